This is an optimization exercise on Yosys and OpenROAD, whose aim is a short achievable clock period and few clock cycles, not a production implementation.
RTL that was checked went through simulation tests only; none was proved equivalent to the original.
Runs are listed by start time; runs that overlapped did not see each other's results, and the first one shown may already differ from the original design.
Not every run is shown, and edits may drop behaviour that the tests do not exercise.
The RTL of runs 3, 4 and 6 was laid out without a check of its function.
Power figures rest on the tool's default switching activity, not on a simulated workload.

==> design/flow/design.v <==
module Mux2to1 #(
    parameter DATA_WIDTH = 32   
)(
    input [DATA_WIDTH-1:0] in0,   
    input [DATA_WIDTH-1:0] in1,   
    input sel,                    
    output reg [DATA_WIDTH-1:0] out  
);
    always @(*) begin
        out = (sel == 1'b0) ? in0 : in1;
    end
endmodule
module Adder (
    input  [31:0]  a,
    input  [31:0]  b, 
    output [31:0] out
);
	reg [31:0] result;
	always@(*) begin
		result = a + b;     
	end
	assign out = result;
endmodule
module pc_incrementer (
    input [31:0] pc_in,
    output [31:0] pc_out
);
    assign pc_out = pc_in + 32'd1;  
endmodule
module branch_mux (
    input branch_taken,           
    input [31:0] branch_address,  
    input [31:0] next_pc,         
    output reg [31:0] pc_out      
);
    always @(*) begin
        if (branch_taken) begin
            pc_out = branch_address;  
        end else begin
            pc_out = next_pc;         
        end
    end
endmodule
module program_counter (
    input clk,                 
    input reset,               
    input freeze,              
    input [31:0] next_address,  
    output reg [31:0] pc        
);
    always @(posedge clk or posedge reset) begin
        if (reset) begin
            pc <= 32'b0;  
        end else if (!freeze) begin
            pc <= next_address;  
        end
    end
endmodule
module IF_Stage (
    input clk,                      
    input rst,                      
    input freeze,                   
    input Branch_taken,             
    input [31:0] BranchAddr,        
    input [31:0] imem_data,         
    output [31:0] PC,               
    output [31:0] Instruction       
);
    wire [31:0] next_address;        
    wire [31:0] selected_address;    
    program_counter pc_module (
        .clk(clk),
        .reset(rst),
        .freeze(freeze & ~Branch_taken),  
        .next_address(selected_address),  
        .pc(PC)
    );
    pc_incrementer pc_inc (
        .pc_in(PC),
        .pc_out(next_address)
    );
    branch_mux branch_selector (
        .branch_taken(Branch_taken),
        .branch_address(BranchAddr),
        .next_pc(next_address),
        .pc_out(selected_address)
    );
    assign Instruction = imem_data;
endmodule
module IF_Stage_Reg (
    input clk,                      
    input rst,                      
    input freeze,                   
    input flush,                    
    input [31:0] PC_in,             
    input [31:0] Instruction_in,    
    output reg [31:0] PC,           
    output reg [31:0] Instruction   
);
    always @(posedge clk or posedge rst) begin
        if (rst) begin
            PC <= 32'b0;
            Instruction <= 32'b0;
        end else if (flush) begin
            PC <= 32'b0;
            Instruction <= 32'b0;
        end else if (!freeze) begin
            PC <= PC_in;
            Instruction <= Instruction_in;
        end
    end
endmodule
module ConditionCheck(
    input [3:0] condition,
    input [3:0] status,
    output reg result
);
    wire n, z, c, v;
    assign {z, c, n, v} = status;
always @(condition, n, z, c, v) begin
        result = 1'b0;
        case (condition)
            4'b0000: result = z;              
            4'b0001: result = ~z;             
            4'b0010: result = c;              
            4'b0011: result = ~c;             
            4'b0100: result = n;              
            4'b0101: result = ~n;             
            4'b0110: result = v;              
            4'b0111: result = ~v;             
            4'b1000: result = c & ~z;         
            4'b1001: result = ~c | z;         
            4'b1010: result = (n == v);       
            4'b1011: result = (n != v);       
            4'b1100: result = ~z & (n == v);  
            4'b1101: result = z & (n != v);   
            4'b1110: result = 1'b1;           
            default: result = 1'b0;
        endcase
    end
endmodule
module ControlUnit(
    input [1:0] mode,
    input [3:0] opcode,
    input sIn,
    output reg [3:0] aluCmd,
    output reg memRead, memWrite,
    output reg wbEn, branch, sOut
);
    always @(mode, opcode, sIn) begin
        aluCmd = 4'd0;
        {memRead, memWrite} = 2'd0;
        {wbEn, branch, sOut} = 3'd0;
        case (opcode)
            4'b1101: aluCmd = 4'b0001;  
            4'b1111: aluCmd = 4'b1001;  
            4'b0100: aluCmd = 4'b0010;  
            4'b0101: aluCmd = 4'b0011;  
            4'b0010: aluCmd = 4'b0100;  
            4'b0110: aluCmd = 4'b0101;  
            4'b0000: aluCmd = 4'b0110;  
            4'b1100: aluCmd = 4'b0111;  
            4'b0001: aluCmd = 4'b1000;  
            4'b1010: aluCmd = 4'b0100;  
            4'b1000: aluCmd = 4'b0110;  
            default: aluCmd = 4'b0001;
        endcase
        case (mode)
            2'b00: begin
                sOut = sIn;
                wbEn = (opcode == 4'b1010 || opcode == 4'b1000) ? 1'b0 : 1'b1;
            end
            2'b01: begin
                wbEn = sIn;
                memRead = sIn;
                memWrite = ~sIn;
            end
            2'b10: branch = 1'b1;
            default:;
        endcase
    end
endmodule
module RegisterFile (
    input clk, rst,
    input [3:0] src1, src2, Dest_wb,
    input [31:0] Result_WB,
    input writeBackEn,
    output [31:0] Val_Rn,Val_Rm 
);
    reg [31:0] register_array [15:0];
    assign Val_Rn = register_array[src1];
    assign Val_Rm = register_array[src2];
    integer i;
    always @(negedge clk) begin
        if (rst) begin
            for (i = 0; i < 16; i = i + 1) begin
                register_array[i] <= 32'b0;
            end
        end else if (writeBackEn) begin
            register_array[Dest_wb] <= Result_WB;
        end
    end
endmodule
module ID_Stage (
    input clk,                
    input rst,                
    input [31:0] Instruction,  
    input [31:0] Result_WB,    
    input writeBackEn,         
    input [3:0] Dest_wb,       
    input hazard,              
    input [3:0] SR,            
    output WB_EN,              
    output MEM_R_EN,           
    output MEM_W_EN,           
    output [3:0] EXE_CMD,      
    output [31:0] Val_Rn,      
    output [31:0] Val_Rm,      
    output imm,                
    output [11:0] Shift_operand,  
    output signed [23:0] Signed_imm_24,  
    output [3:0] Dest,         
    output [3:0] src1,         
    output [3:0] src2,         
    output B,
    output S,
    output Two_src             
);
    wire [3:0] cond_code;           
    wire [1:0] mode;                
    wire [3:0] opcode;              
    wire cond_result;               
    wire ctrl_wbEn, ctrl_memRead, ctrl_memWrite, ctrl_branch, ctrl_s;
    wire [3:0] reg_src2;            
    wire [3:0] ctrl_aluCmd;         
    wire cond_final;                
    assign cond_code = Instruction[31:28];
    assign mode = Instruction[27:26];
    assign opcode = Instruction[24:21];
    assign imm = Instruction[25];
    assign Shift_operand = Instruction[11:0];
    assign Signed_imm_24 = Instruction[23:0];
    assign Dest = Instruction[15:12];
    assign src1 = Instruction[19:16];
    assign Two_src = ~imm | ctrl_memWrite;
    ConditionCheck condition_check(
        .condition(cond_code),
        .status(SR),
        .result(cond_result)
    );
    ControlUnit control_unit(
        .mode(mode),
        .opcode(opcode),
        .sIn(Instruction[20]),
        .aluCmd(ctrl_aluCmd),
        .memRead(ctrl_memRead),
        .memWrite(ctrl_memWrite),
        .wbEn(ctrl_wbEn),
        .branch(ctrl_branch),
        .sOut(ctrl_s)
    );
    RegisterFile rf(
        .clk(clk),
        .rst(rst),
        .src1(Instruction[19:16]),
        .src2(reg_src2),
        .Dest_wb(Dest_wb),
        .Result_WB(Result_WB),
        .writeBackEn(writeBackEn),
        .Val_Rn(Val_Rn),
        .Val_Rm(Val_Rm)
    );
    Mux2to1 #(.DATA_WIDTH(4)) mux_regSrc2(
        .in0(Instruction[3:0]),
        .in1(Instruction[15:12]),
        .sel(ctrl_memWrite),
        .out(reg_src2)
    );
    assign cond_final = ~cond_result | hazard;
    assign src2 = reg_src2;
    Mux2to1 #(.DATA_WIDTH(9)) mux_ctrlSignals(
        .in0({ctrl_aluCmd, ctrl_memRead, ctrl_memWrite, ctrl_wbEn, ctrl_branch, ctrl_s}),
        .in1(9'd0),
        .sel(cond_final),
        .out({EXE_CMD, MEM_R_EN, MEM_W_EN, WB_EN, B, S})
    );
endmodule
module ID_Stage_Reg (
    input clk,                
    input rst,                
    input flush,              
    input WB_EN_IN,           
    input MEM_R_EN_IN,        
    input MEM_W_EN_IN,        
    input B_in,               
    input S_in,               
    input [3:0] EXE_CMD_IN,   
    input [31:0] PC_IN,       
    input [31:0] Val_Rn_IN,   
    input [31:0] Val_Rm_IN,   
    input imm_IN,             
    input signed [11:0] Shift_operand_IN,  
    input [23:0] Signed_imm_24_IN,         
    input [3:0] Dest_IN,      
    input [3:0] SR_in,
    output reg WB_EN,         
    output reg MEM_R_EN,      
    output reg MEM_W_EN,      
    output reg [3:0] EXE_CMD,  
    output reg [31:0] PC,     
    output reg [31:0] Val_Rn,  
    output reg [31:0] Val_Rm,  
    output reg imm,           
    output reg [11:0] Shift_operand,  
    output reg [23:0] Signed_imm_24,  
    output reg [3:0] Dest,     
    output reg B_out,
    output reg S_out,
    output reg [3:0] SR_out
);
    always @(posedge clk or posedge rst) begin
        if (rst) begin
            WB_EN <= 1'b0;
            MEM_R_EN <= 1'b0;
            MEM_W_EN <= 1'b0;
            B_out <= 1'b0;
            S_out <= 1'b0;
            EXE_CMD <= 4'b0;
            PC <= 32'b0;
            Val_Rn <= 32'b0;
            Val_Rm <= 32'b0;
            imm <= 1'b0;
            Shift_operand <= 12'b0;
            Signed_imm_24 <= 24'b0;
            Dest <= 4'b0;
            SR_out <= 4'b0;
        end else if (flush) begin
            WB_EN <= 1'b0;
            MEM_R_EN <= 1'b0;
            MEM_W_EN <= 1'b0;
            B_out <= 1'b0;
            S_out <= 1'b0;
            EXE_CMD <= 4'b0;
            PC <= 32'b0;
            Val_Rn <= 32'b0;
            Val_Rm <= 32'b0;
            imm <= 1'b0;
            Shift_operand <= 12'b0;
            Signed_imm_24 <= 24'b0;
            Dest <= 4'b0;
            SR_out <= 4'b0;
        end else begin
            WB_EN <= WB_EN_IN;
            MEM_R_EN <= MEM_R_EN_IN;
            MEM_W_EN <= MEM_W_EN_IN;
            B_out <= B_in;
            S_out <= S_in;
            EXE_CMD <= EXE_CMD_IN;
            PC <= PC_IN;
            Val_Rn <= Val_Rn_IN;
            Val_Rm <= Val_Rm_IN;
            imm <= imm_IN;
            Shift_operand <= Shift_operand_IN;
            Signed_imm_24 <= Signed_imm_24_IN;
            Dest <= Dest_IN;
            SR_out <= SR_in;
        end
    end
endmodule
module Val2_Generator
(
    input       [11:0]    shifter_operand,
    input                           imm, is_for_memory,
    input   [31:0]       val_Rm,
    output reg [31:0]   val2_out
);
    reg [31:0]  _32bit_immd_temp;
    always @(*) begin
        _32bit_immd_temp = {24'b0, shifter_operand[7:0]};
        if(is_for_memory == 1'b1)
            val2_out = {20'b0, shifter_operand};
        else if(imm == 1'b1) begin
            val2_out = (_32bit_immd_temp >> {shifter_operand[11:8], 1'b0}) |
                       (_32bit_immd_temp << (6'd32 - {shifter_operand[11:8], 1'b0}));
        end
        else begin
            case (shifter_operand[6:5])
                00: begin
                    val2_out = val_Rm << shifter_operand[11:7];
                end
                01: begin
                    val2_out = val_Rm >> shifter_operand[11:7];
                end
                10: begin
                    val2_out = val_Rm >>> shifter_operand[11:7];
                end
                11: begin
                    val2_out = (val_Rm >> shifter_operand[11:7]) |
                               (val_Rm << (6'd32 - shifter_operand[11:7]));
                end
                default:begin
                    val2_out = val_Rm << shifter_operand[11:7];
                end
            endcase
        end
    end
endmodule
module ALU
(
    input       [31:0]   val1, val2,
    input                           carry,
    input       [3:0]               EX_command,
    output  [31:0]   res,
    output  [3:0]               SR
);
    reg V1, C1;
    wire N1, Z1;
    reg [32:0] temp_res;
    assign res = temp_res[31:0];
    assign SR = {Z1, C1, N1, V1};
    assign N1 = res[31];
    assign Z1 = |res ? 0:1;
    always @(*) begin
        V1 = 1'b0;
        C1 = 1'b0;
        case (EX_command)
            4'b0001: begin
                temp_res = val2;
            end
            4'b1001: begin
                temp_res = ~val2;
            end
            4'b0010: begin
                temp_res = val1 + val2;
                C1 = temp_res[32];
                V1 = (val1[31] ~^ val2[31]) & (temp_res[31] ^ val1[31]);
            end
            4'b0011: begin
                temp_res = val1 + val2 + carry;
                C1 = temp_res[32];
                V1 = (val1[31] ~^ val2[31]) & (temp_res[31] ^ val1[31]);
            end
            4'b0100: begin
                temp_res = {val1[31], val1} - {val2[31], val2};
                C1 = temp_res[32];
                V1 = (val1[31] ^ val2[31]) & (temp_res[31] ^ val1[31]);
            end
            4'b0101: begin
                temp_res = val1 - val2 - {31'b0,~carry}; 
                C1 = temp_res[32];
                V1 = (val1[31] ^ val2[31]) & (temp_res[31] ^ val1[31]);
            end
            4'b0110: begin
                temp_res = val1 & val2;
            end
            4'b0111: begin
                temp_res = val1 | val2;
            end
            4'b1000: begin
                temp_res = val1 ^ val2;
            end
            4'b1100: begin
                temp_res = {val1[31], val1} - {val2[31], val2};
                C1 = temp_res[32];
                V1 = (val1[31] ^ val2[31]) & (temp_res[31] ^ val1[31]);
            end
            4'b1110: begin
                temp_res = val1 & val2;
            end
            4'b1010: begin
                temp_res = val1 + val2;
            end
            4'b1010: begin
                temp_res = val1 - val2;
            end
            default:
                temp_res = 32'b0;
        endcase
    end
endmodule
module EXE_Stage
(
  input                    clk,
  input                    rst,
  input  [31:0] pc_in,
  input  [23:0] signed_immediate,
  input  [3:0] EX_command,
  input  [3:0] SR_in,
  input  [11:0] shifter_operand,
  input  [3:0] dst_in,
  input  mem_read_in, mem_write_in, imm, WB_en_in, B_in,
  input  [31:0] val_Rn_in, val_Rm_in,
  output [3:0] dst_out,
  output [3:0] SR_out,
  output [31:0] ALU_res,
  output [31:0] val_Rm_out,
  output [31:0] branch_address,
  output mem_read_out, mem_write_out, WB_en_out, B_out,
  output [31:0] pc 
);
  wire [31:0] val2;
  wire is_for_memory;
  Adder Adder_Inst(
    .a(pc_in + 1'b1),
    .b({{(8){signed_immediate[23]}}, signed_immediate}),
    .out(branch_address)
  );
  wire [31:0] alu_src1;
  wire [31:0] alu_src2;
  Val2_Generator Val2_Generator_Inst(
    .val_Rm(val_Rm_in),
    .shifter_operand(shifter_operand),
    .imm(imm),
    .is_for_memory(is_for_memory),
    .val2_out(val2)
	);
  ALU ALU_Inst(
    .val1(val_Rn_in),
    .val2(val2),
    .EX_command(EX_command),
    .carry(SR_in[2]),
    .res(ALU_res),
    .SR(SR_out)
  );
  assign is_for_memory = mem_read_in | mem_write_in;
  assign pc = pc_in;
  assign dst_out = dst_in;
	assign mem_read_out = mem_read_in;
	assign mem_write_out = mem_write_in;
  assign WB_en_out = WB_en_in;
  assign B_out = B_in;
  assign val_Rm_out = val_Rm_in;
endmodule
module EXE_Stage_Reg
(
  input                    clk,
  input                    rst,
  input  [31:0] pc_in,
  input  [3:0] dst_in,
  input  mem_read_in, mem_write_in, WB_en_in,
  input  [31:0] val_Rm_in,
  input [31:0] ALU_res_in,
  output reg [3:0] dst_out,
  output reg [31:0] ALU_res_out,
  output reg [31:0] val_Rm_out,
  output reg mem_read_out, mem_write_out, WB_en_out,
  output reg [31:0] pc 
);
always @(posedge clk, posedge rst) begin
    if(rst) begin
      pc <= 0;
      dst_out <=  0;
      ALU_res_out <= 0;
      val_Rm_out <= 0;
      mem_read_out <= 0;
      mem_write_out <= 0;
      WB_en_out <= 0;
    end
    else begin
      pc <= pc_in;
      dst_out <= dst_in;
      ALU_res_out <= ALU_res_in;
      val_Rm_out <= val_Rm_in;
      mem_read_out <= mem_read_in;
      mem_write_out <= mem_write_in;
      WB_en_out <= WB_en_in;
    end
end
endmodule
module MEM_Reg
(
    input                       clk,
    input                       rst,
    input [3:0] dst,
    input [31:0] ALU_res,
    input [31:0] mem,
    input mem_read, WB_en,
    output reg [3:0] dst_out,
    output reg [31:0] ALU_res_out,
    output reg [31:0] mem_out,
    output reg mem_read_out, WB_en_out
);
always @(posedge clk, posedge rst) begin
    if(rst) begin
        dst_out <= 0;
        ALU_res_out <= 0;
        mem_out <= 0;
        mem_read_out <= 0;
        WB_en_out <= 0;
    end
    else begin
        dst_out <= dst;
        ALU_res_out <= ALU_res;
        mem_out <= mem;
        mem_read_out <= mem_read;
        WB_en_out <= WB_en;
    end
end
endmodule
module WB_Stage
(
    input                    clk,
    input                    rst,
    input [3:0] dst,
    input [31:0] ALU_res,
    input [31:0] mem,
    input mem_read, WB_en,
    output [3:0] WB_Dest,
    output WB_en_out,
    output [31:0] WB_Value
);
assign WB_Dest = dst;
assign WB_en_out = WB_en;
Mux2to1 #(.DATA_WIDTH(32)) MUX_2_to_1_Reg_File (
		.in0(ALU_res), .in1(mem),
		.sel(mem_read),
		.out(WB_Value)
	);
endmodule
module Status_Reg
(
    input            clk,
    input            rst,
    input            load,
    input      [3:0] status_in,
    output reg [3:0] status
);
    always @(negedge clk or posedge rst) begin
  if(rst) begin
    status <= 0;
  end  
  else if(load) begin
    status <= status_in;
  end
  else begin
    status <= status;
  end    
 end
endmodule
module HazardUnit(
    input [3:0] rn, rdm,
    input twoSrc,
    input [3:0] destEx, destMem,
    input wbEnEx, wbEnMem,  
    output reg hazard
);
   always @(*) begin
        hazard = 1'b0;
        if (wbEnEx) begin
            if ((rn == destEx) || (twoSrc && (rdm == destEx))) begin
                hazard = 1'b1;
            end
        end
        if (wbEnMem) begin
            if ((rn == destMem) || (twoSrc && (rdm == destMem))) begin
                hazard = 1'b1;
            end
        end
    end
endmodule
module arm_core (
    input         clk,
    input         rst,
    output [7:0]  imem_addr,
    input  [31:0] imem_data,
    output [5:0]  dmem_addr,
    output [31:0] dmem_wdata,
    output        dmem_we,
    input  [31:0] dmem_rdata,
    output        wb_en,
    output [3:0]  wb_dest,
    output [31:0] wb_value
);
  wire [31:0] IF_stage_pc_out;
  wire [31:0] IF_stage_instruction_out;
  wire [31:0] branch_address;
  wire EXE_stage_B_out;
  wire hazard_detected;
  IF_Stage IF_Stage_Inst (
    .clk(clk),
    .rst(rst),
    .freeze(hazard_detected),
    .Branch_taken(EXE_stage_B_out),
    .BranchAddr(branch_address),
    .imem_data(imem_data),
    .PC(IF_stage_pc_out),
    .Instruction(IF_stage_instruction_out)
  );
  assign imem_addr = IF_stage_pc_out[7:0];
  wire [31:0] IF_reg_pc_out;
  wire [31:0] IF_reg_instruction_out;
  IF_Stage_Reg IF_Reg_Inst (
    .clk(clk),
    .rst(rst),
    .freeze(hazard_detected),
    .flush(EXE_stage_B_out),
    .PC_in(IF_stage_pc_out),
    .Instruction_in(IF_stage_instruction_out),
    .PC(IF_reg_pc_out),
    .Instruction(IF_reg_instruction_out)
  );
  wire [3:0]  ID_stage_reg_file_dst;
  wire [3:0]  ID_stage_reg_file_src1, ID_stage_reg_file_src2;
  wire [31:0] ID_stage_val_Rn, ID_stage_val_Rm;
  wire [23:0] ID_stage_signed_immediate;
  wire [11:0] ID_stage_shifter_operand;
  wire [3:0]  ID_stage_EX_command_out;
  wire [3:0]  status;
  wire ID_stage_mem_read_out, ID_stage_mem_write_out, ID_stage_WB_en_out,
       ID_stage_Imm_out, ID_stage_B_out, ID_stage_SR_update_out;
  wire [3:0]  WB_Stage_dst_out;
  wire [31:0] WB_Value;
  wire WB_Stage_WB_en_out;
  wire has_src1;
  ID_Stage ID_Stage_Inst (
    .clk(clk),
    .rst(rst),
    .hazard(hazard_detected),
    .Instruction(IF_reg_instruction_out),
    .Dest_wb(WB_Stage_dst_out),
    .Result_WB(WB_Value),
    .writeBackEn(WB_Stage_WB_en_out),
    .SR(status),
    .Dest(ID_stage_reg_file_dst),
    .Val_Rn(ID_stage_val_Rn), .Val_Rm(ID_stage_val_Rm),
    .Signed_imm_24(ID_stage_signed_immediate),
    .Shift_operand(ID_stage_shifter_operand),
    .EXE_CMD(ID_stage_EX_command_out),
    .MEM_R_EN(ID_stage_mem_read_out), .MEM_W_EN(ID_stage_mem_write_out),
    .WB_EN(ID_stage_WB_en_out),
    .imm(ID_stage_Imm_out),
    .B(ID_stage_B_out),
    .S(ID_stage_SR_update_out),
    .Two_src(has_src1),
    .src1(ID_stage_reg_file_src1),
    .src2(ID_stage_reg_file_src2)
  );
  wire [31:0] ID_reg_pc_out;
  wire [3:0]  ID_reg_reg_file_dst_out;
  wire [31:0] ID_reg_val_Rn_out, ID_reg_val_Rm_out;
  wire [23:0] ID_reg_signed_immediate_out;
  wire [11:0] ID_reg_shifter_operand_out;
  wire [3:0]  ID_reg_SR_out, ID_reg_EX_command_out;
  wire ID_reg_mem_read_out, ID_reg_mem_write_out, ID_reg_WB_en_out,
       ID_reg_Imm_out, ID_reg_B_out, ID_reg_SR_update_out;
  ID_Stage_Reg ID_Reg_Inst (
    .clk(clk),
    .rst(rst),
    .flush(EXE_stage_B_out),
    .PC_IN(IF_reg_pc_out),
    .Dest_IN(ID_stage_reg_file_dst),
    .Val_Rn_IN(ID_stage_val_Rn), .Val_Rm_IN(ID_stage_val_Rm),
    .Signed_imm_24_IN(ID_stage_signed_immediate),
    .Shift_operand_IN(ID_stage_shifter_operand),
    .EXE_CMD_IN(ID_stage_EX_command_out),
    .MEM_R_EN_IN(ID_stage_mem_read_out), .MEM_W_EN_IN(ID_stage_mem_write_out),
    .WB_EN_IN(ID_stage_WB_en_out),
    .imm_IN(ID_stage_Imm_out),
    .B_in(ID_stage_B_out),
    .S_in(ID_stage_SR_update_out),
    .PC(ID_reg_pc_out),
    .Dest(ID_reg_reg_file_dst_out),
    .Val_Rn(ID_reg_val_Rn_out), .Val_Rm(ID_reg_val_Rm_out),
    .Signed_imm_24(ID_reg_signed_immediate_out),
    .Shift_operand(ID_reg_shifter_operand_out),
    .EXE_CMD(ID_reg_EX_command_out),
    .MEM_R_EN(ID_reg_mem_read_out), .MEM_W_EN(ID_reg_mem_write_out),
    .WB_EN(ID_reg_WB_en_out),
    .imm(ID_reg_Imm_out),
    .B_out(ID_reg_B_out),
    .S_out(ID_reg_SR_update_out),
    .SR_in(status),
    .SR_out(ID_reg_SR_out)
  );
  wire [31:0] EXE_stage_pc_out;
  wire [3:0]  EXE_stage_reg_file_dst_out;
  wire [31:0] EXE_stage_val_Rm_out;
  wire [3:0]  EXE_stage_SR_out;
  wire [31:0] ALU_res;
  wire EXE_stage_mem_read_out, EXE_stage_mem_write_out, EXE_stage_WB_en_out;
  EXE_Stage EXE_Stage_Inst (
    .clk(clk),
    .rst(rst),
    .pc_in(ID_reg_pc_out),
    .signed_immediate(ID_reg_signed_immediate_out),
    .EX_command(ID_reg_EX_command_out),
    .SR_in(ID_reg_SR_out),
    .shifter_operand(ID_reg_shifter_operand_out),
    .dst_in(ID_reg_reg_file_dst_out),
    .mem_read_in(ID_reg_mem_read_out), .mem_write_in(ID_reg_mem_write_out),
    .imm(ID_reg_Imm_out),
    .WB_en_in(ID_reg_WB_en_out),
    .B_in(ID_reg_B_out),
    .val_Rn_in(ID_reg_val_Rn_out), .val_Rm_in(ID_reg_val_Rm_out),
    .dst_out(EXE_stage_reg_file_dst_out),
    .SR_out(EXE_stage_SR_out),
    .ALU_res(ALU_res),
    .val_Rm_out(EXE_stage_val_Rm_out),
    .branch_address(branch_address),
    .mem_read_out(EXE_stage_mem_read_out), .mem_write_out(EXE_stage_mem_write_out),
    .WB_en_out(EXE_stage_WB_en_out),
    .B_out(EXE_stage_B_out),
    .pc(EXE_stage_pc_out)
  );
  wire [31:0] EXE_reg_pc_out;
  wire [3:0]  EXE_reg_dst_out;
  wire [31:0] EXE_reg_ALU_res_out;
  wire [31:0] EXE_reg_val_Rm_out;
  wire EXE_reg_mem_read_out, EXE_reg_mem_write_out, EXE_reg_WB_en_out;
  EXE_Stage_Reg EXE_Reg_Inst (
    .clk(clk),
    .rst(rst),
    .pc_in(EXE_stage_pc_out),
    .dst_in(EXE_stage_reg_file_dst_out),
    .mem_read_in(EXE_stage_mem_read_out), .mem_write_in(EXE_stage_mem_write_out),
    .WB_en_in(EXE_stage_WB_en_out),
    .val_Rm_in(EXE_stage_val_Rm_out),
    .ALU_res_in(ALU_res),
    .dst_out(EXE_reg_dst_out),
    .ALU_res_out(EXE_reg_ALU_res_out),
    .val_Rm_out(EXE_reg_val_Rm_out),
    .mem_read_out(EXE_reg_mem_read_out), .mem_write_out(EXE_reg_mem_write_out),
    .WB_en_out(EXE_reg_WB_en_out),
    .pc(EXE_reg_pc_out)
  );
  wire [31:0] Mem_Stage_mem_out;
  assign dmem_addr  = EXE_reg_ALU_res_out[7:2];
  assign dmem_wdata = EXE_reg_val_Rm_out;
  assign dmem_we    = EXE_reg_mem_write_out;
  assign Mem_Stage_mem_out = EXE_reg_mem_read_out ? dmem_rdata : 32'b0;
  wire [3:0]  Mem_Reg_dst_out;
  wire [31:0] Mem_Reg_ALU_res_out;
  wire [31:0] Mem_Reg_mem_out;
  wire Mem_Reg_read_out, Mem_Reg_WB_en_out;
  MEM_Reg Mem_Reg_Inst (
    .clk(clk),
    .rst(rst),
    .dst(EXE_reg_dst_out),
    .ALU_res(EXE_reg_ALU_res_out),
    .mem(Mem_Stage_mem_out),
    .mem_read(EXE_reg_mem_read_out),
    .WB_en(EXE_reg_WB_en_out),
    .dst_out(Mem_Reg_dst_out),
    .ALU_res_out(Mem_Reg_ALU_res_out),
    .mem_out(Mem_Reg_mem_out),
    .mem_read_out(Mem_Reg_read_out),
    .WB_en_out(Mem_Reg_WB_en_out)
  );
  WB_Stage WB_Stage_Inst (
    .clk(clk),
    .rst(rst),
    .dst(Mem_Reg_dst_out),
    .ALU_res(Mem_Reg_ALU_res_out),
    .mem(Mem_Reg_mem_out),
    .mem_read(Mem_Reg_read_out),
    .WB_en(Mem_Reg_WB_en_out),
    .WB_Dest(WB_Stage_dst_out),
    .WB_en_out(WB_Stage_WB_en_out),
    .WB_Value(WB_Value)
  );
  assign wb_en    = WB_Stage_WB_en_out;
  assign wb_dest  = WB_Stage_dst_out;
  assign wb_value = WB_Value;
  Status_Reg Status_Reg_Inst (
    .clk(clk),
    .rst(rst),
    .load(ID_reg_SR_update_out),
    .status_in(EXE_stage_SR_out),
    .status(status)
  );
  HazardUnit Hazard_Detection_Unit_Inst (
    .rn(ID_stage_reg_file_src1),
    .rdm(ID_stage_reg_file_src2),
    .destEx(ID_reg_reg_file_dst_out),
    .destMem(EXE_reg_dst_out),
    .wbEnEx(ID_reg_WB_en_out),
    .wbEnMem(EXE_reg_WB_en_out),
    .twoSrc(has_src1),
    .hazard(hazard_detected)
  );
endmodule
==> design/flow/run.sh <==
#!/bin/bash
# synth_recipe.tcl (not shown) runs the flow's synth.tcl, then flattens the netlist and writes it again
# the make line also repeats each setting of config.mk as NAME=value (left out here)
make -C /OpenROAD-flow-scripts/flow DESIGN_CONFIG=/design/flow/config.mk WORK_HOME=/design/flow/orfs CLKGATE_MAP_FILE= SYNTH_SCRIPT=/design/flow/synth_recipe.tcl finish
==> design/flow/config.mk <==
export PLATFORM = sky130hd
export DESIGN_NAME = arm_core
export DESIGN_NICKNAME = arm_core
export VERILOG_FILES = /design/flow/design.v
export SDC_FILE = /design/flow/constraint.sdc
export NUM_CORES = 4
export LEC_CHECK = 0
export CAP_MARGIN = 20
export CORE_MARGIN = 2
export CORE_UTILIZATION = 40
export PLACE_DENSITY = 0.6
export SLEW_MARGIN = 20
==> design/flow/constraint.sdc <==
create_clock -name core_clock -period 16.0 [get_ports {clk}]
set_input_delay 3.2000 -clock core_clock [delete_from_list [all_inputs] [get_ports {clk}]]
set_output_delay 3.2000 -clock core_clock [all_outputs]
set_load 0.01 [all_outputs]
==> results of run 1 <==
-- per-stage QoR --
step | worst slack (ps) | instances | util | hold WS, ps
5_1_grt | 78.4 | 7558 | 0.482 | 355
2_1_floorplan | 259 | 5166 | - | 331
6_report | 427 | 7563 | 0.482 | 344
3_3_place_gp | 663 | 6871 | 0.440 | 335
4_1_cts | 524 | 7558 | 0.482 | 344
3_5_place_dp | 639 | 6873 | 0.440 | 336
-- cell type report --
type,count,area share
repair buffers,461,0.0644
diodes,5,0.000203
clock buffers,111,0.0420
inverters,180,0.0111
clock inverters,575,0.0448
well taps,1662,0.0338
multi-input cells,3765,0.435
flip-flops and latches,804,0.369
-- placed cells by master (no fill, tap or decap), drive strengths merged, types with 63 or more instances in the layout --
cell type | Yosys | routed
xnor2 | 95 | 95
inv | 176 | 711
clkdlybuf4s50 | 0 | 149
buf | 91 | 312
a21oi | 236 | 236
clkbuf | 325 | 111
nand3 | 68 | 68
mux2i | 117 | 117
ha | 163 | 163
a31oi | 86 | 86
a311oi | 68 | 68
o21ai | 123 | 123
a211oi | 242 | 242
nand2 | 589 | 589
nor2b | 96 | 96
mux4 | 191 | 191
and2 | 192 | 192
nor2 | 737 | 737
nor3 | 63 | 63
dfrtp | 288 | 288
edfxtp | 512 | 512
-- cell usage after synthesis (62+ instances only) --
master,number,share of area
nand3_1,67,0.0065
clkbuf_1,325,0.024
a311oi_1,68,0.012
and2_1,190,0.023
a31oi_1,85,0.010
inv_1,171,0.012
nand2_1,589,0.043
edfxtp_1,512,0.30
dfrtp_1,288,0.14
mux4_2,191,0.084
xnor2_1,95,0.016
nor2_1,736,0.054
o21ai_0,118,0.011
a21oi_1,236,0.023
nor3_1,62,0.0060
ha_1,163,0.040
mux2i_1,117,0.023
nor2b_1,96,0.012
a211oi_1,240,0.035
-- worst max-delay path, cell delays in order, from the launching register on --
cell	delay [ps]
dfrtp_4	720
buf_12	320
mux4_2	340
mux2i_1	370
nor3_1	150
nor3_1	240
a31oi_1	230
fa_1	560
inv_1	70
ha_1	200
nor2_1	190
fa_1	270
nand2b_1	110
a2111o_1	500
a41oi_1	230
nand2_1	130
xnor2_1	160
o21ai_0	90
a211o_1	290
or3_1	400
or4b_1	550
nor4_1	280
buf_4	190
nand4b_1	120
or4_1	520
o41ai_2	220
-- final timing paths --
| check | start | end | slack, ps | depth (start not counted) |
|---|---|---|---|---|
| max | ID_Reg_Inst.Signed_imm_24[7] | Status_Reg_Inst.status[3] | 430 | 25 |
| max reg2reg | ID_Reg_Inst.Signed_imm_24[7] | Status_Reg_Inst.status[3] | 430 | 25 |
| min reg2reg | EXE_Reg_Inst.ALU_res_out[11] | Mem_Reg_Inst.ALU_res_out[11] | 340 | 0 |
| max in group asynchronous | rst | Status_Reg_Inst.status[2] | 4520 | 2 |
| min in group asynchronous | rst | Mem_Reg_Inst.ALU_res_out[6] | 3000 | 2 |
| min | EXE_Reg_Inst.ALU_res_out[11] | Mem_Reg_Inst.ALU_res_out[11] | 340 | 0 |
-- flip-flops by register name (all words and copies together) (netlist names), 13 cells and up --
name,count
ID_Stage_Inst.rf.register_array,512
EXE_Reg_Inst.ALU_res_out,32
Mem_Reg_Inst.mem_out,32
ID_Reg_Inst.Val_Rn,32
IF_Reg_Inst.Instruction,32
Mem_Reg_Inst.ALU_res_out,32
EXE_Reg_Inst.val_Rm_out,32
ID_Reg_Inst.Val_Rm,32
ID_Reg_Inst.Signed_imm_24,13
-- routing by layer --
layer,vias up,share of wire,GRT usage
met1,23156,0.39,0.424
met4,6,0.063,0.196
met3,715,0.094,0.0664
met5,-,0.00018,0
li1,20277,-,-
met2,2895,0.46,0.523
-- logic make-up after synthesis --
family,count (synthesis),share of synthesized area
AND/OR/NAND/NOR,1945,0.173
AO/OA/AOI/OAI,1167,0.159
flip-flops,804,0.441
buffers and inverters,597,0.0463
multiplexers,351,0.116
adder cells (fa/ha/maj),174,0.0428
XOR/XNOR,128,0.0218
==> flow_summary.ini, run 1 <==
[clocking]
h-tree-depth = 3
clk_pin_slew_ps = 70
root_buffer = clkbuf_16
cts_buffer_depth = 3
cts_buffers = 92
cts_sinks = 804
cts-resized-gates = 0
cts_setup_buffers = 0
cts_tree = done
clk_latency_ps = 730
ctsHoldBuffers = 0

[outcome]
outcome = finished clean

[floorplanning]
die_area_mm2 = 0.131
initial_core_util = 0.403
die_x_um = 363
coreArea_mm2 = 0.128
die_h_um = 363
row_count = 131
ios = 150

[finish]
design_area_mm2 = 0.0615
multi_input_area_mm2 = 0.0267
drive_gt1_frac = 0.139
n_fill_cell = 11851
syn2layout_area_growth_pct = 19.6
final_nets = 6050
seqCellArea_mm2 = 0.0227

[global_route]
grt_pass1_wl_um = 320000
antenna_found_initial = 18
grt_max_degree = 143
grt_pass1_vias = 46722
track_usage = 0.332
globalRouteOverflowTotal = 0

[logic_synthesis]
seq_area_frac_synth = 0.441
synth_seq_cells = 804
async_flop_share = 0.363
ys_warn_count = 17
synth_area_per_cell_um2 = 9.95
synth_edf_count = 512
synthCells = 5166
synthFlopType = edfxtp_1
synth_area_mm2 = 0.0514
ys_types = 112

[sta]
skew_ps = 81.4
slew_violations = 0
slew_headroom = 0.244
setup_viol = 0
hold_viol = 0
worst_pin_slew_ps = 1110
final.setup.tns_ps = 0
rsz0062_at_grt = no

[place]
io_buffers = 149
dpl-instance-area_mm2 = 0.0561
gp_congestion = 1.03
dp_hpwl_um = 149000

[critical_path]
path_max_fanout = 39
end_kind = flop
crit_type = flop to flop
start_kind = flop
cp.required_ps = 8650
worstPathArrival_ps = 8220

[routing]
wire_per_inst_um = 29.4
drcViolationCount = 0
final_antenna_net_count = 0
vias_per_cell = 6.22
wl_um = 222000
vias = 47049
drt-initial-drc-count = 6348
first_pass_iters = 7

[flow_run]
drv_cap = 0

[worst_hold_path]
hp-class = flop to flop
Testbench counts, summed over its fixed seeds: cycles 41,983.
Power of run 1 is not shown: the default activity estimate is doubtful for this run.
==> run 2: changes to the inputs <==
==> design/flow/design.v (replaced) <==
module arm_core (
    input         clk,
    input         rst,
    output [7:0]  imem_addr,
    input  [31:0] imem_data,
    output [5:0]  dmem_addr,
    output [31:0] dmem_wdata,
    output        dmem_we,
    input  [31:0] dmem_rdata,
    output        wb_en,
    output [3:0]  wb_dest,
    output [31:0] wb_value
);
  localparam OP_MOV = 4'd0, OP_MVN = 4'd1, OP_ADD = 4'd2, OP_ADC = 4'd3,
             OP_SUB = 4'd4, OP_SBC = 4'd5, OP_AND = 4'd6, OP_ORR = 4'd7,
             OP_EOR = 4'd8;
  function cond_pass;
    input [3:0] c;
    input n, z, cf, v;
    begin
      case (c)
        4'b0000: cond_pass = z;
        4'b0001: cond_pass = ~z;
        4'b0010: cond_pass = cf;
        4'b0011: cond_pass = ~cf;
        4'b0100: cond_pass = n;
        4'b0101: cond_pass = ~n;
        4'b0110: cond_pass = v;
        4'b0111: cond_pass = ~v;
        4'b1000: cond_pass = cf & ~z;
        4'b1001: cond_pass = ~cf | z;
        4'b1010: cond_pass = (n == v);
        4'b1011: cond_pass = (n != v);
        4'b1100: cond_pass = ~z & (n == v);
        4'b1101: cond_pass = z & (n != v);
        4'b1110: cond_pass = 1'b1;
        default: cond_pass = 1'b0;
      endcase
    end
  endfunction
  reg  [7:0]  pc;
  reg         ir_valid;
  reg  [31:0] ir;
  reg  [7:0]  ir_pc;
  reg         ir_pred;
  reg         de_valid;
  reg  [3:0]  de_cond;
  reg         de_S, de_wb, de_ld, de_st, de_br, de_pred;
  reg  [3:0]  de_op;
  reg  [3:0]  de_dest;
  reg  [31:0] de_a, de_b, de_sd;
  reg         de_fa_em, de_fa_mw, de_fb_em, de_fb_mw, de_fs_em, de_fs_mw;
  reg  [7:0]  de_target, de_fall;
  reg         em_wen, em_ld, em_st;
  reg  [3:0]  em_dest;
  reg  [31:0] em_val, em_sd;
  reg         mw_wen;
  reg  [3:0]  mw_dest;
  reg  [31:0] mw_val;
  reg         fN, fZ, fC, fV;
  reg  [31:0] rf [0:15];
  wire [31:0] opA = (de_fa_em & em_wen) ? em_val : de_fa_mw ? mw_val : de_a;
  wire [31:0] opB = (de_fb_em & em_wen) ? em_val : de_fb_mw ? mw_val : de_b;
  wire [31:0] opS = (de_fs_em & em_wen) ? em_val : de_fs_mw ? mw_val : de_sd;
  wire e_cond = cond_pass(de_cond, fN, fZ, fC, fV);
  wire e_act  = de_valid & e_cond;
  wire e_sub  = (de_op == OP_SUB) | (de_op == OP_SBC);
  wire e_cin  = (de_op == OP_SUB) ? 1'b1 :
                ((de_op == OP_ADC) | (de_op == OP_SBC)) ? fC : 1'b0;
  wire [31:0] bx  = e_sub ? ~opB : opB;
  wire [32:0] sum = {1'b0, opA} + {1'b0, bx} + {32'b0, e_cin};
  reg  [31:0] res;
  always @(*) begin
    case (de_op)
      OP_MOV:  res = opB;
      OP_MVN:  res = ~opB;
      OP_AND:  res = opA & opB;
      OP_ORR:  res = opA | opB;
      OP_EOR:  res = opA ^ opB;
      OP_ADD, OP_ADC, OP_SUB, OP_SBC: res = sum[31:0];
      default: res = 32'b0;
    endcase
  end
  wire arith = (de_op == OP_ADD) | (de_op == OP_ADC) | (de_op == OP_SUB) | (de_op == OP_SBC);
  wire nN = res[31];
  wire nZ = ~|res;
  wire nC = ~arith ? 1'b0 :
            (de_op == OP_SUB) ? (opA[31] ^ ~opB[31] ^ sum[32]) :
            (de_op == OP_SBC) ? ~sum[32] : sum[32];
  wire nV = arith & (opA[31] ~^ bx[31]) & (res[31] ^ opA[31]);
  wire e_taken    = e_act & de_br;
  wire e_redirect = de_valid & de_br & (e_taken != de_pred);
  wire [7:0] e_rpc = e_taken ? de_target : de_fall;
  wire [3:0] d_cond = ir[31:28];
  wire [1:0] d_mode = ir[27:26];
  wire       d_I    = ir[25];
  wire [3:0] d_opc  = ir[24:21];
  wire       d_Sb   = ir[20];
  wire [3:0] d_rn   = ir[19:16];
  wire [3:0] d_rd   = ir[15:12];
  wire [3:0] d_rm   = ir[3:0];
  wire [4:0] d_sha  = ir[11:7];
  reg  [3:0] d_op;
  reg        d_usea;
  always @(*) begin
    d_usea = 1'b1;
    case (d_opc)
      4'b1101: begin d_op = OP_MOV; d_usea = 1'b0; end
      4'b1111: begin d_op = OP_MVN; d_usea = 1'b0; end
      4'b0100: d_op = OP_ADD;
      4'b0101: d_op = OP_ADC;
      4'b0010: d_op = OP_SUB;
      4'b0110: d_op = OP_SBC;
      4'b0000: d_op = OP_AND;
      4'b1100: d_op = OP_ORR;
      4'b0001: d_op = OP_EOR;
      4'b1010: d_op = OP_SUB;
      4'b1000: d_op = OP_AND;
      default: begin d_op = OP_MOV; d_usea = 1'b0; end
    endcase
  end
  wire d_dp  = (d_mode == 2'b00);
  wire d_mem = (d_mode == 2'b01);
  wire d_ld  = d_mem & d_Sb;
  wire d_st  = d_mem & ~d_Sb;
  wire d_br  = (d_mode == 2'b10);
  wire d_wb  = (d_dp & ~(d_opc == 4'b1010 || d_opc == 4'b1000)) | d_ld;
  wire d_S   = d_dp & d_Sb;
  wire d_use_a  = (d_dp | d_mem) & d_usea;
  wire d_use_m  = d_dp & ~d_I;                
  wire d_shift  = d_use_m & (d_sha != 5'd0);  
  wire d_braw   = d_use_m & (d_sha == 5'd0);  
  wire d_use_s  = d_st;                       
  wire mw_hit_n = mw_wen & (mw_dest == d_rn);
  wire mw_hit_m = mw_wen & (mw_dest == d_rm);
  wire mw_hit_d = mw_wen & (mw_dest == d_rd);
  wire em_hit_m = em_wen & (em_dest == d_rm);
  wire [31:0] rd_n = mw_hit_n ? mw_val : rf[d_rn];
  wire [31:0] rd_d = mw_hit_d ? mw_val : rf[d_rd];
  wire [31:0] rd_m = em_hit_m ? em_val : mw_hit_m ? mw_val : rf[d_rm];
  wire [31:0] imm8 = {24'b0, ir[7:0]};
  wire [4:0]  rot  = {ir[11:8], 1'b0};
  wire [31:0] imm_rot = (imm8 >> rot) | (imm8 << (6'd32 - {1'b0, rot}));
  wire [31:0] shifted = (ir[6:5] == 2'b01) ? (rd_m >> d_sha) : (rd_m << d_sha);
  wire [31:0] d_b = d_mem ? {20'b0, ir[11:0]} : d_I ? imm_rot : shifted;
  wire de_wpot = de_valid & de_wb;
  wire hz_ld = de_wpot & de_ld &
               ((d_use_a & (de_dest == d_rn)) |
                (d_braw  & (de_dest == d_rm)) |
                (d_use_s & (de_dest == d_rd)));
  wire hz_sh = d_shift & ((de_wpot & (de_dest == d_rm)) |
                          (em_wen & em_ld & (em_dest == d_rm)));
  wire d_stall = ir_valid & (hz_ld | hz_sh);
  wire f_a_em = de_wpot & (de_dest == d_rn);
  wire f_a_mw = em_wen & (em_dest == d_rn);
  wire f_b_em = d_braw & de_wpot & (de_dest == d_rm);
  wire f_b_mw = d_braw & em_wen & (em_dest == d_rm);
  wire f_s_em = de_wpot & (de_dest == d_rd);
  wire f_s_mw = em_wen & (em_dest == d_rd);
  wire [3:0] f_cond = imem_data[31:28];
  wire       f_br   = (imem_data[27:25] == 3'b101);
  wire       ir_setter = ir_valid & (ir[27:26] == 2'b00) & ir[20];
  wire       f_flagsafe = ~ir_setter & ~(de_valid & de_S);
  wire       f_pred = f_br & ((f_cond == 4'b1110) |
                      ((f_cond != 4'b1111) &
                       (f_flagsafe ? cond_pass(f_cond, fN, fZ, fC, fV) : imem_data[23])));
  wire [7:0] pc1      = pc + 8'd1;
  wire [7:0] f_target = pc1 + imem_data[7:0];
  assign imem_addr = pc;
  always @(posedge clk or posedge rst) begin
    if (rst) begin
      pc <= 8'd0;
      ir_valid <= 1'b0; ir <= 32'b0; ir_pc <= 8'd0; ir_pred <= 1'b0;
    end else if (e_redirect) begin
      pc <= e_rpc;
      ir_valid <= 1'b0;
    end else if (!d_stall) begin
      pc <= f_pred ? f_target : pc1;
      ir_valid <= 1'b1; ir <= imem_data; ir_pc <= pc; ir_pred <= f_pred;
    end
  end
  always @(posedge clk or posedge rst) begin
    if (rst) begin
      de_valid <= 1'b0; de_cond <= 4'b0; de_S <= 1'b0; de_wb <= 1'b0;
      de_ld <= 1'b0; de_st <= 1'b0; de_br <= 1'b0; de_pred <= 1'b0;
      de_op <= 4'b0; de_dest <= 4'b0;
      de_a <= 32'b0; de_b <= 32'b0; de_sd <= 32'b0;
      de_fa_em <= 1'b0; de_fa_mw <= 1'b0; de_fb_em <= 1'b0; de_fb_mw <= 1'b0;
      de_fs_em <= 1'b0; de_fs_mw <= 1'b0;
      de_target <= 8'd0; de_fall <= 8'd0;
    end else begin
      de_valid <= ir_valid & ~d_stall & ~e_redirect & (d_dp | d_mem | d_br);
      de_cond <= d_cond; de_S <= d_S; de_wb <= d_wb;
      de_ld <= d_ld; de_st <= d_st; de_br <= d_br; de_pred <= ir_pred;
      de_op <= d_op; de_dest <= d_rd;
      de_a <= rd_n; de_b <= d_b; de_sd <= rd_d;
      de_fa_em <= f_a_em; de_fa_mw <= f_a_mw;
      de_fb_em <= f_b_em; de_fb_mw <= f_b_mw;
      de_fs_em <= f_s_em; de_fs_mw <= f_s_mw;
      de_target <= ir_pc + 8'd1 + ir[7:0];
      de_fall <= ir_pc + 8'd1;
    end
  end
  always @(posedge clk or posedge rst) begin
    if (rst) begin
      em_wen <= 1'b0; em_ld <= 1'b0; em_st <= 1'b0; em_dest <= 4'b0;
      em_val <= 32'b0; em_sd <= 32'b0;
      mw_wen <= 1'b0; mw_dest <= 4'b0; mw_val <= 32'b0;
      fN <= 1'b0; fZ <= 1'b0; fC <= 1'b0; fV <= 1'b0;
    end else begin
      em_wen <= e_act & de_wb;
      em_ld  <= e_act & de_ld;
      em_st  <= e_act & de_st;
      em_dest <= de_dest;
      em_val <= res;
      em_sd  <= opS;
      if (e_act & de_S) begin
        fN <= nN; fZ <= nZ; fC <= nC; fV <= nV;
      end
      mw_wen <= em_wen;
      mw_dest <= em_dest;
      mw_val <= em_ld ? dmem_rdata : em_val;
    end
  end
  integer i;
  always @(posedge clk or posedge rst) begin
    if (rst) begin
      for (i = 0; i < 16; i = i + 1) rf[i] <= 32'b0;
    end else if (mw_wen) begin
      rf[mw_dest] <= mw_val;
    end
  end
  assign dmem_addr  = em_val[7:2];
  assign dmem_wdata = em_sd;
  assign dmem_we    = em_st;
  assign wb_en    = mw_wen;
  assign wb_dest  = mw_dest;
  assign wb_value = mw_val;
endmodule
==> run 2 against run 1 <==
Effect of this change:
- die area is 2.3% higher
- routed wire length grew 21%
- critical endpoint is now fZ
- utilization down 2.9 points
- worst setup slack better by 9500 ps
- clock skew down 38 ps
- hold slack improved by 29 ps
- via count up 9.6%
- count of clock-buffer cells in the layout rose by 21
- first-iteration DRC count grew 50%
==> flow_summary.ini, run 2 <==
[global_route]
grt_max_degree = 165
grt_pass1_vias = 49107
antenna_found_initial = 25
grt_pass1_wl_um = 377000
track_usage = 0.388
globalRouteOverflowTotal = 0

[logic_synthesis]
synth_area_mm2 = 0.0526
synthCells = 5389
async_flop_share = 1.00
ys_warn_count = 2
yosys.area_share.simple = 0.105
synth_mux_area_frac = 0.188
synth_compound_area_frac = 0.220
synth_top_cell_by_area = dfrtp_1
synth_area_per_cell_um2 = 9.77
seq_area_frac_synth = 0.386
synth_edf_count = 0
synth.area.top_cells = dfrtp_1 39%, mux2_2 14%, a22oi_1 5.9%
yosysMostFrequentCell = dfrtp_1
synth_seq_cells = 811
synthTopCellsByCount = 811 x dfrtp_1, 641 x mux2_2, 417 x a22oi_1
ys_types = 101
synthFlopType = dfrtp_1
synth_xor_area_frac = 0.0233
synth_top_cell_area_share = 0.386
synth_fa_ha_area_frac = 0.0291
synth_top_family_by_area = compound AO/OA/AOI/OAI gates

[sta]
timing.fmax_mhz = 165
fin_ws_ps = 9950
hold_viol = 0
setup_viol = 0
slew_headroom = 0.103
skew_ps = 43.4
worst_pin_slew_ps = 1330
fin_crit_ps = 6050
final.setup.tns_ps = 0
period_share = 0.378
rsz0062_at_grt = no
slew_violations = 0

[floorplanning]
die_x_um = 367
coreArea_mm2 = 0.131
die_h_um = 367
ios = 150
initial_core_util = 0.402
die_area_mm2 = 0.134
row_count = 133

[routing]
wl_um = 270000
drt-initial-drc-count = 9503
wire_per_inst_um = 37.7
vias = 51586
first_pass_iters = 10
vias_per_cell = 7.21
final_antenna_net_count = 0
drcViolationCount = 0

[finish]
largest_register_ffs = 512
instances_no_fill = 7153
layout_commonest_cell = dfrtp_1
final_nets = 5494
top_register = rf
syn2layout_area_growth_pct = 12.9
drive_gt1_frac = 0.207
fin_util = 0.454
final_cell_mix = 799 x dfrtp_1, 641 x mux2_2, 417 x a22oi_1, 318 x nand2_1, 289 x nor2_1
n_fill_cell = 12402

[clocking]
clk_latency_ps = 770
h-tree-depth = 3
cts_setup_buffers = 0
cts_buffers = 95
cts_buffer_depth = 3
ctsHoldBuffers = 0
cts_tree = done
root_buffer = clkbuf_16
cts_sinks = 811
cts-resized-gates = 0
clk_pin_slew_ps = 60

[power]
power_per_cell_area_mw_per_mm2 = 192
p_leak_nw = 25.3
power_mw = 11.4
ir_drop_uv = 106

[place]
gp_congestion = 1.02
placed_cells = 6964
dp_slack_ps = 9570
dp_hpwl_um = 174000
io_buffers = 149

[flow_run]
drv_cap = 0

[worst_hold_path]
hp-class = flop to flop

[critical_path]
path_max_fanout = 60
end_kind = flop
start_kind = flop
worstPathArrival_ps = 6680
crit_type = flop to flop
cp.required_ps = 16630

[outcome]
outcome = finished clean
==> run 2: routing by layer <==
| layer | global-route usage | vias to the layer above | wire, µm |
|---|---|---|---|
| li1 | - | 20261 | - |
| met2 | 0.520 | 4479 | 106000 |
| met4 | 0.237 | 26 | 20400 |
| met1 | 0.510 | 25556 | 103000 |
| met5 | 0.00570 | - | 282 |
| met3 | 0.168 | 1264 | 40100 |
==> run 2: layout make-up <==
class	count	area, µm²	share of cell area
Multi-Input combinational cell	3959	30200	0.508
Sequential cell	811	20300	0.342
Timing Repair Buffer	327	2850	0.0480
Clock buffer	132	2720	0.0457
Tap cell	1755	2200	0.0370
Clock inverter	39	647	0.0109
Inverter	114	432	0.00727
Antenna cell	16	40.0	0.000674
==> run 2: kinds of logic after synthesis <==
logic type	count (synthesis)
AND/OR/NAND/NOR	1153
multiplexers	889
flip-flops	811
XOR/XNOR	139
AO/OA/AOI/OAI	1658
adder cells (fa/ha/maj)	120
buffers and inverters	619
==> run 2: power by group <==
group	switching, mW	total, mW	internal, mW
Sequential	1.27	4.12	2.85
Clock	0.981	2.38	1.40
Combinational	3.02	4.91	1.88
Total	5.27	11.4	6.13
==> run 2: metrics by stage <==
step / hold slack (ps) / cell area, µm²
floorplan: 349 / 52600
global placement: 361 / 56000
detailed placement: 364 / 56000
CTS: 377 / 59300
global route: 382 / 59400
finish: 373 / 59400
==> run 2: critical path, stage by stage, from the launching register on <==
cell and delay [ps]:
dfrtp_1 860, and2_2 270, buf_4 500, o21ai_1 290, xnor2_1 210, fa_1 490
fa_1 470, nor2b_1 170, o221a_2 260, o211ai_1 150, o21ai_1 150, buf_4 190
a21oi_1 80, a31oi_1 420, nor2_1 100, a211o_1 320, or3_1 380, or3_1 360
o41ai_1 240
==> run 2: worst paths after layout <==
kind                             start         end  slack, ps  cells past startpoint
worst max-delay path            em_wen          fZ       9950                     18
min in group asynchronous          rst   rf[5][25]       3090                      3
worst min-delay path            ir[31]  de_cond[3]        370                      0
max in group asynchronous          rst       ir[2]      10400                      5
worst max register to register  em_wen          fZ       9950                     18
worst min register to register  ir[31]  de_cond[3]        370                      0
Testbench counts for the RTL of run 2, summed over its fixed seeds: cycles 29,786.
==> run 3: changes to the inputs <==
==> design/flow/design.v (replaced) <==
module arm_core (
    input         clk,
    input         rst,
    output [7:0]  imem_addr,
    input  [31:0] imem_data,
    output [5:0]  dmem_addr,
    output [31:0] dmem_wdata,
    output        dmem_we,
    input  [31:0] dmem_rdata,
    output        wb_en,
    output [3:0]  wb_dest,
    output [31:0] wb_value
);
  localparam OP_MOV = 4'd0, OP_MVN = 4'd1, OP_ADD = 4'd2, OP_ADC = 4'd3,
             OP_SUB = 4'd4, OP_SBC = 4'd5, OP_AND = 4'd6, OP_ORR = 4'd7,
             OP_EOR = 4'd8;
  function cond_pass;
    input [3:0] c;
    input n, z, cf, v;
    begin
      case (c)
        4'b0000: cond_pass = z;
        4'b0001: cond_pass = ~z;
        4'b0010: cond_pass = cf;
        4'b0011: cond_pass = ~cf;
        4'b0100: cond_pass = n;
        4'b0101: cond_pass = ~n;
        4'b0110: cond_pass = v;
        4'b0111: cond_pass = ~v;
        4'b1000: cond_pass = cf & ~z;
        4'b1001: cond_pass = ~cf | z;
        4'b1010: cond_pass = (n == v);
        4'b1011: cond_pass = (n != v);
        4'b1100: cond_pass = ~z & (n == v);
        4'b1101: cond_pass = z & (n != v);
        4'b1110: cond_pass = 1'b1;
        default: cond_pass = 1'b0;
      endcase
    end
  endfunction
  reg  [7:0]  pc;
  reg         ir_valid;
  reg  [31:0] ir;
  reg  [7:0]  ir_pc;
  reg         ir_pred;
  reg         de_valid;
  reg  [3:0]  de_cond;
  reg         de_S, de_wb, de_ld, de_st, de_br, de_pred;
  reg         de_arith, de_sub, de_cin1, de_cinc, de_csub, de_csbc;
  reg         de_and, de_orr, de_eor, de_mov, de_mvn;
  reg  [3:0]  de_dest;
  reg  [31:0] de_a, de_b, de_sd;
  reg         de_sa_em, de_sa_mw, de_sa_de, de_sb_em, de_sb_mw, de_sb_de;
  reg         de_ss_em, de_ss_mw, de_ss_de;
  reg  [7:0]  de_target, de_fall;
  reg         em_wen, em_ld, em_st;
  reg  [3:0]  em_dest;
  reg  [31:0] em_val, em_sd;
  reg         mw_wen;
  reg  [3:0]  mw_dest;
  reg  [31:0] mw_val;
  reg         fN, fZ, fC, fV;
  reg  [31:0] rf [0:15];
  wire [31:0] opA = ({32{de_sa_em}} & em_val) | ({32{de_sa_mw}} & mw_val) | ({32{de_sa_de}} & de_a);
  wire [31:0] opB = ({32{de_sb_em}} & em_val) | ({32{de_sb_mw}} & mw_val) | ({32{de_sb_de}} & de_b);
  wire [31:0] opS = ({32{de_ss_em}} & em_val) | ({32{de_ss_mw}} & mw_val) | ({32{de_ss_de}} & de_sd);
  wire e_cond = cond_pass(de_cond, fN, fZ, fC, fV);
  wire e_act  = de_valid & e_cond;
  wire e_cin  = de_cin1 | (de_cinc & fC);
  wire [31:0] bx  = {32{de_sub}} ^ opB;
  wire [32:0] sum = {1'b0, opA} + {1'b0, bx} + {32'b0, e_cin};
  wire [31:0] lres = ({32{de_and}} & (opA & opB)) | ({32{de_orr}} & (opA | opB)) |
                     ({32{de_eor}} & (opA ^ opB)) | ({32{de_mov}} & opB) |
                     ({32{de_mvn}} & ~opB);
  wire [31:0] res  = de_arith ? sum[31:0] : lres;
  wire [31:0] zx = opA ^ bx;
  wire [31:0] zk = {opA[30:0] | bx[30:0], e_cin};
  wire zsum = &(zx ~^ zk);
  wire nN = res[31];
  wire nZ = de_arith ? zsum : ~|lres;
  wire nC = de_arith & (de_csub ? (opA[31] ^ ~opB[31] ^ sum[32]) :
                        de_csbc ? ~sum[32] : sum[32]);
  wire nV = de_arith & (opA[31] ~^ bx[31]) & (sum[31] ^ opA[31]);
  wire e_wen      = e_act & de_wb;
  wire e_taken    = e_act & de_br;
  wire e_redirect = de_valid & de_br & (e_taken != de_pred);
  wire [7:0] e_rpc = e_taken ? de_target : de_fall;
  wire [3:0] d_cond = ir[31:28];
  wire [1:0] d_mode = ir[27:26];
  wire       d_I    = ir[25];
  wire [3:0] d_opc  = ir[24:21];
  wire       d_Sb   = ir[20];
  wire [3:0] d_rn   = ir[19:16];
  wire [3:0] d_rd   = ir[15:12];
  wire [3:0] d_rm   = ir[3:0];
  wire [4:0] d_sha  = ir[11:7];
  reg  [3:0] d_op;
  reg        d_usea;
  always @(*) begin
    d_usea = 1'b1;
    case (d_opc)
      4'b1101: begin d_op = OP_MOV; d_usea = 1'b0; end
      4'b1111: begin d_op = OP_MVN; d_usea = 1'b0; end
      4'b0100: d_op = OP_ADD;
      4'b0101: d_op = OP_ADC;
      4'b0010: d_op = OP_SUB;
      4'b0110: d_op = OP_SBC;
      4'b0000: d_op = OP_AND;
      4'b1100: d_op = OP_ORR;
      4'b0001: d_op = OP_EOR;
      4'b1010: d_op = OP_SUB;
      4'b1000: d_op = OP_AND;
      default: begin d_op = OP_MOV; d_usea = 1'b0; end
    endcase
  end
  wire d_dp  = (d_mode == 2'b00);
  wire d_mem = (d_mode == 2'b01);
  wire d_ld  = d_mem & d_Sb;
  wire d_st  = d_mem & ~d_Sb;
  wire d_br  = (d_mode == 2'b10);
  wire d_wb  = (d_dp & ~(d_opc == 4'b1010 || d_opc == 4'b1000)) | d_ld;
  wire d_S   = d_dp & d_Sb;
  wire d_use_a  = (d_dp | d_mem) & d_usea;
  wire d_use_m  = d_dp & ~d_I;                
  wire d_shift  = d_use_m & (d_sha != 5'd0);  
  wire d_braw   = d_use_m & (d_sha == 5'd0);  
  wire d_use_s  = d_st;                       
  wire mw_hit_n = mw_wen & (mw_dest == d_rn);
  wire mw_hit_m = mw_wen & (mw_dest == d_rm);
  wire mw_hit_d = mw_wen & (mw_dest == d_rd);
  wire em_hit_m = em_wen & (em_dest == d_rm);
  wire [31:0] rd_n = mw_hit_n ? mw_val : (rf[d_rn] & {32{rf_v[d_rn]}});
  wire [31:0] rd_d = mw_hit_d ? mw_val : (rf[d_rd] & {32{rf_v[d_rd]}});
  wire [31:0] rd_m = em_hit_m ? em_val : mw_hit_m ? mw_val : (rf[d_rm] & {32{rf_v[d_rm]}});
  wire [31:0] imm8 = {24'b0, ir[7:0]};
  wire [4:0]  rot  = {ir[11:8], 1'b0};
  wire [31:0] imm_rot = (imm8 >> rot) | (imm8 << (6'd32 - {1'b0, rot}));
  wire [31:0] shifted = (ir[6:5] == 2'b01) ? (rd_m >> d_sha) : (rd_m << d_sha);
  wire [31:0] d_b = d_mem ? {20'b0, ir[11:0]} : d_I ? imm_rot : shifted;
  wire [7:0] d_pc1 = ir_pc + 8'd1;
  wire [7:0] d_tgt = d_pc1 + ir[7:0];
  wire d_tk = cond_pass(d_cond, fN, fZ, fC, fV);
  wire d_known = ir_valid & d_br & ~(de_valid & de_S);
  wire d_redirect = d_known & (d_tk != ir_pred);
  wire d_pred = d_known ? d_tk : ir_pred;
  wire d_redirect_kill = 1'b0;
  wire de_wpot = de_valid & de_wb;
  wire hz_ld = de_wpot & de_ld &
               ((d_use_a & (de_dest == d_rn)) |
                (d_braw  & (de_dest == d_rm)) |
                (d_use_s & (de_dest == d_rd)));
  wire hz_sh = d_shift & ((de_wpot & (de_dest == d_rm)) |
                          (em_wen & em_ld & (em_dest == d_rm)));
  wire d_stall = ir_valid & (hz_ld | hz_sh);
  wire f_a_em = e_wen & (de_dest == d_rn);
  wire f_a_mw = ~f_a_em & em_wen & (em_dest == d_rn);
  wire f_b_em = d_braw & e_wen & (de_dest == d_rm);
  wire f_b_mw = ~f_b_em & d_braw & em_wen & (em_dest == d_rm);
  wire f_s_em = e_wen & (de_dest == d_rd);
  wire f_s_mw = ~f_s_em & em_wen & (em_dest == d_rd);
  wire [3:0] f_cond = imem_data[31:28];
  wire       f_br   = (imem_data[27:25] == 3'b101);
  wire       ir_setter = ir_valid & (ir[27:26] == 2'b00) & ir[20];
  wire       f_flagsafe = ~ir_setter & ~(de_valid & de_S);
  reg  [15:0] pv_fwd, pv_bwd;
  integer k;
  always @(*) begin
    for (k = 0; k < 16; k = k + 1) begin
      pv_fwd[k] = (k == 14) | ((k != 15) & f_flagsafe & cond_pass(k[3:0], fN, fZ, fC, fV));
      pv_bwd[k] = (k == 14) | ((k != 15) & (~f_flagsafe | cond_pass(k[3:0], fN, fZ, fC, fV)));
    end
  end
  wire       f_pred = f_br & (imem_data[23] ? pv_bwd[f_cond] : pv_fwd[f_cond]);
  wire [7:0] pc1      = pc + 8'd1;
  wire [7:0] f_target = pc1 + imem_data[7:0];
  assign imem_addr = pc;
  always @(posedge clk or posedge rst) begin
    if (rst) begin
      pc <= 8'd0;
      ir_valid <= 1'b0;
    end else if (e_redirect) begin
      pc <= e_rpc;
      ir_valid <= 1'b0;
    end else if (d_redirect) begin
      pc <= d_tk ? d_tgt : d_pc1;
      ir_valid <= 1'b0;
    end else if (!d_stall) begin
      pc <= f_pred ? f_target : pc1;
      ir_valid <= 1'b1;
    end
  end
  always @(posedge clk) begin
    if (!d_stall) begin
      ir <= imem_data; ir_pc <= pc; ir_pred <= f_pred;
    end
  end
  always @(posedge clk or posedge rst) begin
    if (rst) de_valid <= 1'b0;
    else     de_valid <= ir_valid & ~d_stall & ~e_redirect & ~d_redirect_kill & (d_dp | d_mem | d_br);
  end
  always @(posedge clk) begin
      de_cond <= d_cond; de_S <= d_S; de_wb <= d_wb;
      de_ld <= d_ld; de_st <= d_st; de_br <= d_br; de_pred <= d_pred;
      de_arith <= (d_op == OP_ADD) | (d_op == OP_ADC) | (d_op == OP_SUB) | (d_op == OP_SBC);
      de_sub   <= (d_op == OP_SUB) | (d_op == OP_SBC);
      de_cin1  <= (d_op == OP_SUB);
      de_cinc  <= (d_op == OP_ADC) | (d_op == OP_SBC);
      de_csub  <= (d_op == OP_SUB);
      de_csbc  <= (d_op == OP_SBC);
      de_and <= (d_op == OP_AND); de_orr <= (d_op == OP_ORR); de_eor <= (d_op == OP_EOR);
      de_mov <= (d_op == OP_MOV); de_mvn <= (d_op == OP_MVN);
      de_dest <= d_rd;
      de_a <= rd_n; de_b <= d_b; de_sd <= rd_d;
      de_sa_em <= f_a_em; de_sa_mw <= f_a_mw; de_sa_de <= ~f_a_em & ~f_a_mw;
      de_sb_em <= f_b_em; de_sb_mw <= f_b_mw; de_sb_de <= ~f_b_em & ~f_b_mw;
      de_ss_em <= f_s_em; de_ss_mw <= f_s_mw; de_ss_de <= ~f_s_em & ~f_s_mw;
      de_target <= d_tgt;
      de_fall <= d_pc1;
  end
  always @(posedge clk or posedge rst) begin
    if (rst) begin
      em_wen <= 1'b0; em_ld <= 1'b0; em_st <= 1'b0;
      mw_wen <= 1'b0;
      fN <= 1'b0; fZ <= 1'b0; fC <= 1'b0; fV <= 1'b0;
    end else begin
      em_wen <= e_wen;
      em_ld  <= e_act & de_ld;
      em_st  <= e_act & de_st;
      if (e_act & de_S) begin
        fN <= nN; fZ <= nZ; fC <= nC; fV <= nV;
      end
      mw_wen <= em_wen;
    end
  end
  always @(posedge clk) begin
    em_dest <= de_dest;
    em_val  <= res;
    em_sd   <= opS;
    mw_dest <= em_dest;
    mw_val  <= em_ld ? dmem_rdata : em_val;
  end
  reg [15:0] rf_v;
  always @(posedge clk or posedge rst) begin
    if (rst) rf_v <= 16'b0;
    else if (mw_wen) rf_v[mw_dest] <= 1'b1;
  end
  always @(posedge clk) begin
    if (mw_wen) rf[mw_dest] <= mw_val;
  end
  assign dmem_addr  = em_val[7:2];
  assign dmem_wdata = em_sd;
  assign dmem_we    = em_st;
  assign wb_en    = mw_wen;
  assign wb_dest  = mw_dest;
  assign wb_value = mw_val;
endmodule
==> design/flow/flow/run.sh (new file) <==
#!/bin/bash
set -euo pipefail
cd "$(dirname "$0")/.."
bash standard.sh SETUP_SLACK_MARGIN=${MARGIN:-11.6} GPL_TIMING_DRIVEN=1 finish > standard.log 2>&1
==> design/flow/standard.sh (new file) <==
#!/bin/bash
# synth_recipe.tcl (not shown) runs the flow's synth.tcl, then flattens the netlist and writes it again
# the make line also repeats each setting of config.mk as NAME=value (left out here)
make -C /OpenROAD-flow-scripts/flow DESIGN_CONFIG=/design/flow/config.mk WORK_HOME=/design/flow/orfs CLKGATE_MAP_FILE= SYNTH_SCRIPT=/design/flow/synth_recipe.tcl "${@:-finish}"
removed: design/flow/run.sh
==> run 3 against run 2 <==
Effect of this change:
- still clean
- non-clock buffer count is 145 higher
- synthesized area is 1.8% lower
- sequential share of layout area is 3.5 points higher
- power is 32% lower
- maximum frequency is 31% higher
- global-route usage is 8.5 points lower
==> flow_summary.ini, run 3 <==
[clocking]
h-tree-depth = 3
cts_sinks = 853
cts_buffers = 96
root_buffer = clkbuf_16
clk_pin_slew_ps = 60
cts_tree = done
clk_latency_ps = 750
ctsHoldBuffers = 0
cts_buffer_depth = 3

[finish]
n_fill_cell = 11219
syn2layout_area_growth_pct = 18.1
layout_commonest_cell = edfxtp_1
largest_register_ffs = 512
top_register = rf
final_nets = 4436
drive_gt1_frac = 0.302
final_cell_mix = 553 x edfxtp_1, 485 x mux4_2, 262 x nand2_1, 255 x buf_4, 197 x dfxtp_1

[sta]
slew_headroom = 0.190
timing.fmax_mhz = 216
final.setup.tns_ps = 0
fin_ws_ps = 11380
worst_pin_slew_ps = 1200
skew_ps = 57.4
holdWs_ps = 411
setup_viol = 0
hold_viol = 0
slew_violations = 0
fin_crit_ps = 4620
rsz0062_at_grt = yes
period_share = 0.289

[floorplanning]
ios = 150
coreArea_mm2 = 0.128
die_x_um = 363
die_h_um = 363
initial_core_util = 0.404
die_area_mm2 = 0.132
row_count = 131

[logic_synthesis]
yosysMostFrequentCell = edfxtp_1
synth_seq_cells = 853
ys_types = 99
synthTopCellsByCount = 553 x edfxtp_1, 485 x mux4_2, 266 x dfxtp_1
seq_area_frac_synth = 0.441
synthCells = 3980
synth_area_mm2 = 0.0517
synth.area.top_cells = edfxtp_1 32%, mux4_2 21%, dfxtp_1 10%
synth_top_cell_by_area = edfxtp_1
synth_top_cell_area_share = 0.321
async_flop_share = 0.0399
synth_edf_count = 553
synthFlopType = edfxtp_1
synth_area_per_cell_um2 = 13.0
ys_warn_count = 1

[routing]
first_pass_iters = 11
wl_um = 204000
drt-initial-drc-count = 5533
drcViolationCount = 0
final_antenna_net_count = 0
vias = 39395
wire_per_inst_um = 34.2
vias_per_cell = 6.61

[global_route]
grt_max_degree = 65
grt_pass1_wl_um = 286000
grt_pass1_vias = 37947
globalRouteOverflowTotal = 0
antenna_found_initial = 15
track_usage = 0.304

[place]
gp_congestion = 1.04
dp_hpwl_um = 124000
io_buffers = 149
dp_slack_ps = 9570

[power]
p_leak_nw = 22.7
power_mw = 7.81
power_per_cell_area_mw_per_mm2 = 128
ir_drop_uv = 97.1

[critical_path]
end_kind = flop
start_kind = input pin
crit_type = input pin to flop
worstPathArrival_ps = 5170
cp.required_ps = 16550
path_max_fanout = 5

[outcome]
outcome = finished clean

[worst_hold_path]
hp-class = flop to flop

[flow_run]
drv_cap = 0
==> run 3: cell count changes after synthesis, moves of 266 or more <==
cell / before / now
edfxtp_1: 0 / 553
dfxtp_1: 0 / 266
mux2_2: 641 / 82
a22oi_1: 417 / 30
mux4_2: 16 / 485
dfrtp_1: 811 / 34
==> run 3: worst paths after layout <==
path | slack, ps | cells past startpoint | end | from
hold / removal | 410 | 0 | mw_dest[0] | em_dest[0]
setup reg to reg | 11620 | 11 | de_b[21] | flop
setup / recovery | 11380 | 13 | pc[2] | imem_data[29]
max in group asynchronous | 12690 | 3 | pc[4] | rst
min in group asynchronous | 2910 | 3 | rf_v[7] | rst
hold reg to reg | 410 | 0 | mw_dest[0] | em_dest[0]
==> run 3: logic make-up after synthesis <==
kind of cell / after synthesis / share of synthesized area
xor gates and xnor gates: 159 / 0.0272
AOI/OAI and AO/OA: 791 / 0.112
muxes: 743 / 0.264
and+or+nand+nor: 777 / 0.0761
DFF: 853 / 0.441
buffers and inverters: 501 / 0.0415
adders and majority gates: 156 / 0.0383
==> run 3: layout make-up <==
cell class,count,area [µm²],area share
inverters,166,623,0.0102
well taps,1662,2080,0.0341
flip-flops and latches,853,23000,0.377
clock buffers,132,2650,0.0434
diodes,3,7.51,0.000123
repair buffers,472,5030,0.0825
multi-input cells,2626,27000,0.443
clock inverters,47,594,0.00974
==> run 3: per-stage QoR <==
stage / instances / util / instance area, µm²
3_5_place_dp: 5574 / 0.429 / 54800
2_1_floorplan: 3980 / - / 51700
6_report: 5961 / 0.477 / 61000
4_1_cts: 5932 / 0.475 / 60700
5_1_grt: 5958 / 0.477 / 61000
3_3_place_gp: 5574 / 0.429 / 54800
==> run 3: what timing repair did <==
item                                    in CTS  in global routing
pin swaps                                   37                 30
endpoints found under the hold margin        0                  0
endpoints found under the setup margin     141                105
gates resized for setup                    643                 44
setup buffers                              151                 26
gates cloned                                28                  0
==> run 3: metal layers <==
metal | part of all wire | routed length (µm) | global-route usage
met4 | 0.043 | 8700 | 0.118
met1 | 0.38 | 77600 | 0.405
met2 | 0.44 | 89300 | 0.452
met5 | 0.00061 | 125 | 0
met3 | 0.14 | 28000 | 0.107
==> run 3: power breakdown <==
group / internal (mW) / leakage (nW) / switching, mW
Combinational: 1.17 / 13.4 / 1.47
Sequential: 2.66 / 7.74 / 0.244
Clock: 1.30 / 1.56 / 0.960
Total: 5.13 / 22.7 / 2.68
==> run 3: critical path: stages <==
cell and delay [ps]:
buf_8 80, mux4_2 500, xnor2_1 140, nand2_1 80, a21oi_2 220, a2111oi_4 50, buf_6 160, buf_8 130
or2_4 220, a21oi_2 110, a21oi_1 50, o21ai_1 150, mux2i_1 90
==> run 4: changes to the inputs <==
--- a/design/flow/design.v
+++ b/design/flow/design.v
@@ -139,11 +139,11 @@
   wire [31:0] d_b = d_mem ? {20'b0, ir[11:0]} : d_I ? imm_rot : shifted;
   wire [7:0] d_pc1 = ir_pc + 8'd1;
   wire [7:0] d_tgt = d_pc1 + ir[7:0];
-  wire d_tk = cond_pass(d_cond, fN, fZ, fC, fV);
-  wire d_known = ir_valid & d_br & ~(de_valid & de_S);
-  wire d_redirect = d_known & (d_tk != ir_pred);
+  wire z_after = (e_act & de_S) ? nZ : fZ;
+  wire d_tk = cond_pass(d_cond, fN, z_after, fC, fV);
+  wire d_known = ir_valid & d_br & (~(de_valid & de_S) | (d_cond[3:1] == 3'b000));
+  wire d_redirect = d_known & (d_tk != ir_pred) & ~e_redirect;
   wire d_pred = d_known ? d_tk : ir_pred;
-  wire d_redirect_kill = 1'b0;
   wire de_wpot = de_valid & de_wb;
   wire hz_ld = de_wpot & de_ld &
                ((d_use_a & (de_dest == d_rn)) |
@@ -170,23 +170,27 @@
       pv_bwd[k] = (k == 14) | ((k != 15) & (~f_flagsafe | cond_pass(k[3:0], fN, fZ, fC, fV)));
     end
   end
-  wire       f_pred = f_br & (imem_data[23] ? pv_bwd[f_cond] : pv_fwd[f_cond]);
-  wire [7:0] pc1      = pc + 8'd1;
-  wire [7:0] f_target = pc1 + imem_data[7:0];
+  wire       f_go = ~e_redirect & ~d_stall;
+  wire       f_pred, f_pred_go;
+  arm_fpred u_fpred (.d(imem_data), .pv_fwd(pv_fwd), .pv_bwd(pv_bwd), .go(f_go),
+                     .pred(f_pred), .pred_go(f_pred_go));
+  wire [7:0] pc1 = pc + 8'd1;
+  wire [7:0] f_target;
+  arm_add8 u_tadd (.a(pc1), .b(imem_data[7:0]), .y(f_target));
+  wire [7:0] pc_alt = e_redirect ? e_rpc : d_stall ? pc : pc1;
+  wire [7:0] pc_f, pc_next;
+  arm_mux8 u_pcsel (.sel(f_pred_go), .a(f_target), .b(pc_alt), .y(pc_f));
+  wire [7:0] d_rpc = ir_pred ? d_pc1 : d_tgt;   
+  arm_mux8 u_pcdsel (.sel(d_redirect), .a(d_rpc), .b(pc_f), .y(pc_next));
   assign imem_addr = pc;
   always @(posedge clk or posedge rst) begin
     if (rst) begin
       pc <= 8'd0;
       ir_valid <= 1'b0;
-    end else if (e_redirect) begin
-      pc <= e_rpc;
-      ir_valid <= 1'b0;
-    end else if (d_redirect) begin
-      pc <= d_tk ? d_tgt : d_pc1;
-      ir_valid <= 1'b0;
-    end else if (!d_stall) begin
-      pc <= f_pred ? f_target : pc1;
-      ir_valid <= 1'b1;
+    end else begin
+      pc <= pc_next;
+      if (e_redirect | d_redirect) ir_valid <= 1'b0;
+      else if (!d_stall) ir_valid <= 1'b1;
     end
   end
   always @(posedge clk) begin
@@ -196,7 +200,7 @@
   end
   always @(posedge clk or posedge rst) begin
     if (rst) de_valid <= 1'b0;
-    else     de_valid <= ir_valid & ~d_stall & ~e_redirect & ~d_redirect_kill & (d_dp | d_mem | d_br);
+    else     de_valid <= ir_valid & ~d_stall & ~e_redirect & (d_dp | d_mem | d_br);
   end
   always @(posedge clk) begin
       de_cond <= d_cond; de_S <= d_S; de_wb <= d_wb;
@@ -254,3 +258,30 @@
   assign wb_dest  = mw_dest;
   assign wb_value = mw_val;
 endmodule
+module arm_fpred (
+    input  [31:0] d,
+    input  [15:0] pv_fwd,
+    input  [15:0] pv_bwd,
+    input         go,
+    output        pred,
+    output        pred_go
+);
+  wire [15:0] v = d[23] ? pv_bwd : pv_fwd;
+  assign pred    = (d[27:25] == 3'b101) & v[d[31:28]];
+  assign pred_go = pred & go;
+endmodule
+module arm_add8 (
+    input  [7:0] a,
+    input  [7:0] b,
+    output [7:0] y
+);
+  assign y = a + b;
+endmodule
+module arm_mux8 (
+    input        sel,
+    input  [7:0] a,
+    input  [7:0] b,
+    output [7:0] y
+);
+  assign y = sel ? a : b;
+endmodule
--- a/design/flow/config.mk
+++ b/design/flow/config.mk
@@ -7,6 +7,8 @@
 export LEC_CHECK = 0
 export CAP_MARGIN = 20
 export CORE_MARGIN = 2
-export CORE_UTILIZATION = 40
-export PLACE_DENSITY = 0.6
+export CORE_UTILIZATION = 60
+export PLACE_DENSITY = 0.72
 export SLEW_MARGIN = 20
+export SYNTH_HIERARCHICAL = 1
+export SYNTH_MINIMUM_KEEP_SIZE = 0
==> run 4 against run 3 <==
Effect of this change:
- first-iteration DRC count increased by 28%
- maximum frequency decreased by 3.6%
- synthesized cell count increased by 1.4%
- die area decreased by 34%
- sequential power about the same
- design area decreased by 2.4%
- highest routed layer unchanged
- combinational power increased by 3%
- sequential share of layout area increased by 0.91 points
- still clean
==> flow_summary.ini, run 4 <==
[critical_path]
path_depth = 13
crit_type = flop to flop
slowest_stage = a222oi_1
cp.required_ps = 16530
ff2ff_path_depth = 13
path_max_fanout = 32
cpLargestDelayFamily = compound AO/OA/AOI/OAI gates
max_stage_delay_ps = 990
start_kind = flop
end_kind = flop
worstPathArrival_ps = 5320
path_cells = buf_4 -> a222oi_1 -> ha_1 -> xnor2_1 -> a2111oi_2 -> nand4_1 -> a31oi_4 -> nor3_1 -> a211o_1 -> xor2_1 -> and3b_2 -> buf_12 -> mux2_4
path_buf_inv = 2

[finish]
n_fill_cell = 5473
top_register = rf
drive_gt1_frac = 0.298
syn2layout_area_growth_pct = 17.7
final_cell_mix = 553 x edfxtp_1, 466 x mux4_2, 302 x nand2_1, 256 x buf_4, 213 x nor2_1
instances_no_fill = 5440
final_nets = 4405
layout_commonest_cell = edfxtp_1
seqCellArea_mm2 = 0.0230
largest_register_ffs = 512
multi_input_area_mm2 = 0.0264

[logic_synthesis]
synth_area_mm2 = 0.0506
synthFlopType = edfxtp_1
seq_area_frac_synth = 0.450
synth_top_cell_area_share = 0.328
synth_area_per_cell_um2 = 12.5
ys_types = 94
synthCells = 4034
yosysMostFrequentCell = edfxtp_1
synthTopCellsByCount = 553 x edfxtp_1, 466 x mux4_2, 302 x nand2_1
ys_warn_count = 7
async_flop_share = 0.0399
synth_edf_count = 553
synth.area.top_cells = edfxtp_1 33%, mux4_2 21%, dfxtp_1 11%
synth_seq_cells = 853
synth_top_cell_by_area = edfxtp_1

[clocking]
ctsHoldBuffers = 0
h-tree-depth = 3
clk_latency_ps = 700
root_buffer = clkbuf_16
cts_buffer_depth = 3
cts_sinks = 853
clk_pin_slew_ps = 70
cts_tree = done
cts_buffers = 89

[worst_hold_path]
hold_depth = 0
hp-class = flop to flop

[power]
ir_drop_uv = 162
p_leak_nw = 21.6
power_per_cell_area_mw_per_mm2 = 132

[place]
placed_cells = 5059
dp_hpwl_um = 120000
io_buffers = 149
gp_congestion = 1.09

[sta]
period_share = 0.300
setup_viol = 0
skew_ps = 73.2
rsz0062_at_grt = yes
hold_viol = 0
fin_crit_ps = 4800
final.setup.tns_ps = 0
timing.fmax_mhz = 208
slew_headroom = 0.0997
slew_violations = 0
worst_pin_slew_ps = 1350

[global_route]
antenna_found_initial = 4
grt_pass1_wl_um = 293000
track_usage = 0.477
grt_pass1_vias = 40114
globalRouteOverflowTotal = 0
grt_max_degree = 88

[routing]
drcViolationCount = 0
first_pass_iters = 9
vias_per_cell = 7.68
wire_per_inst_um = 38.2
wl_um = 208000
drt-initial-drc-count = 7096
final_antenna_net_count = 0
vias = 41794

[flow_run]
drv_cap = 0

[floorplanning]
die_x_um = 294
initial_core_util = 0.606
coreArea_mm2 = 0.0836
die_area_mm2 = 0.0867
die_h_um = 294
row_count = 106
ios = 150

[outcome]
outcome = finished clean
==> run 4: worst paths after layout <==
check / startpoint / to / slack (ps)
worst max-delay path: de_sa_em / pc[2] / 11200
worst min-delay path: em_dest[3] / mw_dest[3] / 410
worst max register to register: de_sa_em / pc[2] / 11200
worst min register to register: em_dest[3] / mw_dest[3] / 410
max in group asynchronous: rst / pc[5] / 12620
min in group asynchronous: rst / rf_v[5] / 2960
==> run 4: per-layer routing <==
metal	GRT usage	wire length, µm	up-vias
met5	0	21	-
met1	0.608	69800	20510
met3	0.142	29700	850
met4	0.354	19600	4
met2	0.692	88500	3903
li1	-	-	16527
==> run 4: area by class of cell <==
cell class / instances / share of cell area
clock buffers: 122 / 0.0417
repair buffers: 487 / 0.0874
inverters: 113 / 0.00723
well taps: 1080 / 0.0227
clock inverters: 45 / 0.0115
multi-input cells: 2734 / 0.443
diodes: 6 / 0.000252
flip-flops and latches: 853 / 0.386
==> run 4: timing repair <==
item	CTS	global route
setup endpoints to repair	148	106
gates cloned	29	3
pin swaps	24	30
setup buffers	135	40
resized for setup	607	63
==> run 4: cells by family after synthesis <==
logic type | count (synthesis) | synth area share
adder cells (fa/ha/maj) | 61 | 0.0155
multiplexers | 731 | 0.265
AO/OA/AOI/OAI | 841 | 0.117
buffers and inverters | 452 | 0.0363
other | 2 | 0.000148
XOR/XNOR | 162 | 0.0280
AND/OR/NAND/NOR | 932 | 0.0880
flip-flops | 853 | 0.450
==> run 4: through the flow <==
step	cell area, µm²	worst slack, ps	hold slack [ps]	power (mW)	utilization
finish	59500	11200	411	7.87	0.713
global route	59500	11200	415	8.04	0.713
CTS	59000	11210	409	7.67	0.706
detailed placement	53200	9580	416	4.97	0.637
global placement	53200	9670	415	4.94	0.637
floorplan	50600	10690	343	4.12	-
==> run 4: power breakdown <==
part	switching [mW]	leakage, nW	internal, mW
clock network	0.945	1.54	1.31
registers	0.230	7.76	2.66
logic	1.54	12.3	1.19
total	2.71	21.6	5.16
==> run 4: Yosys stat by module (local to each module, per instance) <==
module | times used | cells inside | flip-flops and latches
arm_core | 1 | 3941 | 853
arm_fpred | 1 | 33 | 0
arm_add8 | 1 | 42 | 0
arm_mux8 | 2 | 9 | 0
==> run 5: changes to the inputs <==
--- a/design/flow/design.v
+++ b/design/flow/design.v
@@ -43,6 +43,10 @@
   reg  [31:0] ir;
   reg  [7:0]  ir_pc;
   reg         ir_pred;
+  reg  [15:0] ir_n_oh, ir_m_oh, ir_d_oh;
+  reg  [3:0]  ir_sh_lo;
+  reg  [7:0]  ir_sh_hi;
+  reg         ir_lsr;
   reg         de_valid;
   reg  [3:0]  de_cond;
   reg         de_S, de_wb, de_ld, de_st, de_br, de_pred;
@@ -55,14 +59,18 @@
   reg  [7:0]  de_target, de_fall;
   reg         em_wen, em_ld, em_st;
   reg  [3:0]  em_dest;
-  reg  [31:0] em_val, em_sd;
+  reg  [31:0] em_val, em_valf, em_sd;
   reg         mw_wen;
   reg  [3:0]  mw_dest;
   reg  [31:0] mw_val;
   reg         fN, fZ, fC, fV;
+  reg  [7:0]  pc_o;
+  reg  [5:0]  em_addr;
+  reg  [31:0] wb_val_o;
   reg  [31:0] rf [0:15];
-  wire [31:0] opA = ({32{de_sa_em}} & em_val) | ({32{de_sa_mw}} & mw_val) | ({32{de_sa_de}} & de_a);
-  wire [31:0] opB = ({32{de_sb_em}} & em_val) | ({32{de_sb_mw}} & mw_val) | ({32{de_sb_de}} & de_b);
+  reg  [15:0] rf_v;
+  wire [31:0] opA = ({32{de_sa_em}} & em_valf) | ({32{de_sa_mw}} & mw_val) | ({32{de_sa_de}} & de_a);
+  wire [31:0] opB = ({32{de_sb_em}} & em_valf) | ({32{de_sb_mw}} & mw_val) | ({32{de_sb_de}} & de_b);
   wire [31:0] opS = ({32{de_ss_em}} & em_val) | ({32{de_ss_mw}} & mw_val) | ({32{de_ss_de}} & de_sd);
   wire e_cond = cond_pass(de_cond, fN, fZ, fC, fV);
   wire e_act  = de_valid & e_cond;
@@ -125,17 +133,25 @@
   wire d_shift  = d_use_m & (d_sha != 5'd0);  
   wire d_braw   = d_use_m & (d_sha == 5'd0);  
   wire d_use_s  = d_st;                       
-  wire mw_hit_n = mw_wen & (mw_dest == d_rn);
-  wire mw_hit_m = mw_wen & (mw_dest == d_rm);
-  wire mw_hit_d = mw_wen & (mw_dest == d_rd);
   wire em_hit_m = em_wen & (em_dest == d_rm);
-  wire [31:0] rd_n = mw_hit_n ? mw_val : (rf[d_rn] & {32{rf_v[d_rn]}});
-  wire [31:0] rd_d = mw_hit_d ? mw_val : (rf[d_rd] & {32{rf_v[d_rd]}});
-  wire [31:0] rd_m = em_hit_m ? em_val : mw_hit_m ? mw_val : (rf[d_rm] & {32{rf_v[d_rm]}});
+  wire [511:0] rf_flat;
+  genvar gr;
+  generate
+    for (gr = 0; gr < 16; gr = gr + 1) begin : g_rf
+      assign rf_flat[gr*32 +: 32] = rf[gr];
+    end
+  endgenerate
+  wire [31:0] rd_n, rd_d, rd_m0;
+  arm_rfread u_rd_n (.sel(ir_n_oh & rf_v), .regs(rf_flat), .y(rd_n));
+  arm_rfread u_rd_d (.sel(ir_d_oh & rf_v), .regs(rf_flat), .y(rd_d));
+  arm_rfread u_rd_m (.sel(ir_m_oh & rf_v), .regs(rf_flat), .y(rd_m0));
+  wire [31:0] rd_m = em_hit_m ? em_val : rd_m0;
   wire [31:0] imm8 = {24'b0, ir[7:0]};
   wire [4:0]  rot  = {ir[11:8], 1'b0};
   wire [31:0] imm_rot = (imm8 >> rot) | (imm8 << (6'd32 - {1'b0, rot}));
-  wire [31:0] shifted = (ir[6:5] == 2'b01) ? (rd_m >> d_sha) : (rd_m << d_sha);
+  wire [31:0] shifted;
+  arm_shift u_shift (.x(rd_m), .lo_l(ir_sh_lo & {4{~ir_lsr}}), .lo_r(ir_sh_lo & {4{ir_lsr}}),
+                     .hi_l(ir_sh_hi & {8{~ir_lsr}}), .hi_r(ir_sh_hi & {8{ir_lsr}}), .y(shifted));
   wire [31:0] d_b = d_mem ? {20'b0, ir[11:0]} : d_I ? imm_rot : shifted;
   wire [7:0] d_pc1 = ir_pc + 8'd1;
   wire [7:0] d_tgt = d_pc1 + ir[7:0];
@@ -160,29 +176,22 @@
   wire f_s_mw = ~f_s_em & em_wen & (em_dest == d_rd);
   wire [3:0] f_cond = imem_data[31:28];
   wire       f_br   = (imem_data[27:25] == 3'b101);
-  wire       ir_setter = ir_valid & (ir[27:26] == 2'b00) & ir[20];
-  wire       f_flagsafe = ~ir_setter & ~(de_valid & de_S);
-  reg  [15:0] pv_fwd, pv_bwd;
-  integer k;
-  always @(*) begin
-    for (k = 0; k < 16; k = k + 1) begin
-      pv_fwd[k] = (k == 14) | ((k != 15) & f_flagsafe & cond_pass(k[3:0], fN, fZ, fC, fV));
-      pv_bwd[k] = (k == 14) | ((k != 15) & (~f_flagsafe | cond_pass(k[3:0], fN, fZ, fC, fV)));
-    end
-  end
   wire       f_go = ~e_redirect & ~d_stall;
-  wire       f_pred, f_pred_go;
-  arm_fpred u_fpred (.d(imem_data), .pv_fwd(pv_fwd), .pv_bwd(pv_bwd), .go(f_go),
-                     .pred(f_pred), .pred_go(f_pred_go));
+  wire       f_pred = f_br & ((f_cond == 4'b1110) | ((f_cond != 4'b1111) & imem_data[23]));
+  wire       f_pred_go = f_pred & f_go;
   wire [7:0] pc1 = pc + 8'd1;
   wire [7:0] f_target;
   arm_add8 u_tadd (.a(pc1), .b(imem_data[7:0]), .y(f_target));
-  wire [7:0] pc_alt = e_redirect ? e_rpc : d_stall ? pc : pc1;
-  wire [7:0] pc_f, pc_next;
-  arm_mux8 u_pcsel (.sel(f_pred_go), .a(f_target), .b(pc_alt), .y(pc_f));
   wire [7:0] d_rpc = ir_pred ? d_pc1 : d_tgt;   
-  arm_mux8 u_pcdsel (.sel(d_redirect), .a(d_rpc), .b(pc_f), .y(pc_next));
-  assign imem_addr = pc;
+  wire [7:0] pc_alt = e_redirect ? e_rpc : d_redirect ? d_rpc : d_stall ? pc : pc1;
+  wire       sel_t = f_pred_go & ~d_redirect;
+  wire [7:0] pc_next;
+  arm_mux8 u_pcsel (.sel(sel_t), .a(f_target), .b(pc_alt), .y(pc_next));
+  wire       sel_to = sel_t & ~rst;
+  wire [7:0] pc_alt_o = pc_alt & {8{~rst}};
+  wire [7:0] pc_next_o;
+  arm_mux8 u_pcselo (.sel(sel_to), .a(f_target), .b(pc_alt_o), .y(pc_next_o));
+  assign imem_addr = pc_o;
   always @(posedge clk or posedge rst) begin
     if (rst) begin
       pc <= 8'd0;
@@ -196,6 +205,12 @@
   always @(posedge clk) begin
     if (!d_stall) begin
       ir <= imem_data; ir_pc <= pc; ir_pred <= f_pred;
+      ir_n_oh  <= 16'b1 << imem_data[19:16];
+      ir_m_oh  <= 16'b1 << imem_data[3:0];
+      ir_d_oh  <= 16'b1 << imem_data[15:12];
+      ir_sh_lo <= 4'b1 << imem_data[8:7];
+      ir_sh_hi <= 8'b1 << imem_data[11:9];
+      ir_lsr   <= (imem_data[6:5] == 2'b01);
     end
   end
   always @(posedge clk or posedge rst) begin
@@ -237,38 +252,32 @@
     end
   end
   always @(posedge clk) begin
+    pc_o <= pc_next_o;
+    if (e_act & (de_ld | de_st)) em_addr <= res[7:2];
+    if (em_wen) wb_val_o <= m_val;
+  end
+  always @(posedge clk) begin
     em_dest <= de_dest;
-    em_val  <= res;
+    em_valf <= res;
+    if (e_act) em_val <= res;
     em_sd   <= opS;
     mw_dest <= em_dest;
-    mw_val  <= em_ld ? dmem_rdata : em_val;
+    mw_val  <= m_val;
   end
-  reg [15:0] rf_v;
+  wire [31:0] m_val = em_ld ? dmem_rdata : em_val;
   always @(posedge clk or posedge rst) begin
     if (rst) rf_v <= 16'b0;
-    else if (mw_wen) rf_v[mw_dest] <= 1'b1;
+    else if (em_wen) rf_v[em_dest] <= 1'b1;
   end
   always @(posedge clk) begin
-    if (mw_wen) rf[mw_dest] <= mw_val;
+    if (em_wen) rf[em_dest] <= m_val;
   end
-  assign dmem_addr  = em_val[7:2];
+  assign dmem_addr  = em_addr;
   assign dmem_wdata = em_sd;
   assign dmem_we    = em_st;
   assign wb_en    = mw_wen;
   assign wb_dest  = mw_dest;
-  assign wb_value = mw_val;
-endmodule
-module arm_fpred (
-    input  [31:0] d,
-    input  [15:0] pv_fwd,
-    input  [15:0] pv_bwd,
-    input         go,
-    output        pred,
-    output        pred_go
-);
-  wire [15:0] v = d[23] ? pv_bwd : pv_fwd;
-  assign pred    = (d[27:25] == 3'b101) & v[d[31:28]];
-  assign pred_go = pred & go;
+  assign wb_value = wb_val_o;
 endmodule
 module arm_add8 (
     input  [7:0] a,
@@ -285,3 +294,37 @@
 );
   assign y = sel ? a : b;
 endmodule
+module arm_rfread (
+    input  [15:0]  sel,
+    input  [511:0] regs,
+    output [31:0]  y
+);
+  reg [31:0] acc;
+  integer k;
+  always @(*) begin
+    acc = 32'b0;
+    for (k = 0; k < 16; k = k + 1)
+      acc = acc | ({32{sel[k]}} & regs[k*32 +: 32]);
+  end
+  assign y = acc;
+endmodule
+module arm_shift (
+    input  [31:0] x,
+    input  [3:0]  lo_l,
+    input  [3:0]  lo_r,
+    input  [7:0]  hi_l,
+    input  [7:0]  hi_r,
+    output [31:0] y
+);
+  reg [31:0] s1, s2;
+  integer j;
+  always @(*) begin
+    s1 = 32'b0;
+    for (j = 0; j < 4; j = j + 1)
+      s1 = s1 | ({32{lo_l[j]}} & (x << j)) | ({32{lo_r[j]}} & (x >> j));
+    s2 = 32'b0;
+    for (j = 0; j < 8; j = j + 1)
+      s2 = s2 | ({32{hi_l[j]}} & (s1 << (4*j))) | ({32{hi_r[j]}} & (s1 >> (4*j)));
+  end
+  assign y = s2;
+endmodule
--- a/design/flow/config.mk
+++ b/design/flow/config.mk
@@ -7,8 +7,8 @@
 export LEC_CHECK = 0
 export CAP_MARGIN = 20
 export CORE_MARGIN = 2
-export CORE_UTILIZATION = 60
-export PLACE_DENSITY = 0.72
+export CORE_UTILIZATION = 45
+export PLACE_DENSITY = 0.62
 export SLEW_MARGIN = 20
 export SYNTH_HIERARCHICAL = 1
 export SYNTH_MINIMUM_KEEP_SIZE = 0
==> run 5 against run 4 <==
Effect of this change:
- still clean on timing, DRC and antenna
- global-route usage down 11 points
- worst setup slack better by 230 ps
- sequential power up 9.7%
- die area up 29%
- combinational power down 39%
- critical endpoint is now de_b[17]
==> flow_summary.ini, run 5 <==
[routing]
wl_um = 214000
wire_per_inst_um = 37.1
first_pass_iters = 15
drt-initial-drc-count = 8110
drcViolationCount = 0
final_antenna_net_count = 0
vias = 42802
vias_per_cell = 7.44

[floorplanning]
coreArea_mm2 = 0.109
initial_core_util = 0.452
ios = 150
row_count = 121
die_x_um = 334
die_h_um = 334
die_area_mm2 = 0.112

[power]
power_per_cell_area_mw_per_mm2 = 131
p_leak_nw = 20.3
power_mw = 7.46
ir_drop_uv = 103

[place]
placed_cells = 5391
io_buffers = 149
gp_congestion = 0.964
dp_hpwl_um = 126000

[critical_path]
ff2ff_path_depth = 13
rr_endpoint = de_b[17]
rr_startpoint = ir_m_oh[4]
end_kind = flop
worstPathArrival_ps = 5120
crit_type = flop to flop
path_max_fanout = 32
r2r_slack_ps = 11430
cp.required_ps = 16550
start_kind = flop
crit_start = ir_m_oh[4]
crit_end = de_b[17]

[clocking]
h-tree-depth = 3
clk_pin_slew_ps = 60
ctsHoldBuffers = 0
root_buffer = clkbuf_16
cts_tree = done
cts_sinks = 980
clk_latency_ps = 740
cts_buffers = 107
cts_buffer_depth = 3

[logic_synthesis]
synth_edf_count = 684
synth_area_mm2 = 0.0491
ys_types = 91
seq_area_frac_synth = 0.542
synthCells = 4030
synth_area_per_cell_um2 = 12.2
yosysMostFrequentCell = edfxtp_1
synth.area.top_cells = edfxtp_1 42%, dfxtp_1 11%, a22o_1 7.1%
synthTopCellsByCount = 684 x edfxtp_1, 397 x a22o_1, 387 x a221oi_1
synth_top_cell_by_area = edfxtp_1
synth_top_cell_area_share = 0.418
ys_warn_count = 9
synth_seq_cells = 980
async_flop_share = 0.0347
synthFlopType = edfxtp_1

[sta]
slew_headroom = 0.247
final.setup.tns_ps = 0
skew_ps = 67.2
timing.fmax_mhz = 219
hold_viol = 0
worst_pin_slew_ps = 1130
slew_violations = 0
fin_crit_ps = 4570
setup_viol = 0
period_share = 0.286
rsz0062_at_grt = yes
holdWs_ps = 417

[global_route]
track_usage = 0.366
globalRouteOverflowTotal = 0
grt_max_degree = 77
use_met2 = 0.515
grt_pass1_wl_um = 292000
grt_pass1_vias = 39663
use_met1 = 0.481
antenna_found_initial = 20
use_met3 = 0.136
busiest_layer = met2

[flow_run]
drv_cap = 0

[finish]
fin_util = 0.525
syn2layout_area_growth_pct = 16.1
final_nets = 4368
final_cell_mix = 684 x edfxtp_1, 397 x a22o_1, 383 x a221oi_1, 248 x dfxtp_1, 236 x buf_4
layout_commonest_cell = edfxtp_1
largest_register_ffs = 512
drive_gt1_frac = 0.196
instances_no_fill = 5755
top_register = rf

[outcome]
outcome = finished clean

[worst_hold_path]
hp-class = flop to flop
## run 5: cell count changes in the layout (fill, tap and decap cells not counted), moves of 177 or more
cell / delta
a22oi_1: +183
a221oi_1: +362
a22o_1: +392
nand2_1: -177
mux4_2: -466
## run 5: how the worst min path moves through the flow
stage	from	endpoint	slack [ps]	cells after the start
2_1_floorplan	ir[31]	de_cond[3]	350	0
3_3_place_gp	ir[15]	de_dest[3]	410	0
3_5_place_dp	ir[12]	de_dest[0]	410	0
4_1_cts	ir[12]	de_dest[0]	420	0
5_1_grt	ir[15]	de_dest[3]	440	0
6_report	ir[12]	de_dest[0]	420	0
## run 5: worst max-delay path, cell delays in order, from the launching register on
cell and delay (ps):
edfxtp_1 410, and2_1 190, buf_6 270, a22o_1 270
a221oi_1 330, nand4_1 480, mux2_4 450, buf_4 160
a222oi_1 340, nand3_2 290, a22oi_1 230, nand3_1 180
a222oi_1 610, nor2_2 180
## run 5: timing repair
action,4_1_cts,5_1_grt
buffers inserted,105,44
resized for setup,413,116
cloned,2,4
pin swaps,75,74
endpoints found under the setup margin,137,97
## run 5: through the flow
step / setup WS [ps] / area, µm²
CTS: 11390 / 56100
detailed placement: 9890 / 51700
floorplan: 11200 / 49200
global placement: 9980 / 51700
finish: 11430 / 57000
global route: 11310 / 57000
## run 5: Yosys stat by module, one instance, submodules excluded
module | flops+latches | times used
arm_rfread | 0 | 3
arm_mux8 | 0 | 2
arm_shift | 0 | 1
arm_add8 | 0 | 1
arm_core | 980 | 1
## run 5: area by class of cell
| type | count | area [µm²] |
|---|---|---|
| repair inverters | 2 | 12.5 |
| inverters | 96 | 364 |
| repair buffers | 407 | 3240 |
| flip-flops and latches | 980 | 26700 |
| fillers | 9366 | 51500 |
| well taps | 1414 | 1770 |
| multi-input cells | 2647 | 21200 |
| clock inverters | 60 | 709 |
| diodes | 5 | 12.5 |
| clock buffers | 144 | 3030 |
## run 5: power by group
group,switching [mW],internal (mW)
Clock,1.09,1.53
Combinational,1.03,0.624
Sequential,0.200,2.97
## run 5: logic make-up (layout without fill, tap and decap cells)
logic type / after synthesis / count (layout) / synth area share
AO/OA/AOI/OAI: 1475 / 1476 / 0.251
flip-flops: 980 / 980 / 0.542
AND/OR/NAND/NOR: 810 / 810 / 0.0861
buffers and inverters: 404 / 709 / 0.0426
multiplexers: 155 / 155 / 0.0359
XOR/XNOR: 145 / 145 / 0.0259
adder cells (fa/ha/maj): 61 / 61 / 0.0160
other: 0 / 5 / 0
## run 5: layer usage
metal,vias to the layer above,part of all wire
met3,846,0.15
met2,3681,0.41
met5,-,0.0012
met4,22,0.068
li1,17227,-
met1,21026,0.37
Testbench counts for the RTL of run 5, summed over its fixed seeds: cycles 29,140.
==> run 6: changes to the inputs <==
--- a/design/flow/design.v
+++ b/design/flow/design.v
@@ -69,20 +69,28 @@
   reg  [31:0] wb_val_o;
   reg  [31:0] rf [0:15];
   reg  [15:0] rf_v;
-  wire [31:0] opA = ({32{de_sa_em}} & em_valf) | ({32{de_sa_mw}} & mw_val) | ({32{de_sa_de}} & de_a);
-  wire [31:0] opB = ({32{de_sb_em}} & em_valf) | ({32{de_sb_mw}} & mw_val) | ({32{de_sb_de}} & de_b);
+  wire [31:0] opA, opB, opAl, opBl;
+  arm_fwd u_fa  (.s_em(de_sa_em), .s_mw(de_sa_mw), .s_de(de_sa_de),
+                 .em(em_valf), .mw(mw_val), .de(de_a), .y(opA));
+  arm_fwd u_fb  (.s_em(de_sb_em), .s_mw(de_sb_mw), .s_de(de_sb_de),
+                 .em(em_valf), .mw(mw_val), .de(de_b), .y(opB));
+  arm_fwd u_fal (.s_em(de_sa_em), .s_mw(de_sa_mw), .s_de(de_sa_de),
+                 .em(em_valf), .mw(mw_val), .de(de_a), .y(opAl));
+  arm_fwd u_fbl (.s_em(de_sb_em), .s_mw(de_sb_mw), .s_de(de_sb_de),
+                 .em(em_valf), .mw(mw_val), .de(de_b), .y(opBl));
   wire [31:0] opS = ({32{de_ss_em}} & em_val) | ({32{de_ss_mw}} & mw_val) | ({32{de_ss_de}} & de_sd);
   wire e_cond = cond_pass(de_cond, fN, fZ, fC, fV);
   wire e_act  = de_valid & e_cond;
   wire e_cin  = de_cin1 | (de_cinc & fC);
   wire [31:0] bx  = {32{de_sub}} ^ opB;
   wire [32:0] sum = {1'b0, opA} + {1'b0, bx} + {32'b0, e_cin};
-  wire [31:0] lres = ({32{de_and}} & (opA & opB)) | ({32{de_orr}} & (opA | opB)) |
-                     ({32{de_eor}} & (opA ^ opB)) | ({32{de_mov}} & opB) |
-                     ({32{de_mvn}} & ~opB);
+  wire [31:0] lres = ({32{de_and}} & (opAl & opBl)) | ({32{de_orr}} & (opAl | opBl)) |
+                     ({32{de_eor}} & (opAl ^ opBl)) | ({32{de_mov}} & opBl) |
+                     ({32{de_mvn}} & ~opBl);
   wire [31:0] res  = de_arith ? sum[31:0] : lres;
-  wire [31:0] zx = opA ^ bx;
-  wire [31:0] zk = {opA[30:0] | bx[30:0], e_cin};
+  wire [31:0] bxl = {32{de_sub}} ^ opBl;
+  wire [31:0] zx = opAl ^ bxl;
+  wire [31:0] zk = {opAl[30:0] | bxl[30:0], e_cin};
   wire zsum = &(zx ~^ zk);
   wire nN = res[31];
   wire nZ = de_arith ? zsum : ~|lres;
@@ -158,7 +166,13 @@
   wire z_after = (e_act & de_S) ? nZ : fZ;
   wire d_tk = cond_pass(d_cond, fN, z_after, fC, fV);
   wire d_known = ir_valid & d_br & (~(de_valid & de_S) | (d_cond[3:1] == 3'b000));
-  wire d_redirect = d_known & (d_tk != ir_pred) & ~e_redirect;
+  wire d_tk1 = cond_pass(d_cond, fN, 1'b1, fC, fV);
+  wire d_tk0 = cond_pass(d_cond, fN, 1'b0, fC, fV);
+  wire d_rbase = d_known & ~e_redirect;
+  wire d_redirect;
+  arm_zsel u_zsel (.z(nZ), .es(e_act & de_S), .zq(fZ),
+                   .r1(d_rbase & (d_tk1 != ir_pred)), .r0(d_rbase & (d_tk0 != ir_pred)),
+                   .y(d_redirect));
   wire d_pred = d_known ? d_tk : ir_pred;
   wire de_wpot = de_valid & de_wb;
   wire hz_ld = de_wpot & de_ld &
@@ -183,12 +197,15 @@
   wire [7:0] f_target;
   arm_add8 u_tadd (.a(pc1), .b(imem_data[7:0]), .y(f_target));
   wire [7:0] d_rpc = ir_pred ? d_pc1 : d_tgt;   
-  wire [7:0] pc_alt = e_redirect ? e_rpc : d_redirect ? d_rpc : d_stall ? pc : pc1;
+  wire [7:0] pc_alt0 = e_redirect ? e_rpc : d_stall ? pc : pc1;
+  wire [7:0] pc_alt;
+  arm_mux8 u_dsel (.sel(d_redirect), .a(d_rpc), .b(pc_alt0), .y(pc_alt));
   wire       sel_t = f_pred_go & ~d_redirect;
   wire [7:0] pc_next;
   arm_mux8 u_pcsel (.sel(sel_t), .a(f_target), .b(pc_alt), .y(pc_next));
   wire       sel_to = sel_t & ~rst;
-  wire [7:0] pc_alt_o = pc_alt & {8{~rst}};
+  wire [7:0] pc_alt_o;
+  arm_mux8 u_dselo (.sel(d_redirect), .a(d_rpc & {8{~rst}}), .b(pc_alt0 & {8{~rst}}), .y(pc_alt_o));
   wire [7:0] pc_next_o;
   arm_mux8 u_pcselo (.sel(sel_to), .a(f_target), .b(pc_alt_o), .y(pc_next_o));
   assign imem_addr = pc_o;
@@ -253,8 +270,15 @@
   end
   always @(posedge clk) begin
     pc_o <= pc_next_o;
-    if (e_act & (de_ld | de_st)) em_addr <= res[7:2];
-    if (em_wen) wb_val_o <= m_val;
+  end
+  always @(posedge clk or posedge rst) begin
+    if (rst) begin
+      em_addr <= 6'd0;
+      wb_val_o <= 32'd0;
+    end else begin
+      em_addr <= res[7:2];
+      wb_val_o <= m_val;
+    end
   end
   always @(posedge clk) begin
     em_dest <= de_dest;
@@ -262,7 +286,7 @@
     if (e_act) em_val <= res;
     em_sd   <= opS;
     mw_dest <= em_dest;
-    mw_val  <= m_val;
+    if (em_wen) mw_val <= m_val;
   end
   wire [31:0] m_val = em_ld ? dmem_rdata : em_val;
   always @(posedge clk or posedge rst) begin
@@ -328,3 +352,27 @@
   end
   assign y = s2;
 endmodule
+module arm_fwd (
+    input         s_em,
+    input         s_mw,
+    input         s_de,
+    input  [31:0] em,
+    input  [31:0] mw,
+    input  [31:0] de,
+    output [31:0] y
+);
+  assign y = ({32{s_em}} & em) | ({32{s_mw}} & mw) | ({32{s_de}} & de);
+endmodule
+module arm_zsel (
+    input  z,
+    input  es,
+    input  zq,
+    input  r1,
+    input  r0,
+    output y
+);
+  wire rq = zq ? r1 : r0;
+  wire a1 = es ? r1 : rq;
+  wire a0 = es ? r0 : rq;
+  assign y = z ? a1 : a0;
+endmodule
==> run 6 against run 5 <==
Effect of this change:
- sequential power about the same
- hold slack improved by 20 ps
- utilization decreased by 1.2 points
- first-iteration DRC count decreased by 6.1%
- critical path depth increased by 5
- count of clock-buffer cells in the layout decreased by 2
- synthesized area increased by 5.7%
- die area increased by 5.6%
==> flow_summary.ini, run 6 <==
[critical_path]
ff2ff_path_depth = 18
rr_endpoint = pc_o[0]
crit_end = pc_o[0]
cp.required_ps = 16570
path_max_fanout = 8
worstPathArrival_ps = 5150
r2r_slack_ps = 11420
start_kind = flop
rr_startpoint = de_sb_em
crit_type = flop to flop
end_kind = flop
crit_start = de_sb_em

[sta]
period_share = 0.286
final.setup.tns_ps = 0
fin_crit_ps = 4580
slew_headroom = 0.173
setup_viol = 0
worst_pin_slew_ps = 1240
slew_violations = 0
timing.fmax_mhz = 218
skew_ps = 38.5
holdWs_ps = 437
fin_ws_ps = 11420
hold_viol = 0
rsz0062_at_grt = yes

[place]
gp_congestion = 0.967
dpl-instance-area_mm2 = 0.0542
dp_hpwl_um = 128000
dp_slack_ps = 10120
placed_cells = 5771
io_buffers = 149

[logic_synthesis]
yosysMostFrequentCell = edfxtp_1
synthFlopType = edfxtp_1
synth_area_mm2 = 0.0519
synth_seq_cells = 980
seq_area_frac_synth = 0.516
ys_warn_count = 9
synth_edf_count = 678
synthTopCellsByCount = 678 x edfxtp_1, 397 x a22o_1, 382 x a221oi_1
synth.area.top_cells = edfxtp_1 39%, dfxtp_1 8.9%, a22o_1 6.7%
async_flop_share = 0.0735
synth_top_cell_by_area = edfxtp_1
synth_top_cell_area_share = 0.392
synthCells = 4337
ys_types = 86
synth_area_per_cell_um2 = 12.0

[power]
p_switching_mw = 2.20
power_frac_seq = 0.433
power_mw = 7.25
intPower_mw = 5.04
p_leak_nw = 22.4
power_per_cell_area_mw_per_mm2 = 124
combPwrFrac = 0.219
clkPwrFrac = 0.348
switching_share = 0.304
ir_drop_uv = 101

[clocking]
clk_latency_ps = 720
cts_tree = done
ctsHoldBuffers = 0
h-tree-depth = 3
root_buffer = clkbuf_16
clk_pin_slew_ps = 60
cts_buffers = 102
cts_sinks = 980
cts_buffer_depth = 3

[finish]
design_area_mm2 = 0.0587
layout_commonest_cell = edfxtp_1
largest_register_ffs = 512
top_register = rf
n_fill_cell = 9961
instances_no_fill = 6045
fin_util = 0.513
seqCellArea_mm2 = 0.0268
syn2layout_area_growth_pct = 13.0
final_cell_mix = 678 x edfxtp_1, 397 x a22o_1, 381 x a221oi_1, 273 x inv_1, 212 x a222oi_1
multi_input_area_mm2 = 0.0225
final_nets = 4663
drive_gt1_frac = 0.156

[routing]
wire_per_inst_um = 34.5
drt-initial-drc-count = 7615
wl_um = 209000
drcViolationCount = 0
final_antenna_net_count = 0
vias_per_cell = 7.22
vias = 43654
first_pass_iters = 15

[floorplanning]
die_h_um = 344
row_count = 124
die_x_um = 344
coreArea_mm2 = 0.114
initial_core_util = 0.454
ios = 150
die_area_mm2 = 0.118

[flow_run]
drv_cap = 0

[worst_hold_path]
hp-class = flop to flop

[global_route]
track_usage = 0.340
grt_max_degree = 73
grt_pass1_wl_um = 290000
grt_pass1_vias = 40978
antenna_found_initial = 14
globalRouteOverflowTotal = 0

[outcome]
outcome = finished clean
## run 6: cell count changes in the layout (fill, tap and decap cells not counted), moves of 37 or more
| cell | before | now |
|---|---|---|
| buf_4 | 236 | 155 |
| xor2_1 | 38 | 79 |
| nor2_1 | 176 | 126 |
| dfrtp_1 | 32 | 70 |
| dfxtp_1 | 248 | 211 |
| inv_1 | 91 | 273 |
| ha_1 | 48 | 150 |
| a222oi_1 | 123 | 212 |
## run 6: modules after synthesis, one instance, submodules excluded
module,cells inside,copies in the design
arm_zsel,2,1
arm_add8,42,1
arm_mux8,9,4
arm_fwd,73,4
arm_rfread,336,3
arm_core,2618,1
arm_shift,339,1
## run 6: worst max-delay path: stages (launching register included)
cell and delay [ps]:
dfxtp_4 390, buf_12 160, a222oi_1 310, inv_1 170, inv_2 90, ha_1 140, inv_1 40, a222oi_1 460
nand4_1 290, nor4_2 330, nand3_1 150, o21ai_4 310, mux2i_1 150, mux2_4 330, buf_12 130, nor4b_4 250
buf_4 170, and2_4 240, mux2_4 320
## run 6: final cells by class
type	count	area share
Multi-Input combinational cell	2748	0.384
Inverter	285	0.0184
Clock buffer	142	0.0505
Timing Repair Buffer	325	0.0479
Antenna cell	3	0.000128
Tap cell	1512	0.0323
Clock inverter	50	0.00962
Sequential cell	980	0.457
## run 6: kinds of logic after synthesis
kind of cell | share of synthesized area
DFF | 0.516
buffers and inverters | 0.0573
muxes | 0.0374
xor gates and xnor gates | 0.0319
and+or+nand+nor | 0.0769
adders and majority gates | 0.0380
AOI/OAI and AO/OA | 0.243
## run 6: metal layers
metal / GRT usage / share of wire
met1: 0.435 / 0.37
met2: 0.509 / 0.43
met3: 0.0961 / 0.13
met4: 0.210 / 0.071
met5: 0 / 0.000072
## run 6: worst min path at each step
stage	from	endpoint	slack, ps	cells after the start
detailed placement	ir[15]	de_dest[3]	430	0
global route	de_dest[0]	em_dest[0]	450	0
global placement	ir[15]	de_dest[3]	420	0
finish	ir[15]	de_dest[3]	440	0
CTS	ir[15]	de_dest[3]	440	0
floorplan	em_dest[3]	mw_dest[3]	330	0
## run 6: power groups by stage
stage          clock [mW]  combinational, mW  sequential (mW)
3_5_place_dp            0               1.52             3.18
2_1_floorplan           0              0.995             3.11
5_1_grt              2.63               1.68             3.15
6_report             2.52               1.59             3.14
4_1_cts              2.54               1.52             3.13
3_3_place_gp            0               1.50             3.18
## run 6: timing repair
action / in CTS / in global routing
endpoints found under the setup margin: 229 / 88
cloned: 3 / 4
hold endpoints to repair: 0 / 0
buffers inserted: 32 / 40
resized for setup: 429 / 41
pin swaps: 35 / 43
==> run 7: changes to the inputs <==
--- a/design/flow/design.v
+++ b/design/flow/design.v
@@ -92,6 +92,7 @@
   wire [31:0] zx = opAl ^ bxl;
   wire [31:0] zk = {opAl[30:0] | bxl[30:0], e_cin};
   wire zsum = &(zx ~^ zk);
+  wire z_d = de_arith ? &(opAl ~^ opBl) : ~|lres;
   wire nN = res[31];
   wire nZ = de_arith ? zsum : ~|lres;
   wire nC = de_arith & (de_csub ? (opA[31] ^ ~opB[31] ^ sum[32]) :
@@ -149,28 +150,32 @@
       assign rf_flat[gr*32 +: 32] = rf[gr];
     end
   endgenerate
-  wire [31:0] rd_n, rd_d, rd_m0;
+  wire [31:0] rd_n, rd_d;
   arm_rfread u_rd_n (.sel(ir_n_oh & rf_v), .regs(rf_flat), .y(rd_n));
   arm_rfread u_rd_d (.sel(ir_d_oh & rf_v), .regs(rf_flat), .y(rd_d));
-  arm_rfread u_rd_m (.sel(ir_m_oh & rf_v), .regs(rf_flat), .y(rd_m0));
-  wire [31:0] rd_m = em_hit_m ? em_val : rd_m0;
+  wire [31:0] rd_m;
+  arm_rfread_x u_rd_m (.sel(ir_m_oh & rf_v & {16{~em_hit_m}}), .regs(rf_flat),
+                       .sx(em_hit_m), .x(em_val), .y(rd_m));
   wire [31:0] imm8 = {24'b0, ir[7:0]};
   wire [4:0]  rot  = {ir[11:8], 1'b0};
   wire [31:0] imm_rot = (imm8 >> rot) | (imm8 << (6'd32 - {1'b0, rot}));
   wire [31:0] shifted;
+  wire d_regop = d_dp & ~d_I;
   arm_shift u_shift (.x(rd_m), .lo_l(ir_sh_lo & {4{~ir_lsr}}), .lo_r(ir_sh_lo & {4{ir_lsr}}),
-                     .hi_l(ir_sh_hi & {8{~ir_lsr}}), .hi_r(ir_sh_hi & {8{ir_lsr}}), .y(shifted));
-  wire [31:0] d_b = d_mem ? {20'b0, ir[11:0]} : d_I ? imm_rot : shifted;
+                     .hi_l(ir_sh_hi & {8{~ir_lsr & d_regop}}), .hi_r(ir_sh_hi & {8{ir_lsr & d_regop}}), .y(shifted));
+  wire [31:0] d_imm = d_mem ? {20'b0, ir[11:0]} : (d_dp & d_I) ? imm_rot : 32'b0;
+  wire [31:0] d_b = shifted | d_imm;
   wire [7:0] d_pc1 = ir_pc + 8'd1;
   wire [7:0] d_tgt = d_pc1 + ir[7:0];
   wire z_after = (e_act & de_S) ? nZ : fZ;
   wire d_tk = cond_pass(d_cond, fN, z_after, fC, fV);
-  wire d_known = ir_valid & d_br & (~(de_valid & de_S) | (d_cond[3:1] == 3'b000));
+  wire d_known = ir_valid & d_br & (~(de_valid & de_S) |
+                 ((d_cond[3:1] == 3'b000) & (~de_arith | de_csub)));
   wire d_tk1 = cond_pass(d_cond, fN, 1'b1, fC, fV);
   wire d_tk0 = cond_pass(d_cond, fN, 1'b0, fC, fV);
   wire d_rbase = d_known & ~e_redirect;
   wire d_redirect;
-  arm_zsel u_zsel (.z(nZ), .es(e_act & de_S), .zq(fZ),
+  arm_zsel u_zsel (.z(z_d), .es(e_act & de_S), .zq(fZ),
                    .r1(d_rbase & (d_tk1 != ir_pred)), .r0(d_rbase & (d_tk0 != ir_pred)),
                    .y(d_redirect));
   wire d_pred = d_known ? d_tk : ir_pred;
@@ -198,16 +203,11 @@
   arm_add8 u_tadd (.a(pc1), .b(imem_data[7:0]), .y(f_target));
   wire [7:0] d_rpc = ir_pred ? d_pc1 : d_tgt;   
   wire [7:0] pc_alt0 = e_redirect ? e_rpc : d_stall ? pc : pc1;
-  wire [7:0] pc_alt;
-  arm_mux8 u_dsel (.sel(d_redirect), .a(d_rpc), .b(pc_alt0), .y(pc_alt));
-  wire       sel_t = f_pred_go & ~d_redirect;
-  wire [7:0] pc_next;
-  arm_mux8 u_pcsel (.sel(sel_t), .a(f_target), .b(pc_alt), .y(pc_next));
-  wire       sel_to = sel_t & ~rst;
-  wire [7:0] pc_alt_o;
-  arm_mux8 u_dselo (.sel(d_redirect), .a(d_rpc & {8{~rst}}), .b(pc_alt0 & {8{~rst}}), .y(pc_alt_o));
-  wire [7:0] pc_next_o;
-  arm_mux8 u_pcselo (.sel(sel_to), .a(f_target), .b(pc_alt_o), .y(pc_next_o));
+  wire [7:0] pc_f, pc_next, pc_f_o, pc_next_o;
+  arm_mux8 u_pcsel  (.sel(f_pred_go), .a(f_target), .b(pc_alt0), .y(pc_f));
+  arm_mux8 u_dsel   (.sel(d_redirect), .a(d_rpc), .b(pc_f), .y(pc_next));
+  arm_mux8 u_pcselo (.sel(f_pred_go & ~rst), .a(f_target), .b(pc_alt0 & {8{~rst}}), .y(pc_f_o));
+  arm_mux8 u_dselo  (.sel(d_redirect), .a(d_rpc & {8{~rst}}), .b(pc_f_o), .y(pc_next_o));
   assign imem_addr = pc_o;
   always @(posedge clk or posedge rst) begin
     if (rst) begin
@@ -255,32 +255,26 @@
   end
   always @(posedge clk or posedge rst) begin
     if (rst) begin
-      em_wen <= 1'b0; em_ld <= 1'b0; em_st <= 1'b0;
-      mw_wen <= 1'b0;
+      em_wen <= 1'b0; em_ld <= 1'b0;
       fN <= 1'b0; fZ <= 1'b0; fC <= 1'b0; fV <= 1'b0;
     end else begin
       em_wen <= e_wen;
       em_ld  <= e_act & de_ld;
-      em_st  <= e_act & de_st;
       if (e_act & de_S) begin
         fN <= nN; fZ <= nZ; fC <= nC; fV <= nV;
       end
-      mw_wen <= em_wen;
     end
   end
   always @(posedge clk) begin
     pc_o <= pc_next_o;
   end
-  always @(posedge clk or posedge rst) begin
-    if (rst) begin
-      em_addr <= 6'd0;
-      wb_val_o <= 32'd0;
-    end else begin
-      em_addr <= res[7:2];
-      wb_val_o <= m_val;
-    end
+  always @(posedge clk) begin
+    em_addr  <= {6{de_ld | de_st}} & res[7:2];
+    wb_val_o <= m_val;
   end
   always @(posedge clk) begin
+    em_st   <= e_act & de_st;
+    mw_wen  <= em_wen;
     em_dest <= de_dest;
     em_valf <= res;
     if (e_act) em_val <= res;
@@ -376,3 +370,19 @@
   wire a0 = es ? r0 : rq;
   assign y = z ? a1 : a0;
 endmodule
+module arm_rfread_x (
+    input  [15:0]  sel,
+    input  [511:0] regs,
+    input          sx,
+    input  [31:0]  x,
+    output [31:0]  y
+);
+  reg [31:0] acc;
+  integer k;
+  always @(*) begin
+    acc = {32{sx}} & x;
+    for (k = 0; k < 16; k = k + 1)
+      acc = acc | ({32{sel[k]}} & regs[k*32 +: 32]);
+  end
+  assign y = acc;
+endmodule
==> design/flow/flow/run.sh (replaced) <==
#!/bin/bash
set -euo pipefail
cd "$(dirname "$0")/.."
bash standard.sh SETUP_SLACK_MARGIN=${MARGIN:-11.6} GPL_TIMING_DRIVEN=1 \
  "BUFFER_PORTS_ARGS=-buffer_cell sky130_fd_sc_hd__buf_4" \
  "CTS_ARGS=-sink_clustering_enable -repair_clock_nets -sink_clustering_size 30 -sink_clustering_max_diameter 100 -distance_between_buffers 1000 -branching_point_buffers_distance 1000" \
  finish > standard.log 2>&1
==> run 7 against run 6 <==
Effect of this change:
- sequential share of layout area increased by 1.3 points
- critical path depth down 8
- first-iteration DRC count rose by 20%
- power down 13%
- synthesized cell count decreased by 0.46%
- critical endpoint is now pc_o[7]
==> flow_summary.ini, run 7 <==
[outcome]
outcome = finished clean

[flow_run]
drv_cap = 0

[critical_path]
path_max_fanout = 8
crit_type = input pin to flop
rr_endpoint = de_b[19]
start_kind = input pin
ff2ff_path_depth = 15
r2r_slack_ps = 11600
end_kind = flop
worstPathArrival_ps = 5010
rr_startpoint = ir[3]
cp.required_ps = 16570

[logic_synthesis]
yosysMostFrequentCell = edfxtp_1
synth_area_mm2 = 0.0512
seq_area_frac_synth = 0.519
synth.area.top_cells = edfxtp_1 40%, dfxtp_1 11%, a221oi_1 5.4%
ys_warn_count = 10
synthTopCellsByCount = 678 x edfxtp_1, 319 x a22oi_1, 317 x a221oi_1
synth_top_cell_area_share = 0.398
synth_seq_cells = 980
synth_edf_count = 678
synthFlopType = edfxtp_1
ys_types = 98
synth_top_cell_by_area = edfxtp_1
async_flop_share = 0.0327
synthCells = 4317
synth_area_per_cell_um2 = 11.9

[global_route]
antenna_found_initial = 8
grt_pass1_vias = 40413
globalRouteOverflowTotal = 0
track_usage = 0.348
grt_pass1_wl_um = 293000
grt_max_degree = 74

[floorplanning]
die_area_mm2 = 0.117
initial_core_util = 0.455
die_h_um = 341
row_count = 123
coreArea_mm2 = 0.113
die_x_um = 341
ios = 150

[clocking]
root_buffer = clkbuf_16
h-tree-depth = 2
cts_buffers = 43
cts_tree = done
cts_sinks = 980
clk_pin_slew_ps = 110
clk_latency_ps = 710
cts_buffer_depth = 3
ctsHoldBuffers = 0

[routing]
wire_per_inst_um = 36.1
drcViolationCount = 0
vias_per_cell = 7.43
vias = 44040
final_antenna_net_count = 0
drt-initial-drc-count = 9101
wl_um = 214000
first_pass_iters = 14

[finish]
drive_gt1_frac = 0.167
final_nets = 4613
syn2layout_area_growth_pct = 10.6
top_register = rf
final_cell_mix = 678 x edfxtp_1, 314 x a22oi_1, 296 x a22o_1, 294 x a221oi_1, 287 x buf_4
seqCellArea_mm2 = 0.0266
largest_register_ffs = 512
n_fill_cell = 9912
layout_commonest_cell = edfxtp_1
multi_input_area_mm2 = 0.0226

[sta]
slew_headroom = 0.187
slew_violations = 0
rsz0062_at_grt = yes
fin_crit_ps = 4440
worst_pin_slew_ps = 1220
skew_ps = 59.0
final.setup.tns_ps = 0
setup_viol = 0
period_share = 0.277
timing.fmax_mhz = 225
hold_viol = 0
fin_ws_ps = 11560

[place]
io_buffers = 149
dp_slack_ps = 10280
gp_congestion = 0.962
dp_hpwl_um = 126000

[worst_hold_path]
hold_depth = 0
min-delay-start = de_dest[3]
hp-class = flop to flop
holdPathEnd = em_dest[3]

[power]
power_per_cell_area_mw_per_mm2 = 112
ir_drop_uv = 81.7
p_leak_nw = 21.4
-- run 7: cell types whose count changed in the layout (fill, tap and decap cells not counted), moves of 34 or more --
cell / previous run / this run
buf_4: 155 / 287
dfrtp_1: 70 / 30
clkbuf_16: 109 / 50
clkdlybuf4s50_1: 58 / 0
buf_2: 66 / 0
a22oi_1: 195 / 314
a22o_1: 397 / 296
and3_1: 11 / 53
nand4_1: 149 / 115
a221oi_1: 381 / 294
-- run 7: metal layers --
metal,global-route usage,routed length (µm),share of wire,up-vias
met4,0.201,15300,0.072,10
met2,0.499,87900,0.41,4103
met1,0.450,76700,0.36,21242
met3,0.127,33900,0.16,943
li1,-,-,-,17742
met5,0.00817,152,0.00071,-
-- run 7: worst max-delay path by stage --
| stage | startpoint | endpoint | slack [ps] |
|---|---|---|---|
| CTS | ir[0] | de_b[2] | 11490 |
| detailed placement | imem_data[30] | pc_o[4] | 10280 |
| floorplan | imem_data[0] | pc[6] | 11220 |
| finish | imem_data[30] | pc_o[7] | 11560 |
| global route | imem_data[30] | pc_o[4] | 11500 |
| global placement | imem_data[30] | pc_o[4] | 10210 |
-- run 7: per-module statistics from Yosys (local to each module, per instance) --
module        cells  times used
arm_fwd          73           4
arm_core       2531           1
arm_add8         42           1
arm_mux8          9           4
arm_rfread_x    403           1
arm_zsel          2           1
arm_shift       339           1
arm_rfread      336           2
-- run 7: cell families after synthesis --
logic type	after synthesis	synth area share
buffers and inverters	592	0.0557
DFF	980	0.519
xor gates and xnor gates	190	0.0328
AOI/OAI and AO/OA	1510	0.244
muxes	113	0.0272
adders and majority gates	155	0.0385
and+or+nand+nor	777	0.0828
-- run 7: metrics by stage --
stage | power, mW | hold WS (ps) | cell area, µm² | cells | utilization
after floorplan | 4.17 | 326 | 51300 | 4317 | -
after global placement | 4.75 | 422 | 53200 | 5740 | 0.472
after detailed placement | 4.77 | 421 | 53200 | 5740 | 0.472
after CTS | 6.21 | 428 | 55200 | 5844 | 0.490
after global routing | 6.54 | 440 | 56600 | 5927 | 0.503
final | 6.33 | 426 | 56600 | 5930 | 0.503
-- run 7: worst max-delay path, cell delays in order --
cell and delay (ps):
buf_8 80, nand3_4 100, nor2_4 120, a21oi_4 50
nor3_4 240, nor3b_4 240, buf_6 150, and2_4 250
mux2_4 310, mux2_4 260
-- run 7: report_power, final --
group | leakage (nW) | internal, mW | switching, mW
logic | 11.7 | 0.667 | 1.03
clock network | 0.681 | 0.572 | 0.872
registers | 9.03 | 2.99 | 0.207
-- run 7: final cells by class --
| cell class | instances | share of cell area |
|---|---|---|
| Sequential cell | 980 | 0.470 |
| Multi-Input combinational cell | 2749 | 0.400 |
| Timing Repair Buffer | 341 | 0.0529 |
| Tap cell | 1500 | 0.0331 |
| Clock buffer | 66 | 0.0213 |
| Inverter | 277 | 0.0185 |
| Clock inverter | 14 | 0.00413 |
| Antenna cell | 3 | 0.000133 |
-- run 7: repair_timing --
action	4_1_cts	5_1_grt
resized for setup	105	144
cloned	0	9
setup endpoints to repair	78	121
pin swaps	23	99
setup buffers	24	74
Testbench counts for the RTL of run 7, summed over its fixed seeds: cycles 29,142.
==> run 8: changes to the inputs <==
==> design/flow/flow/run.sh (replaced) <==
#!/bin/bash
set -euo pipefail
cd "$(dirname "$0")/.."
bash standard.sh SETUP_SLACK_MARGIN=${MARGIN:-11.6} GPL_TIMING_DRIVEN=1 \
  "BUFFER_PORTS_ARGS=-buffer_cell sky130_fd_sc_hd__buf_4" finish > standard.log 2>&1
==> run 8 against run 7 <==
Effect of this change:
- still clean
- sequential cell count is the same
- design area grew 3.2%
- first-iteration DRC count grew 5.6%
- sequential share of layout area shrank 1.5 points
- clock skew shrank 17 ps
- clock power grew 69%
- hold slack lost 2.7 ps
- register-to-register slack gained 30 ps
- sequential power is essentially flat
- count of clock-buffer cells in the layout grew 75
- critical path depth is the same
- critical path type unchanged
- critical endpoint is now pc_o[0]
==> flow_summary.ini, run 8 <==
[logic_synthesis]
synth_area_per_cell_um2 = 11.9
synthCells = 4317
synth_seq_cells = 980
synthTopCellsByCount = 678 x edfxtp_1, 319 x a22oi_1, 317 x a221oi_1
synth.area.top_cells = edfxtp_1 40%, dfxtp_1 11%, a221oi_1 5.4%
synth_top_cell_area_share = 0.398
yosysMostFrequentCell = edfxtp_1
ys_warn_count = 10
async_flop_share = 0.0327
synth_edf_count = 678
synth_top_cell_by_area = edfxtp_1
synthFlopType = edfxtp_1
seq_area_frac_synth = 0.519
ys_types = 98
synth_area_mm2 = 0.0512

[sta]
timing.fmax_mhz = 226
setup_viol = 0
fin_crit_ps = 4430
skew_ps = 42.2
slew_headroom = 0.167
rsz0062_at_grt = yes
fin_ws_ps = 11570
period_share = 0.277
hold_viol = 0
slew_violations = 0
worst_pin_slew_ps = 1250
final.setup.tns_ps = 0

[finish]
final_nets = 4670
final_cell_mix = 678 x edfxtp_1, 314 x a22oi_1, 302 x a221oi_1, 296 x a22o_1, 296 x buf_4
syn2layout_area_growth_pct = 14.1
fin_util = 0.519
largest_register_ffs = 512
drive_gt1_frac = 0.183
layout_commonest_cell = edfxtp_1
top_register = rf

[power]
power_per_cell_area_mw_per_mm2 = 125
clkPwrFrac = 0.333
p_switching_mw = 2.29
combPwrFrac = 0.230
p_leak_nw = 22.4
switching_share = 0.313
ir_drop_uv = 93.4
intPower_mw = 5.03
power_frac_seq = 0.437

[floorplanning]
coreArea_mm2 = 0.113
die_area_mm2 = 0.117
die_x_um = 341
ios = 150
row_count = 123
die_h_um = 341
initial_core_util = 0.455

[flow_run]
drv_cap = 0

[clocking]
clk_pin_slew_ps = 60
h-tree-depth = 3
cts_buffers = 104
cts_sinks = 980
cts_tree = done
root_buffer = clkbuf_16
cts_buffer_depth = 3
clk_latency_ps = 720

[place]
io_buffers = 149
dp_hpwl_um = 126000
dp_slack_ps = 10280
gp_congestion = 0.962

[routing]
vias = 44586
drt-initial-drc-count = 9615
wl_um = 215000
final_antenna_net_count = 0
first_pass_iters = 14
vias_per_cell = 7.38
wire_per_inst_um = 35.6
drcViolationCount = 0

[global_route]
track_usage = 0.351
globalRouteOverflowTotal = 0
use_met2 = 0.496
grt_pass1_vias = 41265
antenna_found_initial = 9
grt_pass1_wl_um = 296000
use_met1 = 0.453
busiest_layer = met2
use_met3 = 0.132
grt_max_degree = 74

[critical_path]
crit_type = input pin to flop
start_kind = input pin
path_cells = buf_8 -> nand3_4 -> nor2_4 -> a21oi_4 -> nor3_4 -> nor3b_4 -> buf_6 -> and2_4 -> mux2_4 -> mux2_4
rr_startpoint = de_sb_mw
slowest_stage = mux2_4
cp.required_ps = 16570
cpMostUsedCell = mux2_4
crit_end = pc_o[0]
r2r_slack_ps = 11630
max_stage_delay_ps = 320
crit_start = imem_data[30]
rr_endpoint = pc_o[0]
ff2ff_path_depth = 15
path_max_fanout = 8
end_kind = flop
worstPathArrival_ps = 5000

[worst_hold_path]
hp-class = flop to flop

[outcome]
outcome = finished clean
[run 8: cell types whose count changed in the layout (fill, tap and decap cells not counted), moves of 5 or more]
cell,before,now
a221oi_2,39,31
clkinv_1,1,9
clkbuf_16,50,116
clkinv_2,1,22
buf_4,287,296
a221oi_1,294,302
dfxtp_1,242,247
buf_6,26,16
clkinvlp_4,2,9
clkbuf_8,0,10
inv_4,1,6
[run 8: cells by family after synthesis]
family,synth area share
buffers and inverters,0.0557
AOI/OAI and AO/OA,0.244
DFF,0.519
muxes,0.0272
adders and majority gates,0.0385
and+or+nand+nor,0.0828
xor gates and xnor gates,0.0328
[run 8: worst min path at each step]
stage	from	endpoint	slack, ps	cells past startpoint
after floorplan	em_dest[2]	mw_dest[2]	330	0
after global placement	de_sd[18]	em_sd[18]	420	2
after detailed placement	de_dest[0]	em_dest[0]	420	0
after CTS	de_dest[0]	em_dest[0]	420	0
after global routing	de_dest[0]	em_dest[0]	430	0
final	de_dest[3]	em_dest[3]	420	0
[run 8: what timing repair did]
action / in CTS / in global routing
hold buffers: 0 / 0
resized for setup: 90 / 112
cloned: 2 / 8
setup endpoints to repair: 71 / 130
hold endpoints to repair: 0 / 0
buffers inserted: 36 / 57
pin swaps: 32 / 87
[run 8: final cells by class]
cell class | count | area (µm²)
antenna | 3 | 7.51
inverter | 277 | 1050
clock inverter | 55 | 438
clock buffer | 141 | 2990
timing repair buffer | 336 | 2880
tap | 1500 | 1880
sequential | 980 | 26600
multi-input combinational | 2750 | 22600
fill | 9769 | 54200
[run 8: Yosys stat by module, one instance, submodules excluded]
| module | flip-flops and latches | cells |
|---|---|---|
| arm_core | 980 | 2531 |
| arm_rfread_x | 0 | 403 |
| arm_rfread | 0 | 336 |
| arm_shift | 0 | 339 |
| arm_fwd | 0 | 73 |
| arm_add8 | 0 | 42 |
| arm_mux8 | 0 | 9 |
| arm_zsel | 0 | 2 |
[run 8: critical path, delay by kind of cell]
kind            cells  cell delay, ps
compound gates      1              50
mux                 2             590
buf+inv             2             240
simple gates        5             920
[run 8: metrics by stage]
stage               hold WS (ps)  cells  total power, mW  area (µm²)
floorplan                    326   4317             4.17       51300
global placement             422   5740             4.75       53200
detailed placement           421   5740             4.77       53200
CTS                          418   5974             7.22       57300
global route                 431   6039             7.55       58400
finish                       423   6042             7.32       58400
[run 8: power by group through the flow]
| stage | Clock (mW) | Sequential [mW] | Combinational (mW) |
|---|---|---|---|
| after global routing | 2.55 | 3.21 | 1.79 |
| after global placement | 0 | 3.23 | 1.52 |
| after CTS | 2.45 | 3.18 | 1.58 |
| after detailed placement | 0 | 3.23 | 1.54 |
| final | 2.44 | 3.20 | 1.69 |
| after floorplan | 0 | 3.15 | 1.02 |
[run 8: metal layers]
layer	part of all wire	routed length, µm
met1	0.36	77100
met2	0.41	88000
met3	0.16	33800
met4	0.074	15900
met5	0.0010	221

==> separate check: timing with driven ports <==
How much do the figures lean on ideal ports? The routed layouts below were timed once more, with nothing changed but the port constraints.
Step 1: set_driving_cell puts a clkbuf_16 on clk and a buf_2 on each other input, an assumption about the parent block.
Step 2, shift: input delay + t, output delay - t, t = (earliest + latest rising clock arrival at the registers) / 2. This alone moves slack from input paths to output paths.
Three values: ideal, step 1, step 2; two values: the first two.
run	t (ns)	setup WS [ns]	clock arrival spread, ns	worst data-port slew with drivers (ns)
run 2	0.828	9.951 / 9.951 / 9.634	0.061 / 0.061	0.06
run 3	0.803	11.375 / 11.333 / 10.602	0.059 / 0.060	0.07
run 4	0.734	11.202 / 11.202 / 10.476	0.079 / 0.079	0.15
run 5	0.792	11.427 / 11.347 / 10.789	0.068 / 0.068	0.06
run 6	0.772	11.419 / 11.419 / 10.827	0.042 / 0.043	0.07
run 7	0.761	11.561 / 11.509 / 10.824	0.066 / 0.066	0.05
run 8	0.780	11.574 / 11.533 / 10.819	0.044 / 0.044	0.05
After both steps every run listed still meets setup and hold. For run 3, which loses most, drivers alone change the setup slack by -0.042 ns; drivers and shift together by -0.773 ns. Setup slack includes reset recovery checks.
